Context: an optimization exercise on an open-source flow, tuned for small area. The choices shown serve that exercise and are no tape-out recipe. RTL that was checked went through simulation tests only; none was proved equivalent to the original. The runs stand in the order in which they began. Some may have run side by side, so a run need not build on the results above it, and the first need not be the original design. Some runs may be left out. An edit can pass the tests and still lose a function that they never use. No functional check of the RTL was part of run 1. Power is estimated from default activity; no workload was simulated.

### flow/run.sh
#!/bin/bash
# synth_recipe.tcl (not shown) runs the flow's synth.tcl, then flattens the netlist and writes it again
# the make line also repeats each setting of config.mk as NAME=value (left out here)
make -C /OpenROAD-flow-scripts/flow DESIGN_CONFIG=/design/flow/config.mk WORK_HOME=/design/flow/orfs CLKGATE_MAP_FILE= SYNTH_SCRIPT=/design/flow/synth_recipe.tcl finish
### flow/config.mk
export PLATFORM = sky130hd
export DESIGN_NAME = avg_median
export DESIGN_NICKNAME = avg_median
export VERILOG_FILES = /design/flow/design.v
export SDC_FILE = /design/flow/constraint.sdc
export NUM_CORES = 4
export LEC_CHECK = 0
export CAP_MARGIN = 20
export CORE_MARGIN = 2
export CORE_UTILIZATION = 45
export SLEW_MARGIN = 20
### flow/constraint.sdc
create_clock -name core_clock -period 8.0 [get_ports {Clk}]
set_input_delay 1.6000 -clock core_clock [delete_from_list [all_inputs] [get_ports {Clk}]]
set_output_delay 1.6000 -clock core_clock [all_outputs]
set_load 0.01 [all_outputs]
### flow/design.v
module MovingAverage #(
  parameter G_AVERAGE_LENGTH_LOG = 10   
)(
  input wire Clk,                       
  input wire Reset,                     
  input wire signed [15:0] InputA,      
  input wire signed [15:0] InputB,      
  input wire [15:0] Control0,           
  input wire [15:0] Control1,           
  output wire signed [15:0] OutputA,    
  output wire signed [15:0] OutputB     
);
  reg signed [15:0] p_moving_average [0:2**G_AVERAGE_LENGTH_LOG-1];   
  reg signed [16+G_AVERAGE_LENGTH_LOG-1:0] r_acc;                     
  reg r_data_valid;                                                   
  reg signed [15:0] temp_reg;                                         
  integer j;
  always @ (posedge Clk) begin
    if (Reset == 1'b1) begin                                          
      for (j=0; j<2**G_AVERAGE_LENGTH_LOG; j=j+1) begin
        p_moving_average[j] <= 16'd0;                                 
      end   
      for (j=0; j<16+G_AVERAGE_LENGTH_LOG; j=j+1) begin
        r_acc[j]<= 1'b0;                                              
      end
      temp_reg <= 16'd0;                                              
    end else begin
      p_moving_average[0] <= InputA;                                  
      for (j=1; j<2**G_AVERAGE_LENGTH_LOG; j=j+1) begin
        p_moving_average[j] <= p_moving_average[j-1];
      end
      r_acc <= r_acc + InputA - p_moving_average[2**G_AVERAGE_LENGTH_LOG-1];         
      temp_reg <= r_acc[16+G_AVERAGE_LENGTH_LOG-1:G_AVERAGE_LENGTH_LOG];             
    end
  end
  assign OutputA = temp_reg;
  assign OutputB = 16'sd0;   
endmodule
module MovingMedian (
  input wire Clk,                            
  input wire Reset,                          
  input wire signed [15:0] Input,            
  output wire signed [15:0] Output           
);
  reg signed [15:0] moving_window [0:4];
  reg signed [15:0] staged_sort [0:29];
  reg signed [15:0] median;
  always @(posedge Clk) begin
    integer i;
    if (Reset==1'b1)
      for (i=0; i<5; i=i+1) begin
        moving_window[i] <= 0;                         
      end
    else
    begin
      moving_window[0] <= Input;                       
      for (i=1; i<5; i=i+1) begin
        moving_window[i] <= moving_window[i-1];
      end
    end
  end
  always @(posedge Clk) begin
    integer i,j;
    if (Reset==1'b1) begin
      for (i=0; i<30; i=i+1) begin
          staged_sort[i] <= 0;                         
      end
      median <= 16'd0;
    end else begin
      for (j=0;j<5; j=j+1) begin
        staged_sort[j] <= moving_window[j];
      end
      if (staged_sort[0]>staged_sort[1]) begin
        staged_sort[5] <= staged_sort[1];
        staged_sort[6] <= staged_sort[0];
      end else begin
        staged_sort[5] <= staged_sort[0];
        staged_sort[6] <= staged_sort[1];
      end
      if (staged_sort[2]>staged_sort[3]) begin
        staged_sort[7] <= staged_sort[3];
        staged_sort[8] <= staged_sort[2];
      end else begin
        staged_sort[7] <= staged_sort[2];
        staged_sort[8] <= staged_sort[3];
      end
      staged_sort[9]<=staged_sort[4];  
      staged_sort[10]<= staged_sort[5];
      if (staged_sort[6]>staged_sort[7]) begin
        staged_sort[11] <= staged_sort[7];
        staged_sort[12] <= staged_sort[6];
      end else begin
        staged_sort[11] <= staged_sort[6];
        staged_sort[12] <= staged_sort[7];
      end
      if (staged_sort[8]>staged_sort[9]) begin
        staged_sort[13] <= staged_sort[9];
        staged_sort[14] <= staged_sort[8];
      end else begin
        staged_sort[13] <= staged_sort[8];
        staged_sort[14] <= staged_sort[9];
      end
      if (staged_sort[10]>staged_sort[11]) begin
        staged_sort[15] <= staged_sort[11];
        staged_sort[16] <= staged_sort[10];
      end else begin
        staged_sort[15] <= staged_sort[10];
        staged_sort[16] <= staged_sort[11];
      end
      if (staged_sort[12]>staged_sort[13]) begin
        staged_sort[17] <= staged_sort[13];
        staged_sort[18] <= staged_sort[12];
      end else begin
        staged_sort[17] <= staged_sort[12];
        staged_sort[18] <= staged_sort[13];
      end
      staged_sort[19] <= staged_sort[14];
      staged_sort[20] <= staged_sort[20];
      if (staged_sort[16]>staged_sort[17]) begin
        staged_sort[21] <= staged_sort[17];
        staged_sort[22] <= staged_sort[16];
      end else begin
        staged_sort[21] <= staged_sort[16];
        staged_sort[22] <= staged_sort[17];
      end
      if (staged_sort[18]>staged_sort[19]) begin
        staged_sort[23] <= staged_sort[19];
        staged_sort[24] <= staged_sort[18];
      end else begin
        staged_sort[23] <= staged_sort[18];
        staged_sort[24] <= staged_sort[19];
      end
      if (staged_sort[20]>staged_sort[21]) begin
        staged_sort[25] <= staged_sort[21];
        staged_sort[26] <= staged_sort[20];
      end else begin
        staged_sort[25] <= staged_sort[20];
        staged_sort[26] <= staged_sort[21];
      end
      if (staged_sort[22]>staged_sort[23]) begin
        staged_sort[27] <= staged_sort[23];
        staged_sort[28] <= staged_sort[22];
      end else begin
        staged_sort[27] <= staged_sort[22];
        staged_sort[28] <= staged_sort[23];
      end
      staged_sort[29] <= staged_sort[24];
      median <=staged_sort[27];
    end
  end
  assign Output = median;
endmodule
module avg_median (
    input wire Clk,
    input wire Reset,
    input wire signed [15:0] InputA,
    output wire signed [15:0] OutputA,
    output wire signed [15:0] OutputB
);
  MovingAverage #(.G_AVERAGE_LENGTH_LOG(8)) M1(Clk, Reset, InputA, 16'sd0, 16'd0, 16'd0, OutputA, );
  MovingMedian M2(Clk, Reset, InputA, OutputB);
endmodule
==> key figures, run 1 <==
Die
  • Die Y: around 530 µm
  • Initial Util: a little under half
  • DIE AREA: about 280000 µm²
  • FP Rows: 193
  • Die Width: between 500 and 600 µm
  • Ports: 50
  • Area of the core: ~280000 µm²

Clocking
  • CTS tree: done
  • Clock sinks: 4408
  • Register clock-pin slew on the reported worst setup and hold paths: 0.06 ns
  • H-tree lvl count: 5
  • Post-CTS Repair Setup Buffers: 0
  • CTS max path bufs: 4
  • Cts hold-fix bufs: 0
  • Clock Latency Late Sink: between 0.9 and 1 ns
  • CTS root buf: clkbuf_16
  • CTS Buf Count: 430
  • Post-CTS sizing: 0

Finish
  • Max reg flops: around 4000
  • Layout area overhead: 15.2%
  • Largest register by flop count: M1.p_moving_average
  • Final instance area: 144000 µm²
  • NumNets Final: around 11000
  • Layout cell share with drive strength beyond 1: between 7 and 8%
  • # fillers: roughly 24000

Synth
  • Post-synth top area share: roughly 70%
  • Top post-synthesis cells by area: dfxtp_1, nor2b_1, mux2i_1, ha_1, clkbuf_1
  • Synth Net Count: 10500
  • Synth area leader: dfxtp_1
  • Yosys warnings: 5
  • Asr flop ratio synth: 0%
  • Post-synth EDFFs: 0
  • Post-synthesis sequential area ratio: about 71%
  • Post-synth cell types: 51
  • Synth Cell Area: roughly 130000 µm²
  • Post-synth top flop: dfxtp_1
  • #FFs+latches synth: between 4000 and 5000
  • Post-Synthesis Cells: 10300
  • Mean Syn Cell Area: between 10 and 15 µm²

Timing
  • Crit share post-route: 57.7%
  • Final setup fails: 0
  • RSZ-0062 raised after global routing: no
  • Min Clock Period, post-route: 4.62 ns
  • Setup_tns: 0 ns
  • Clock Skew: just over 0.08 ns
  • Slew Limit Fails: 0
  • Worst slew pin tran: ~1.1 ns
  • Final Hold Vio Count: 0
  • Final worst setup slack: between 3 and 4 ns
  • Fmax: 216 MHz
  • Worst slew margin: 27.9%

Hold path
  • Hold Startpoint: M1.p_moving_average[86][12]$_SDFF_PP0_
  • Hold EP: M1.p_moving_average[87][12]$_SDFF_PP0_
  • Hold Path Stages: 1
  • Hold crit path type: reg2reg

Routing
  • Final ANT Viol Nets: 0
  • Wire per inst: ~12 µm
  • DR vias: slightly above 60000
  • DRT iter0 DRCs: 2677
  • Wire length on met2: around 75000 µm
  • DR WL met3: 7100 µm
  • Met1 WL: around 90000 µm
  • First-pass DRT Iterations: 6
  • Top Layer Used: met4
  • DRC viols: 0
  • DR vias/cell: approximately 4.2
  • Final WL: ~180000 µm

Pwr
  • Worst vdd ir: 0.207 mV
  • Leak Pwr: approximately 58 nW
  • Comb pwr share: between 4 and 5%
  • Clock power share: a little under half
  • P_int: roughly 35 mW
  • Switch Pwr: approximately 9.5 mW
  • Power Density: 312 nW/µm²
  • Seq pwr share: between 40% and 50%
  • Switch share: around a fifth

GRT
  • Remaining Overflow, GRT: 0
  • Global-route wire length before repair: a little over 300000 µm
  • Antenna violations before repair: 1
  • GR Util All Layers: 12.7%
  • Pin count of the biggest net entering global routing: between 200 and 250
  • Number of global-route vias before repair: 61800

Setup path
  • Flop2flop setup slack: approximately 4.3 ns
  • Critical Setup Path Class: in2reg
  • Worst EP arrival: roughly 5.4 ns
  • Worst flop-to-flop path endpoint: M1.r_acc[23]$_SDFF_PP0_
  • FF-to-FF Start: M1.p_moving_average[255][1]$_SDFF_PP0_
  • CP Capture Type: flip-flop
  • Required time worst endpoint: just under 9 ns
  • CP max FO: 5
  • Worst Reg-to-Reg Cells: 10
  • Worst Setup Start Kind: input port

Place
  • Post-DP Area: 129000 µm²
  • Final RePlAce weighted congestion: ~0.8
  • Pre-CTS setup slack: between 2 and 2.5 ns
  • HPWL after DPL: roughly 96000 µm
  • IO Port Bufs: roughly 50

Run
  • Max Cap Violations: 0

Run status
  • Outcome: finished clean
==> metrics by stage <==
step           util, %  instances  hold WS (ns)  power [mW]
2_1_floorplan        -      10300         0.414        24.0
3_3_place_gp      46.6      13600         0.416        24.5
3_5_place_dp      46.6      13600         0.420        24.5
4_1_cts           52.1      14400         0.367        45.7
5_1_grt           52.1      14400         0.389        46.8
6_report          52.1      14400         0.380        44.9
==> layer usage <==
layer  vias up  track usage, %
li1      31500               -
met1     28700            18.2
met2       594            19.1
met3       355            2.78
met4         0            3.95
met5         -               0
==> cells by family after synthesis <==
kind of cell | share of synthesized area (%)
flip-flops | 70.5
AND/OR/NAND/NOR | 22.0
buffers and inverters | 2.52
AO/OA/AOI/OAI | 0.939
adder cells (fa/ha/maj) | 2.06
XOR/XNOR | 0.161
multiplexers | 1.81
==> layout make-up <==
class	count	area, µm²	share of cell area [%]
clock buffer	613	12500	8.70
multi-input combinational	5104	33700	23.4
inverter	321	1200	0.836
tap	3705	4640	3.22
timing repair buffer	97	1080	0.753
clock inverter	183	2680	1.86
antenna	2	5.00	0.00347
sequential	4408	88200	61.2
==> cell usage in the layout, fill, tap and decap left out, types with 17 or more instances in the layout <==
master and instances:
bufinv_16 53, fa_1 23, inv_1 321, clkbuf_16 435, clkbuf_8 99, dfxtp_1 4408
buf_4 30, clkinv_2 90, o21ai_0 29, a21oi_1 64, nand2b_1 98, clkdlybuf4s50_1 48
ha_1 169, buf_12 17, nand2_1 24, nand4_1 20, nor2b_1 4066, clkbuf_1 79
mux2i_1 225, nor2_1 203
==> how the worst max path moves through the flow <==
stage	start	to	slack (ns)	cells past startpoint
after floorplan	InputA[1]	M1.r_acc[20]$_SDFF_PP0_	3.63	11
after global placement	InputA[1]	M1.r_acc[23]$_SDFF_PP0_	2.40	12
after detailed placement	InputA[1]	M1.r_acc[23]$_SDFF_PP0_	2.49	12
after CTS	InputA[1]	M1.r_acc[23]$_SDFF_PP0_	3.48	12
after global routing	InputA[1]	M1.r_acc[20]$_SDFF_PP0_	3.24	12
final	InputA[1]	M1.r_acc[23]$_SDFF_PP0_	3.38	12
==> power by group through the flow <==
stage                     clock network, mW  logic [mW]  registers [mW]
after global placement                    0        1.92            22.6
after detailed placement                  0        1.91            22.6
after floorplan                           0        1.46            22.6
final                                  20.9        1.88            22.1
after global routing                   22.6        2.10            22.1
after CTS                              21.6        1.91            22.1
==> cells in the mapped netlist, drive strengths merged (4+ instances only) <==
cell type  count
a211oi        11
a21boi         6
a21o          16
a21oi         64
and3           7
and4          13
buf           19
clkbuf       485
dfxtp       4408
fa            23
ha           169
inv          321
mux2i        225
nand2         24
nand2b        98
nand3         16
nand3b         4
nand4         20
nor2         203
nor2b       4066
nor3          16
nor4           6
o211ai        16
o21a           7
o21ai         30
o21bai        10
o31a           5
xnor2         16
xor2           7
==> worst max-delay path: stages <==
cell and delay [ns]:
clkdlybuf4s50_1 0.45, inv_1 0.07, fa_1 0.54, inv_1 0.07, ha_1 0.32, a211oi_1 0.27, nor2_1 0.14, o41ai_2 0.53
a41oi_1 0.44, a2111oi_0 0.56, nor2_1 0.12, mux2_2 0.29
==> run 2: changes to the inputs <==
==> flow/design.v (replaced) <==
module MovingAverage (
  input wire Clk,
  input wire Reset,
  input wire signed [15:0] InputA,       
  input wire signed [15:0] Oldest,       
  input wire OldestValid,                
  output wire signed [15:0] OutputA
);
  reg signed [23:0] r_acc;
  reg signed [15:0] temp_reg;
  wire signed [15:0] old = OldestValid ? Oldest : 16'sd0;
  always @(posedge Clk) begin
    if (Reset) begin
      r_acc <= 24'sd0;
      temp_reg <= 16'sd0;
    end else begin
      r_acc <= r_acc + InputA - old;
      temp_reg <= r_acc[23:8];
    end
  end
  assign OutputA = temp_reg;
endmodule
module MovingMedian (
  input wire Clk,
  input wire Reset,
  input wire [16*6-1:0] Taps,       
  input wire [5:0] TapsValid,       
  output wire signed [15:0] Output
);
  wire signed [15:0] t6 = Taps[0 +: 16];
  reg [3:0] c1;
  reg [2:0] c2;
  reg [1:0] c3;
  reg       c4;
  wire t6_pos = !t6[15] && (t6[14:0] != 15'd0);
  wire [4:1] gt_new;
  genvar d;
  generate
    for (d = 1; d <= 4; d = d + 1) begin : cmp
      wire signed [15:0] other = Taps[16*d +: 16];
      assign gt_new[d] = TapsValid[0] & (TapsValid[d] ? (t6 > other) : t6_pos);
    end
  endgenerate
  always @(posedge Clk) begin
    if (Reset) begin
      c1 <= 4'd0;
      c2 <= 3'd0;
      c3 <= 2'd0;
      c4 <= 1'b0;
    end else begin
      c1 <= {c1[2:0], gt_new[1]};
      c2 <= {c2[1:0], gt_new[2]};
      c3 <= {c3[0],   gt_new[3]};
      c4 <= gt_new[4];
    end
  end
  wire g01 = c1[0], g12 = c1[1], g23 = c1[2], g34 = c1[3];
  wire g02 = c2[0], g13 = c2[1], g24 = c2[2];
  wire g03 = c3[0], g14 = c3[1];
  wire g04 = c4;
  wire [3:0] b0 = { g04,  g03,  g02,  g01};
  wire [3:0] b1 = { g14,  g13,  g12, !g01};
  wire [3:0] b2 = { g24,  g23, !g12, !g02};
  wire [3:0] b3 = { g34, !g23, !g13, !g03};
  wire [3:0] b4 = {!g34, !g24, !g14, !g04};
  function two_of_four(input [3:0] b);
    two_of_four = (b == 4'b0011) | (b == 4'b0101) | (b == 4'b0110) |
                  (b == 4'b1001) | (b == 4'b1010) | (b == 4'b1100);
  endfunction
  wire [4:0] sel = {two_of_four(b4) & TapsValid[5], two_of_four(b3) & TapsValid[4],
                    two_of_four(b2) & TapsValid[3], two_of_four(b1) & TapsValid[2],
                    two_of_four(b0) & TapsValid[1]};
  assign Output = ({16{sel[0]}} & Taps[16*1 +: 16]) |
                  ({16{sel[1]}} & Taps[16*2 +: 16]) |
                  ({16{sel[2]}} & Taps[16*3 +: 16]) |
                  ({16{sel[3]}} & Taps[16*4 +: 16]) |
                  ({16{sel[4]}} & Taps[16*5 +: 16]);
endmodule
module avg_median (
    input wire Clk,
    input wire Reset,
    input wire signed [15:0] InputA,
    output wire signed [15:0] OutputA,
    output wire signed [15:0] OutputB
);
  reg [16*256-1:0] sr;
  always @(posedge Clk)
    sr <= {sr[16*255-1:0], InputA};
  reg [8:0] cnt;
  always @(posedge Clk)
    if (Reset)
      cnt <= 9'd0;
    else if (!cnt[8])
      cnt <= cnt + 9'd1;
  wire valid255 = cnt[8];
  wire [5:0] valid_med;    
  genvar g;
  generate
    for (g = 0; g < 6; g = g + 1) begin : vm
      assign valid_med[g] = cnt[8] | (cnt[7:0] >= (g + 7));
    end
  endgenerate
  MovingAverage M1 (
    .Clk(Clk), .Reset(Reset), .InputA(InputA),
    .Oldest(sr[16*255 +: 16]), .OldestValid(valid255),
    .OutputA(OutputA)
  );
  MovingMedian M2 (
    .Clk(Clk), .Reset(Reset),
    .Taps(sr[16*6 +: 16*6]), .TapsValid(valid_med),
    .Output(OutputB)
  );
endmodule
==> key figures, run 2 <==
Hold path
  • Hold crit path type: reg2reg

Clocking
  • Post-CTS Repair Setup Buffers: 0 (unchanged)
  • H-tree lvl count: 5 (unchanged)
  • CTS Buf Count: 383 (-11%)
  • CTS tree: done
  • CTS max path bufs: 4 (unchanged)
  • Post-CTS sizing: 0 (unchanged)
  • Clock sinks: 4155 (-5.7%)
  • Register clock-pin slew on the reported worst setup and hold paths: 0.06 ns (about the same)
  • Cts hold-fix bufs: 0 (unchanged)
  • Clock Latency Late Sink: 0.95 ns (about the same)
  • CTS root buf: clkbuf_16

Synth
  • Post-synth top flop: dfxtp_1
  • Synth area leader: dfxtp_1
  • Asr flop ratio synth: 0% (unchanged)
  • Most frequent cell after synthesis: dfxtp_1
  • Post-synth cell types: 59 (+16%)
  • Post-synth EDFFs: 0 (unchanged)
  • Post-synthesis sequential area ratio: 94.3% (+24 points)
  • Top cells by count, synth: dfxtp_1, inv_1, ha_1
  • Top post-synthesis cells by area: dfxtp_1, ha_1, inv_1, fa_1, a21oi_1
  • Post-synth top area share: 94.3% (+24 points)
  • Yosys warnings: 3 (-2)
  • Synth Cell Area: 88200 µm² (-29%)
  • Mean Syn Cell Area: 18.1 µm² (+49%)
  • Post-Synthesis Cells: 4882 (-53%)
  • Synth Net Count: 5015 (-52%)
  • #FFs+latches synth: 4155 (-5.7%)

Place
  • Final RePlAce weighted congestion: 0.775 (-2.9%)
  • Pre-CTS setup slack: 2.51 ns (+0.0147 ns)
  • IO Port Bufs: 49 (unchanged)
  • Post-DP Area: 91900 µm² (-29%)
  • HPWL after DPL: 55500 µm (-42%)

Setup path
  • Worst Reg-to-Reg Cells: 11 (+1)
  • CP max FO: 16 (+11)
  • Worst EP arrival: 3.84 ns (-1.56 ns)
  • Required time worst endpoint: 6.40 ns (-2.38 ns)
  • Worst setup endpoint: OutputB[9]
  • Crit path launch: cnt[7]$_SDFFE_PP0N_
  • Flop2flop setup slack: 4.02 ns (-0.31 ns)
  • FF-to-FF Start: cnt[8]$_SDFF_PP0_
  • Worst Setup Start Kind: flip-flop
  • Worst flop-to-flop path endpoint: M1.r_acc[20]$_SDFF_PP0_
  • Critical Setup Path Class: reg2out
  • CP Capture Type: primary output

Die
  • Die Y: 447 µm (-16%)
  • Area of the core: 195000 µm² (-30%)
  • Die Width: 447 µm (-16%)
  • FP Rows: 162 (-16%)
  • DIE AREA: 200000 µm² (-29%)
  • Ports: 50 (unchanged)
  • Initial Util: 45.3% (about the same)

Finish
  • Register Area: 83200 µm² (-5.7%)
  • Most frequent cells in the layout: dfxtp_1, clkbuf_16, inv_1
  • # fillers: 15300 (-36%)
  • Layout Utilization: 53.8% (+1.6 points)
  • Layout area overhead: 18.7%
  • NumNets Final: 5429 (-49%)
  • Most common cell after layout, fill and taps aside: dfxtp_1
  • Multi-input logic area: 4370 µm² (-87%)
  • Final instance area: 105000 µm² (-27%)
  • Layout cell share with drive strength beyond 1: 11.4% (+4.2 points)
  • Max reg flops: 4096 (+2.8%)

Timing
  • Crit share post-route: 68.0% (+10 points)
  • Slew Limit Fails: 0 (unchanged)
  • Min Clock Period, post-route: 5.44 ns (+0.819 ns)
  • Final setup fails: 0 (unchanged)
  • Final worst setup slack: 2.56 ns (-0.819 ns)
  • Setup_tns: 0 ns (unchanged)
  • Fmax: 184 MHz (-15%)
  • Final Hold Vio Count: 0 (unchanged)
  • Worst slew pin tran: 1.12 ns (+0.0411 ns)
  • Worst slew margin: 25.1% (-2.7 points)
  • Clock Skew: 0.0695 ns (-0.0136 ns)
  • RSZ-0062 raised after global routing: no

Pwr
  • Clock power share: 44.7% (-1.9 points)
  • Switch Pwr: 7.86 mW (-17%)
  • P_int: 32.2 mW (-9.2%)
  • Power Density: 382 nW/µm² (+23%)
  • Seq pwr share: 52.7% (+3.5 points)
  • Leak Pwr: 42.9 nW (-26%)
  • Worst vdd ir: 0.246 mV (+19%)
  • Comb pwr share: 2.6% (-1.6 points)
  • Switch share: 19.6% (-1.5 points)

Routing
  • DR vias/cell: 3.90 (-8.0%)
  • Final WL: 105000 µm (-41%)
  • DRC viols: 0 (unchanged)
  • DR vias: 32000 (-48%)
  • Wire per inst: 12.8 µm (+3.5%)
  • Final ANT Viol Nets: 0 (unchanged)
  • DRT iter0 DRCs: 1562 (-42%)
  • First-pass DRT Iterations: 6 (unchanged)

GRT
  • Global-route wire length before repair: 173000 µm (-44%)
  • Remaining Overflow, GRT: 0 (unchanged)
  • Pin count of the biggest net entering global routing: 67 (-71%)
  • Number of global-route vias before repair: 32800 (-47%)
  • Antenna violations before repair: 3 (+2)
  • GR Util All Layers: 10.8% (-1.9 points)

Run status
  • Outcome: finished clean

Run
  • Max Cap Violations: 0 (unchanged)
-- run 2: metrics by stage --
stage                     std cells  power, mW  hold slack, ns
after floorplan                4882       22.2           0.310
after global placement         7535       22.6           0.310
after detailed placement       7535       22.6           0.312
after CTS                      8205       40.6           0.265
after global routing           8206       41.6           0.267
final                          8211       40.0           0.267
-- run 2: cell families (layout without fill, tap and decap cells) --
group | Yosys count | after routing | share of synthesized area, %
AOI/OAI and AO/OA | 180 | 180 | 1.45
and+or+nand+nor | 222 | 222 | 1.29
other | 0 | 6 | 0
buffers and inverters | 174 | 873 | 0.752
DFF | 4155 | 4155 | 94.3
xor gates and xnor gates | 26 | 26 | 0.258
muxes | 10 | 10 | 0.123
adders and majority gates | 115 | 115 | 1.83
-- run 2: area by class of cell --
class,count,area share (%)
antenna,6,0.0143
clock buffer,525,10.5
clock inverter,145,1.77
inverter,150,0.538
multi-input combinational,553,4.17
sequential,4155,79.4
tap,2624,3.13
timing repair buffer,53,0.492
-- run 2: power by group through the flow --
stage / Sequential [mW] / Clock [mW] / Combinational [mW]
after floorplan: 21.5 / 0 / 0.735
after global placement: 21.6 / 0 / 1.06
after detailed placement: 21.5 / 0 / 1.06
after CTS: 21.1 / 18.5 / 1.07
after global routing: 21.1 / 19.3 / 1.19
final: 21.1 / 17.9 / 1.04
-- run 2: critical path, cell delays in order (launching register included) --
cell,delay [ns]
dfxtp_1,0.33
or4_4,0.56
nor3_1,0.63
a21oi_2,0.36
a222oi_1,0.31
nand2_1,0.15
clkdlybuf4s50_1,0.60
-- run 2: per-layer routing --
layer  up-vias  track usage, %  share of wire (%)  wire length [µm]
met4         0            5.37                3.9              4090
met1     15000            15.3                 51             53600
met3       348            2.91                4.5              4760
met5         -               0                  0                 0
li1      16200               -                  -                 -
met2       474            15.3                 41             42600
-- run 2: worst min path at each step --
stage	start	end	slack, ns	cells past startpoint
after floorplan	sr[984]$_DFF_P_	sr[1000]$_DFF_P_	0.31	0
after CTS	sr[894]$_DFF_P_	sr[910]$_DFF_P_	0.26	0
after global placement	sr[868]$_DFF_P_	sr[884]$_DFF_P_	0.31	0
after detailed placement	sr[84]$_DFF_P_	sr[100]$_DFF_P_	0.31	0
after global routing	sr[394]$_DFF_P_	sr[410]$_DFF_P_	0.27	0
final	sr[894]$_DFF_P_	sr[910]$_DFF_P_	0.27	0
==> run 3: changes to the inputs <==
--- a/flow/config.mk
+++ b/flow/config.mk
@@ -9,3 +9,5 @@
 export CORE_MARGIN = 2
-export CORE_UTILIZATION = 45
+export CORE_UTILIZATION = 85
+export CTS_CLUSTER_DIAMETER = 100
+export CTS_CLUSTER_SIZE = 32
 export SLEW_MARGIN = 20
==> key figures, run 3 <==
Run status
  • Outcome: did not finish
  • Last flow stage reached: 3_5_place_dp
  • Err: Error: detail_place.tcl, 38 bad optional access

Place
  • IO Port Bufs: 49 (unchanged)
  • Final RePlAce weighted congestion: 0.819 (+5.6%)

Die
  • FP Rows: 118 (-27%)
  • Die Y: 326 µm (-27%)
  • Die Width: 326 µm (-27%)
  • Initial Util: 85.5% (+40 points)
  • Ports: 50 (unchanged)

Synth
  • Post-synth cell types: 59 (unchanged)
  • Post-synthesis sequential area ratio: 94.3% (unchanged)
  • Top cells by count, synth: dfxtp_1, inv_1, ha_1
  • Mean Syn Cell Area: 18.1 µm² (unchanged)
  • Synth Net Count: 5015 (unchanged)
  • Top post-synthesis cells by area: dfxtp_1, ha_1, inv_1, fa_1, a21oi_1
  • Yosys warnings: 3 (unchanged)
  • Most frequent cell after synthesis: dfxtp_1
  • Post-synth top flop: dfxtp_1
  • Post-Synthesis Cells: 4882 (unchanged)
  • Synth Cell Area: 88200 µm² (unchanged)
  • #FFs+latches synth: 4155 (unchanged)
  • Asr flop ratio synth: 0% (unchanged)
  • Post-synth top area share: 94.3% (unchanged)
  • Synth area leader: dfxtp_1
  • Post-synth EDFFs: 0 (unchanged)
==> run 3: cell counts after synthesis <==
No cell type changed its count.
==> run 3: metrics by stage <==
stage / hold slack [ns] / cells
2_1_floorplan: 0.310 / 4882
3_3_place_gp: 0.310 / 6290
==> run 3: power by group through the flow <==
stage	sequential, mW	clock (mW)	combinational [mW]
2_1_floorplan	21.5	0	0.735
3_3_place_gp	21.5	0	0.990
==> run 3: cell families after synthesis <==
| family | share of synthesized area, % |
|---|---|
| compound gates | 1.45 |
| xor+xnor | 0.258 |
| fa+ha+maj | 1.83 |
| buf+inv | 0.752 |
| flops | 94.3 |
| mux | 0.123 |
| simple gates | 1.29 |
==> run 3: how the worst max path moves through the flow <==
stage | to | startpoint | slack (ns) | cells past startpoint
2_1_floorplan | M1.r_acc[20]$_SDFF_PP0_ | InputA[1] | 3.73 | 10
3_3_place_gp | M1.r_acc[20]$_SDFF_PP0_ | InputA[1] | 2.63 | 11
==> run 4: changes to the inputs <==
--- a/flow/design.v
+++ b/flow/design.v
@@ -16,3 +16,3 @@
     end else begin
-      r_acc <= r_acc + InputA - old;
+      r_acc <= r_acc - ({{8{old[15]}}, old} - {{8{InputA[15]}}, InputA});
       temp_reg <= r_acc[23:8];
@@ -40,3 +40,4 @@
       wire signed [15:0] other = Taps[16*d +: 16];
-      assign gt_new[d] = TapsValid[0] & (TapsValid[d] ? (t6 > other) : t6_pos);
+      wire [16:0] s = {1'b0, ~other[15], other[14:0]} + {1'b0, t6[15], ~t6[14:0]} + 17'd1;
+      assign gt_new[d] = TapsValid[0] & (TapsValid[d] ? !s[16] : t6_pos);
     end
==> flow/flow/run.sh (new file) <==
#!/bin/bash
# Standard layout, with the clock tree built from the arguments in flow/cts_args.txt.
set -euo pipefail
ARGS=$(cat flow/cts_args.txt)
bash standard.sh "CTS_ARGS=$ARGS" finish > make_finish.log 2>&1
==> flow/flow/cts_args.txt (new file) <==
-sink_clustering_enable -repair_clock_nets -sink_clustering_size 30 -sink_clustering_max_diameter 40 -distance_between_buffers 60
==> flow/standard.sh (new file) <==
#!/bin/bash
# synth_recipe.tcl (not shown) runs the flow's synth.tcl, then flattens the netlist and writes it again
# the make line also repeats each setting of config.mk as NAME=value (left out here)
make -C /OpenROAD-flow-scripts/flow DESIGN_CONFIG=/design/flow/config.mk WORK_HOME=/design/flow/orfs CLKGATE_MAP_FILE= SYNTH_SCRIPT=/design/flow/synth_recipe.tcl "${@:-finish}"
--- a/flow/config.mk
+++ b/flow/config.mk
@@ -9,5 +9,3 @@
 export CORE_MARGIN = 2
-export CORE_UTILIZATION = 85
-export CTS_CLUSTER_DIAMETER = 100
-export CTS_CLUSTER_SIZE = 32
+export CORE_UTILIZATION = 75
 export SLEW_MARGIN = 20
removed: flow/run.sh
==> key figures, run 4 <==
Die
  • Initial Util: 75.5% (-9.9 points)
  • Ports: 50 (unchanged)
  • Die Width: 346 µm (+6.0%)
  • Die Y: 346 µm (+6.0%)
  • FP Rows: 125 (+5.9%)

Place
  • Post-DP Area: approximately 90000 µm²
  • Pre-CTS setup slack: roughly 1.9 ns
  • IO Port Bufs: 49 (unchanged)
  • HPWL after DPL: ~53000 µm
  • Final RePlAce weighted congestion: 0.793 (-3.1%)

Run status
  • Outcome: did not finish
  • Err: [ERROR DPL-0033] detailed placement checks failed during check placement.
  • Last flow stage reached: 4_1_cts

Synth
  • Post-synthesis sequential area ratio: 94.9% (+0.59 points)
  • Synth Cell Area: 87700 µm² (-0.63%)
  • Post-synth top area share: 94.9% (+0.59 points)
  • Post-synth cell types: 63 (+6.8%)
  • Post-Synthesis Cells: 4785 (-2.0%)
  • Top cells by count, synth: dfxtp_1, ha_1, nand2_1
  • Most frequent cell after synthesis: dfxtp_1
  • Yosys warnings: 3 (unchanged)
  • Mean Syn Cell Area: 18.3 µm² (+1.4%)
  • Synth area leader: dfxtp_1
  • Asr flop ratio synth: 0% (unchanged)
  • #FFs+latches synth: 4155 (unchanged)
  • Synth Net Count: 4901 (-2.3%)
  • Post-synth top flop: dfxtp_1
  • Post-synth EDFFs: 0 (unchanged)
  • Top post-synthesis cells by area: dfxtp_1, ha_1, a21o_1, xor2_1, nor2b_1

Clocking
  • CTS root buf: clkbuf_16
  • Post-CTS Repair Setup Buffers: 0
  • Cts hold-fix bufs: 0
  • CTS max path bufs: 6
  • CTS Buf Count: roughly 240
  • H-tree lvl count: 4
  • Clock sinks: roughly 4200
  • Post-CTS sizing: 0
-- run 4: changes by cell type after synthesis, sizes merged, moves of 7 or more --
cell | before | now
xor2 | 16 | 23
a21oi | 48 | 37
nand2b | 3 | 11
nor2 | 60 | 46
nand4 | 17 | 8
xnor2 | 10 | 18
fa | 23 | 2
inv | 150 | 46
-- run 4: power by group through the flow --
stage                     logic [mW]  clock network, mW  registers (mW)
after detailed placement       0.544                  0            21.6
after global placement         0.532                  0            21.6
after floorplan                0.405                  0            21.5
-- run 4: how the worst min path moves through the flow --
stage	slack (ns)	endpoint	cells past startpoint
2_1_floorplan	0.31	sr[1000]$_DFF_P_	0
3_3_place_gp	0.31	sr[3527]$_DFF_P_	0
3_5_place_dp	0.31	sr[1116]$_DFF_P_	0
-- run 4: logic make-up after synthesis --
group / share of synthesized area, %
fa+ha+maj: 1.42
mux: 0.106
xor+xnor: 0.410
buf+inv: 0.295
simple gates: 1.38
flops: 94.9
compound gates: 1.50
-- run 4: stage by stage --
stage / cells / total power, mW / hold WS [ns] / util, %
after detailed placement: 6340 / 22.1 / 0.312 / 77.5
after global placement: 6340 / 22.1 / 0.310 / 77.5
after floorplan: 4785 / 21.9 / 0.310 / -
==> run 5: changes to the inputs <==
==> flow/flow/cts_args.txt (replaced) <==
-sink_clustering_enable -repair_clock_nets -sink_clustering_size 28 -sink_clustering_max_diameter 60 -distance_between_buffers 60 -balance_levels
==> key figures, run 5 <==
Timing
  • WHS: 0.312 ns
  • Worst slew pin tran: roughly 1.1 ns
  • Final Hold Vio Count: 0
  • Crit share post-route: between 70% and 80%
  • Min Clock Period, post-route: ~5.7 ns
  • Fmax: between 150 and 200 MHz
  • RSZ-0062 raised after global routing: no
  • Slew Limit Fails: 0
  • Clock Skew: slightly above 0.04 ns
  • Final setup fails: 0
  • Worst slew margin: between 20% and 30%
  • Setup_tns: 0 ns

Synth
  • Top cells by count, synth: dfxtp_1, ha_1, nand2_1
  • Synth Cell Area: 87700 µm² (unchanged)
  • Synth area leader: dfxtp_1
  • Post-synth EDFFs: 0 (unchanged)
  • Post-Synthesis Cells: 4785 (unchanged)
  • #FFs+latches synth: 4155 (unchanged)
  • Post-synth top area share: 94.9% (unchanged)
  • Mean Syn Cell Area: 18.3 µm² (unchanged)
  • Post-synth top flop: dfxtp_1
  • Yosys warnings: 3 (unchanged)
  • Most frequent cell after synthesis: dfxtp_1
  • Post-synth cell types: 63 (unchanged)
  • Asr flop ratio synth: 0% (unchanged)
  • Top post-synthesis cells by area: dfxtp_1, ha_1, a21o_1, xor2_1, nor2b_1
  • Synth Net Count: 4901 (unchanged)
  • Post-synthesis sequential area ratio: 94.9% (unchanged)

Die
  • Ports: 50 (unchanged)
  • Die Width: 346 µm (unchanged)
  • DIE AREA: about 120000 µm²
  • FP Rows: 125 (unchanged)
  • Area of the core: roughly 120000 µm²
  • Die Y: 346 µm (unchanged)
  • Initial Util: 75.5% (unchanged)

Pwr
  • Clock power share: 32.2%
  • Comb pwr share: approximately 1.8%
  • Switch Pwr: ~6.4 mW
  • Final Total Pwr: around 32 mW
  • P_int: between 20 and 30 mW
  • Switch share: between 20% and 30%
  • Leak Pwr: 38.7 nW
  • Seq pwr share: approximately two thirds
  • Worst vdd ir: ~0.24 mV
  • Power Density: about 340 nW/µm²

Finish
  • Layout cell share with drive strength beyond 1: approximately 4.5%
  • Layout Utilization: between 80% and 90%
  • Most frequent cells in the layout: dfxtp_1, clkbuf_16, ha_1
  • Most common cell after layout, fill and taps aside: dfxtp_1
  • Max reg flops: roughly 4100
  • Layout area overhead: 8.37%
  • NumNets Final: 5120
  • Final cell count without fillers: 6550

Setup path
  • Worst EP arrival: between 4 and 5 ns
  • CP max stage cell: a21boi_2
  • Crit path buf inv count: 1
  • Worst Setup Start Kind: flip-flop
  • Family with the most delay on the worst path: compound AO/OA/AOI/OAI gates
  • CP max FO: 23
  • Worst path most repeated cell: nand2_1
  • Cell-by-cell trace of the critical path: nor3_1 -> nand2_1 -> a21o_1 -> a21boi_2 -> a222oi_1 -> nand2_1 -> clkdlybuf4s50_1
  • CP Capture Type: primary output
  • Worst path max stage delay: 0.89 ns
  • Critical Setup Path Class: reg2out
  • Required time worst endpoint: roughly 6.4 ns

Clocking
  • CTS Buf Count: 186 (-23%)
  • Post-CTS sizing: 0 (unchanged)
  • Clock Latency Late Sink: 0.95 ns
  • H-tree lvl count: 4 (unchanged)
  • CTS root buf: clkbuf_16
  • Clock sinks: 4155 (unchanged)
  • CTS tree: done
  • Post-CTS Repair Setup Buffers: 0 (unchanged)
  • Cts hold-fix bufs: 0 (unchanged)
  • Register clock-pin slew on the reported worst setup and hold paths: 0.10 ns
  • CTS max path bufs: 6 (unchanged)

Run status
  • Outcome: finished clean

Routing
  • Wire per inst: approximately 19 µm
  • DRC viols: 0
  • Final WL: approximately 130000 µm
  • DRT iter0 DRCs: between 1500 and 2000
  • DR vias: 31400
  • DR vias/cell: 4.79
  • First-pass DRT Iterations: 5
  • Final ANT Viol Nets: 0

GRT
  • Global-route wire length before repair: around 200000 µm
  • Antenna violations before repair: 19
  • Number of global-route vias before repair: 34600
  • Remaining Overflow, GRT: 0
  • GR Util All Layers: between 20% and 30%
  • Pin count of the biggest net entering global routing: 58

Place
  • IO Port Bufs: 49 (unchanged)
  • Inst Count DP: 6340 (unchanged)
  • HPWL after DPL: 53300 µm (unchanged)
  • Final RePlAce weighted congestion: 0.793 (unchanged)

Hold path
  • Hold crit path type: reg2reg

Run
  • Max Cap Violations: 0
-- run 5: cell counts after synthesis --
No cell type changed its count.
-- run 5: power by group through the flow --
stage / combinational, mW / clock, mW / sequential [mW]
final: 0.572 / 10.3 / 21.1
after global routing: 0.629 / 11.2 / 21.2
after CTS: 0.570 / 10.5 / 21.1
after detailed placement: 0.544 / 0 / 21.6
after global placement: 0.532 / 0 / 21.6
after floorplan: 0.405 / 0 / 21.5
-- run 5: routing by layer --
layer | share of wire, % | global-route usage, %
met5 | 0 | 0
met4 | 2.8 | 6.23
met3 | 4.0 | 3.02
met2 | 50 | 36.5
met1 | 44 | 29.4
-- run 5: final timing paths --
path | from | to | slack [ns] | depth (start not counted)
setup / recovery | cnt[8]$_SDFF_PP0_ | OutputB[4] | 2.27 | 7
hold reg to reg | sr[3783]$_DFF_P_ | sr[3799]$_DFF_P_ | 0.31 | 0
setup reg to reg | cnt[8]$_SDFF_PP0_ | M1.r_acc[21]$_SDFF_PP0_ | 3.17 | 17
hold / removal | sr[3783]$_DFF_P_ | sr[3799]$_DFF_P_ | 0.31 | 0
-- run 5: layout make-up --
| cell class | instances | area (µm²) |
|---|---|---|
| sequential | 4155 | 83200 |
| timing repair buffer | 53 | 515 |
| multi-input combinational | 562 | 4220 |
| clock buffer | 191 | 4720 |
| tap | 1524 | 1910 |
| inverter | 46 | 173 |
| fill | 5143 | 21100 |
| clock inverter | 17 | 264 |
| antenna | 2 | 5.00 |
-- run 5: metrics by stage --
stage	cell area [µm²]	worst slack (ns)
after floorplan	87700	3.08
after global placement	90000	1.93
after detailed placement	90000	1.89
after CTS	95000	1.90
after global routing	95000	2.11
final	95000	2.27
-- run 5: cell families after synthesis --
group	share of synthesized area [%]
buffers and inverters	0.295
xor gates and xnor gates	0.410
AOI/OAI and AO/OA	1.50
adders and majority gates	1.42
DFF	94.9
muxes	0.106
and+or+nand+nor	1.38
-- run 5: worst reg2reg max path, cell delays in order, from the launching register on --
cell       delay, ns
dfxtp_2         0.73
nand2_1         0.14
ha_1            0.24
fa_1            0.41
and2b_1         0.25
o2111ai_1       0.18
and3_4          0.23
o21bai_1        0.17
a21o_1          0.17
nand3_1         0.10
a311oi_1        0.33
xnor2_1         0.18
ha_1            0.31
or2_2           0.31
a21oi_1         0.20
a21oi_1         0.11
mux2i_1         0.27
mux2_1          0.38
==> run 6: changes to the inputs <==
==> flow/flow/run.sh (replaced) <==
#!/bin/bash
# Standard layout, with extra ORFS make variables, one VAR=value per line in
# flow/make_vars.txt (for example the clock tree's CTS_ARGS).
set -euo pipefail
mapfile -t VARS < <(grep -v '^\s*$' flow/make_vars.txt)
bash standard.sh "${VARS[@]}" finish > make_finish.log 2>&1
==> flow/flow/make_vars.txt (new file) <==
CTS_ARGS=-sink_clustering_enable -repair_clock_nets -sink_clustering_size 28 -sink_clustering_max_diameter 60 -distance_between_buffers 60 -balance_levels -dont_use_dummy_load
BUFFER_PORTS_ARGS=-buffer_cell sky130_fd_sc_hd__buf_1
removed: flow/flow/cts_args.txt
==> key figures, run 6 <==
Run status
  • Outcome: finished clean

Setup path
  • CP max FO: 23 (unchanged)
  • Worst Setup Start Kind: flip-flop
  • Flop2flop setup slack: 2.81 ns (-0.36 ns)
  • FF-to-FF Start: cnt[8]$_SDFF_PP0_
  • CP Capture Type: primary output
  • Required time worst endpoint: 6.40 ns (about the same)
  • Worst flop-to-flop path endpoint: M1.r_acc[18]$_SDFF_PP0_
  • Worst setup endpoint: OutputB[12]
  • Critical Setup Path Class: reg2out
  • Crit path launch: cnt[8]$_SDFF_PP0_
  • Worst Reg-to-Reg Cells: 18 (+1)
  • Worst EP arrival: 4.50 ns (+0.37 ns)

Finish
  • Max reg flops: 4096 (unchanged)
  • Layout area overhead: 7.66%
  • Layout cell share with drive strength beyond 1: 4.10% (-0.42 points)
  • Most frequent cells in the layout: dfxtp_1, clkbuf_16, ha_1
  • Most common cell after layout, fill and taps aside: dfxtp_1
  • Layout Utilization: 81.3% (-0.54 points)
  • NumNets Final: 5121 (+0.020%)
  • Final instance area: 94400 µm² (-0.66%)
  • # fillers: 5191 (+0.93%)

Clocking
  • Register clock-pin slew on the reported worst setup and hold paths: 0.11 ns (about the same)
  • Cts hold-fix bufs: 0 (unchanged)
  • CTS Buf Count: 186 (unchanged)
  • CTS tree: done
  • Post-CTS sizing: 0 (unchanged)
  • H-tree lvl count: 4 (unchanged)
  • Clock sinks: 4155 (unchanged)
  • Clock Latency Late Sink: 0.95 ns (about the same)
  • CTS root buf: clkbuf_16
  • CTS max path bufs: 6 (unchanged)
  • Post-CTS Repair Setup Buffers: 0 (unchanged)

Pwr
  • Final Total Pwr: 31.6 mW (-1.3%)
  • Leak Pwr: 38.4 nW (-0.70%)
  • Worst vdd ir: 0.302 mV (+26%)
  • Power Density: 335 nW/µm² (-0.60%)

Place
  • Final RePlAce weighted congestion: 0.777 (-2.0%)
  • HPWL after DPL: 53900 µm (+1.0%)
  • Pre-CTS setup slack: 2.38 ns (+0.484 ns)
  • IO Port Bufs: 49 (unchanged)
  • Post-DP Area: 89700 µm² (-0.33%)

Synth
  • Post-synth top flop: dfxtp_1
  • Synth Net Count: 4901 (unchanged)
  • #FFs+latches synth: 4155 (unchanged)
  • Post-synth cell types: 63 (unchanged)
  • Synth area leader: dfxtp_1
  • Asr flop ratio synth: 0% (unchanged)
  • Most frequent cell after synthesis: dfxtp_1
  • Yosys warnings: 3 (unchanged)
  • Top post-synthesis cells by area: dfxtp_1, ha_1, a21o_1, xor2_1, nor2b_1
  • Mean Syn Cell Area: 18.3 µm² (unchanged)
  • Post-synth EDFFs: 0 (unchanged)
  • Post-synth top area share: 94.9% (unchanged)
  • Top cells by count, synth: dfxtp_1, ha_1, nand2_1
  • Synth Cell Area: 87700 µm² (unchanged)
  • Post-Synthesis Cells: 4785 (unchanged)
  • Post-synthesis sequential area ratio: 94.9% (unchanged)

Die
  • Die Y: 346 µm (unchanged)
  • Area of the core: 116000 µm² (unchanged)
  • Initial Util: 75.5% (unchanged)
  • DIE AREA: 120000 µm² (unchanged)
  • FP Rows: 125 (unchanged)
  • Ports: 50 (unchanged)
  • Die Width: 346 µm (unchanged)

GRT
  • GR Util All Layers: 21.3% (-0.25 points)
  • Global-route wire length before repair: 199000 µm (-0.38%)
  • Number of global-route vias before repair: 34300 (-0.68%)
  • Pin count of the biggest net entering global routing: 58 (unchanged)
  • Antenna violations before repair: 8 (-11)
  • Remaining Overflow, GRT: 0 (unchanged)

Timing
  • Setup_tns: 0 ns (unchanged)
  • Slew Limit Fails: 0 (unchanged)
  • Worst slew pin tran: 1.14 ns (+0.000213 ns)
  • Min Clock Period, post-route: 6.10 ns (+0.368 ns)
  • Final setup fails: 0 (unchanged)
  • RSZ-0062 raised after global routing: no
  • Crit share post-route: 76.2% (+4.6 points)
  • Worst slew margin: 23.4% (+0.19 points)
  • Clock Skew: 0.0780 ns (+0.0373 ns)
  • Final worst setup slack: 1.90 ns (-0.368 ns)
  • Fmax: 164 MHz (-6.0%)
  • Final Hold Vio Count: 0 (unchanged)

Routing
  • First-pass DRT Iterations: 5 (unchanged)
  • DRC viols: 0 (unchanged)
  • Wire per inst: 19.0 µm (-1.3%)
  • DR vias/cell: 4.80 (+0.26%)
  • DRT iter0 DRCs: 1859 (-4.8%)
  • Final WL: 124000 µm (-1.6%)
  • DR vias: 31300 (-0.045%)
  • Final ANT Viol Nets: 0 (unchanged)

Hold path
  • Hold crit path type: reg2reg

Run
  • Max Cap Violations: 0 (unchanged)
## run 6: cell counts after synthesis
No cell type changed its count.
## run 6: power breakdown
group	switching, mW	leakage [nW]	internal, mW	total (mW)
Combinational	0.297	2.37	0.246	0.542
Sequential	0.161	33.8	21.0	21.1
Clock	5.77	2.29	4.19	9.96
## run 6: layout make-up
class                           instances  area [µm²]  area share, %
Sequential cell                      4155       83200           88.1
Clock buffer                          186        4650           4.93
Multi-Input combinational cell        562        4220           4.47
Tap cell                             1524        1910           2.02
Timing Repair Buffer                   54         223          0.236
Inverter                               46         173          0.183
Antenna cell                            3        7.51        0.00796
## run 6: metrics by stage
| stage | instances | hold WS, ns |
|---|---|---|
| 2_1_floorplan | 4785 | 0.310 |
| 3_3_place_gp | 6341 | 0.310 |
| 3_5_place_dp | 6341 | 0.312 |
| 4_1_cts | 6527 | 0.266 |
| 5_1_grt | 6527 | 0.267 |
| 6_report | 6530 | 0.270 |
## run 6: per-layer routing
metal / GRT usage, % / vias to the layer above / part of all wire [%]
li1: - / 15300 / -
met1: 29.4 / 15100 / 45
met2: 36.1 / 623 / 49
met3: 2.90 / 238 / 3.8
met4: 5.37 / 0 / 2.4
met5: 0 / - / 0
## run 6: worst min-delay path by stage
| stage | startpoint | end | slack (ns) | cells past startpoint |
|---|---|---|---|---|
| 2_1_floorplan | sr[984]$_DFF_P_ | sr[1000]$_DFF_P_ | 0.31 | 0 |
| 3_3_place_gp | sr[3365]$_DFF_P_ | sr[3381]$_DFF_P_ | 0.31 | 0 |
| 3_5_place_dp | sr[1160]$_DFF_P_ | sr[1176]$_DFF_P_ | 0.31 | 0 |
| 4_1_cts | sr[3590]$_DFF_P_ | sr[3606]$_DFF_P_ | 0.27 | 0 |
| 5_1_grt | sr[46]$_DFF_P_ | sr[62]$_DFF_P_ | 0.27 | 0 |
| 6_report | sr[3590]$_DFF_P_ | sr[3606]$_DFF_P_ | 0.27 | 0 |
## run 6: critical path: stages, from the launching register on
cell and delay (ns):
dfxtp_1 1.04, nor3_1 0.16, nand2_1 0.22, a21o_1 0.18, a21oi_1 0.12, a31oi_2 0.94, a222oi_1 0.34, nand2_1 0.27
buf_1 0.26
## run 6: cells by family (layout without fill, tap and decap cells)
logic type	Yosys count	in the layout	synth area share (%)
DFF	4155	4155	94.9
and+or+nand+nor	230	230	1.38
AOI/OAI and AO/OA	184	184	1.50
adders and majority gates	98	98	1.42
buffers and inverters	68	286	0.295
xor gates and xnor gates	41	41	0.410
muxes	9	9	0.106
other	0	3	0
==> run 7: changes to the inputs <==
==> flow/flow/make_vars.txt (replaced) <==
CTS_ARGS=-sink_clustering_enable -repair_clock_nets -sink_clustering_size 28 -sink_clustering_max_diameter 60 -distance_between_buffers 60 -balance_levels -dont_use_dummy_load -buf_list {sky130_fd_sc_hd__clkbuf_16 sky130_fd_sc_hd__buf_12} -sink_clustering_buffer sky130_fd_sc_hd__buf_12 -tree_buf sky130_fd_sc_hd__clkbuf_16 -root_buf sky130_fd_sc_hd__clkbuf_16
==> key figures, run 7 <==
Clocking
  • Clock Latency Late Sink: 0.93 ns (-0.02 ns)
  • Clock sinks: 4155 (unchanged)
  • H-tree lvl count: 4 (unchanged)
  • Post-CTS Repair Setup Buffers: 0 (unchanged)
  • CTS tree: done
  • CTS Buf Count: 186 (unchanged)
  • Post-CTS sizing: 0 (unchanged)
  • CTS max path bufs: 6 (unchanged)
  • CTS root buf: clkbuf_16
  • Cts hold-fix bufs: 0 (unchanged)
  • Register clock-pin slew on the reported worst setup and hold paths: 0.09 ns (-0.02 ns)

Synth
  • Mean Syn Cell Area: 18.3 µm² (unchanged)
  • Most frequent cell after synthesis: dfxtp_1
  • Synth Net Count: 4901 (unchanged)
  • Post-Synthesis Cells: 4785 (unchanged)
  • Asr flop ratio synth: 0% (unchanged)
  • Top cells by count, synth: dfxtp_1, ha_1, nand2_1
  • Yosys warnings: 3 (unchanged)
  • Post-synth top area share: 94.9% (unchanged)
  • #FFs+latches synth: 4155 (unchanged)
  • Synth Cell Area: 87700 µm² (unchanged)
  • Top post-synthesis cells by area: dfxtp_1, ha_1, a21o_1, xor2_1, nor2b_1
  • Post-synthesis sequential area ratio: 94.9% (unchanged)
  • Post-synth EDFFs: 0 (unchanged)
  • Post-synth top flop: dfxtp_1
  • Post-synth cell types: 63 (unchanged)
  • Synth area leader: dfxtp_1

Timing
  • Worst slew margin: 25.5% (+2.0 points)
  • Worst slew pin tran: 1.12 ns (-0.0270 ns)
  • Fmax: 175 MHz (+6.6%)
  • Final Hold Vio Count: 0 (unchanged)
  • Crit share post-route: 71.5% (-4.7 points)
  • Setup_tns: 0 ns (unchanged)
  • Clock Skew: 0.0903 ns (+0.0123 ns)
  • Min Clock Period, post-route: 5.72 ns (-0.377 ns)
  • RSZ-0062 raised after global routing: no
  • Slew Limit Fails: 0 (unchanged)
  • Final setup fails: 0 (unchanged)

Routing
  • DR vias: 31100 (-0.85%)
  • DRC viols: 0 (unchanged)
  • Final ANT Viol Nets: 0 (unchanged)
  • DRT iter0 DRCs: 1872 (+0.70%)
  • Wire per inst: 18.9 µm (-0.64%)
  • First-pass DRT Iterations: 8 (+3)
  • Final WL: 123000 µm (-0.66%)
  • DR vias/cell: 4.76 (-0.83%)

Die
  • Area of the core: 116000 µm² (unchanged)
  • FP Rows: 125 (unchanged)
  • Ports: 50 (unchanged)
  • Die Width: 346 µm (unchanged)
  • Die Y: 346 µm (unchanged)
  • DIE AREA: 120000 µm² (unchanged)
  • Initial Util: 75.5% (unchanged)

Setup path
  • FF-to-FF Start: cnt[8]$_SDFF_PP0_
  • Worst Reg-to-Reg Cells: 18 (unchanged)
  • Worst EP arrival: 4.12 ns (-0.38 ns)
  • CP max FO: 23 (unchanged)
  • CP Capture Type: primary output
  • Flop2flop setup slack: 3.09 ns (+0.28 ns)
  • Critical Setup Path Class: reg2out
  • Worst flop-to-flop path endpoint: M1.r_acc[22]$_SDFF_PP0_
  • Worst Setup Start Kind: flip-flop
  • Required time worst endpoint: 6.40 ns (about the same)

Pwr
  • Power Density: 333 nW/µm² (-0.49%)
  • Leak Pwr: 38.1 nW (-0.89%)
  • Worst vdd ir: 0.265 mV (-12%)

GRT
  • Pin count of the biggest net entering global routing: 58 (unchanged)
  • Antenna violations before repair: 6 (-2)
  • Number of global-route vias before repair: 34000 (-0.93%)
  • GR Util All Layers: 21.1% (-0.16 points)
  • Remaining Overflow, GRT: 0 (unchanged)
  • Global-route wire length before repair: 197000 µm (-0.88%)

Place
  • Post-DP Area: 90000 µm² (+0.33%)
  • IO Port Bufs: 49 (unchanged)
  • Final RePlAce weighted congestion: 0.793 (+2.1%)
  • HPWL after DPL: 53300 µm (-1.0%)

Finish
  • Most common cell after layout, fill and taps aside: dfxtp_1
  • Max reg flops: 4096 (unchanged)
  • Layout cell share with drive strength beyond 1: 4.12% (+0.021 points)
  • Final instance area: 93900 µm² (-0.51%)
  • Layout Utilization: 80.9% (-0.41 points)
  • Most frequent cells in the layout: dfxtp_1, buf_12, ha_1
  • Layout area overhead: 7.11%
  • NumNets Final: 5120 (-0.020%)

Hold path
  • Hold crit path type: reg2reg
  • Hold Startpoint: sr[13]$_DFF_P_
  • Hold Path Stages: 0 (unchanged)
  • Hold EP: sr[29]$_DFF_P_

Run status
  • Outcome: finished clean

Run
  • Max Cap Violations: 0 (unchanged)
run 7: cell counts after synthesis:
Identical to the previous run, type by type.
run 7: per-layer routing:
layer	global-route usage (%)	routed length (µm)	vias to the layer above
li1	-	-	15300
met1	29.1	55000	14900
met2	35.7	60500	584
met3	3.10	4970	253
met4	5.31	2950	2
met5	0	13	-
run 7: worst max-delay path by stage:
stage                       from                       to  slack, ns  depth (start not counted)
2_1_floorplan          InputA[0]  M1.r_acc[17]$_SDFF_PP0_       3.08                         16
3_3_place_gp           InputA[0]  M1.r_acc[18]$_SDFF_PP0_       1.93                         18
3_5_place_dp           InputA[0]  M1.r_acc[20]$_SDFF_PP0_       1.89                         18
4_1_cts        cnt[8]$_SDFF_PP0_               OutputB[4]       1.87                          7
5_1_grt        cnt[8]$_SDFF_PP0_               OutputB[0]       2.09                          9
6_report       cnt[8]$_SDFF_PP0_               OutputB[0]       2.28                          9
run 7: kinds of logic after synthesis:
| family | share of synthesized area (%) |
|---|---|
| adders and majority gates | 1.42 |
| and+or+nand+nor | 1.38 |
| buffers and inverters | 0.295 |
| xor gates and xnor gates | 0.410 |
| AOI/OAI and AO/OA | 1.50 |
| muxes | 0.106 |
| DFF | 94.9 |
run 7: report_power, final:
part	leakage, nW	switching [mW]	internal, mW
clock network	1.84	5.89	3.72
logic	2.48	0.298	0.272
registers	33.8	0.165	21.0
total	38.1	6.35	25.0
run 7: critical path, cell delays in order (launching register included):
cell             delay (ns)
dfxtp_2                0.52
nor3_1                 0.41
nand2_1                0.17
a21o_1                 0.23
a21oi_1                0.37
a31oi_1                0.08
buf_4                  0.24
a222oi_1               0.40
nand2_1                0.21
clkdlybuf4s50_1        0.54
run 7: layout make-up:
type,count,area [µm²]
sequential,4155,83200
fill,5250,22200
multi-input combinational,562,4220
clock buffer,186,3880
tap,1524,1910
timing repair buffer,53,515
inverter,46,173
antenna,3,7.51
run 7: stage by stage:
stage | power [mW] | hold WS [ns] | instances | worst slack, ns
global placement | 22.1 | 0.310 | 6340 | 1.93
finish | 31.3 | 0.256 | 6529 | 2.28
CTS | 31.5 | 0.254 | 6526 | 1.87
floorplan | 21.9 | 0.310 | 4785 | 3.08
detailed placement | 22.1 | 0.312 | 6340 | 1.89
global route | 32.2 | 0.260 | 6526 | 2.09
==> run 8: changes to the inputs <==
--- a/flow/design.v
+++ b/flow/design.v
@@ -3,3 +3,4 @@
   input wire Reset,
-  input wire signed [15:0] InputA,       
+  input wire signed [15:0] Newest,       
+  input wire NewestValid,                
   input wire signed [15:0] Oldest,       
@@ -8,15 +9,32 @@
 );
-  reg signed [23:0] r_acc;
-  reg signed [15:0] temp_reg;
-  wire signed [15:0] old = OldestValid ? Oldest : 16'sd0;
-  always @(posedge Clk) begin
-    if (Reset) begin
-      r_acc <= 24'sd0;
-      temp_reg <= 16'sd0;
-    end else begin
-      r_acc <= r_acc - ({{8{old[15]}}, old} - {{8{InputA[15]}}, InputA});
-      temp_reg <= r_acc[23:8];
+  reg [23:0] r_acc;
+  wire [15:0] a  = Newest & {16{NewestValid}};
+  wire [15:0] nb = ~(Oldest & {16{OldestValid}});
+  wire [16:0] dc;
+  wire [16:0] d;
+  assign dc[0] = 1'b1;
+  genvar i;
+  generate
+    for (i = 0; i < 16; i = i + 1) begin : sub
+      assign d[i]    = a[i] ^ nb[i] ^ dc[i];
+      assign dc[i+1] = (a[i] & nb[i]) | (dc[i] & (a[i] ^ nb[i]));
     end
-  end
-  assign OutputA = temp_reg;
+  endgenerate
+  assign d[16] = a[15] ^ nb[15] ^ dc[16];
+  wire [24:0] sc;
+  wire [23:0] s;
+  assign sc[0] = 1'b0;
+  generate
+    for (i = 0; i < 24; i = i + 1) begin : add
+      wire di = d[i < 16 ? i : 16];
+      assign s[i]    = r_acc[i] ^ di ^ sc[i];
+      assign sc[i+1] = (r_acc[i] & di) | (sc[i] & (r_acc[i] ^ di));
+    end
+  endgenerate
+  always @(posedge Clk)
+    if (Reset)
+      r_acc <= 24'd0;
+    else
+      r_acc <= s;
+  assign OutputA = r_acc[23:8];
 endmodule
@@ -29,3 +47,3 @@
 );
-  wire signed [15:0] t6 = Taps[0 +: 16];
+  wire [15:0] t6 = Taps[0 +: 16];
   reg [3:0] c1;
@@ -34,10 +52,15 @@
   reg       c4;
+  wire [15:0] nt6 = {t6[15], ~t6[14:0]};
   wire t6_pos = !t6[15] && (t6[14:0] != 15'd0);
   wire [4:1] gt_new;
-  genvar d;
+  genvar d, i;
   generate
     for (d = 1; d <= 4; d = d + 1) begin : cmp
-      wire signed [15:0] other = Taps[16*d +: 16];
-      wire [16:0] s = {1'b0, ~other[15], other[14:0]} + {1'b0, t6[15], ~t6[14:0]} + 17'd1;
-      assign gt_new[d] = TapsValid[0] & (TapsValid[d] ? !s[16] : t6_pos);
+      wire [15:0] o = {~Taps[16*d + 15], Taps[16*d +: 15]};
+      wire [16:0] c;
+      assign c[0] = 1'b1;
+      for (i = 0; i < 16; i = i + 1) begin : bt
+        assign c[i+1] = (o[i] & nt6[i]) | (c[i] & (o[i] | nt6[i]));
+      end
+      assign gt_new[d] = TapsValid[0] & (TapsValid[d] ? !c[16] : t6_pos);
     end
@@ -86,5 +109,5 @@
 );
-  reg [16*256-1:0] sr;
+  reg [16*257-1:0] sr;
   always @(posedge Clk)
-    sr <= {sr[16*255-1:0], InputA};
+    sr <= {sr[16*256-1:0], InputA};
   reg [8:0] cnt;
@@ -93,5 +116,6 @@
       cnt <= 9'd0;
-    else if (!cnt[8])
+    else if (!(cnt[8] & cnt[0]))
       cnt <= cnt + 9'd1;
-  wire valid255 = cnt[8];
+  wire valid0   = |cnt;
+  wire valid256 = cnt[8] & cnt[0];
   wire [5:0] valid_med;    
@@ -104,4 +128,5 @@
   MovingAverage M1 (
-    .Clk(Clk), .Reset(Reset), .InputA(InputA),
-    .Oldest(sr[16*255 +: 16]), .OldestValid(valid255),
+    .Clk(Clk), .Reset(Reset),
+    .Newest(sr[0 +: 16]), .NewestValid(valid0),
+    .Oldest(sr[16*256 +: 16]), .OldestValid(valid256),
     .OutputA(OutputA)
==> flow/flow/make_vars.txt (replaced) <==
CTS_ARGS=-sink_clustering_enable -repair_clock_nets -sink_clustering_max_diameter 60 -distance_between_buffers 60 -balance_levels -dont_use_dummy_load -sink_clustering_size 28
BUFFER_PORTS_ARGS=-buffer_cell sky130_fd_sc_hd__buf_1
==> key figures, run 8 <==
Place
  • HPWL after DPL: 48200 µm (-9.6%)
  • Post-DP Area: 88600 µm² (-1.5%)
  • IO Port Bufs: 49 (unchanged)
  • Pre-CTS setup slack: -2.13 ns (-4.02 ns)
  • Inst Count DP: 6174 (-2.6%)
  • Final RePlAce weighted congestion: 0.809 (+2.0%)

Clocking
  • H-tree lvl count: 4 (unchanged)
  • CTS root buf: clkbuf_16
  • Post-CTS sizing: 4 (+4)
  • CTS Buf Count: 183 (-1.6%)
  • CTS max path bufs: 6 (unchanged)
  • Cts hold-fix bufs: 0 (unchanged)
  • Post-CTS Repair Setup Buffers: 2 (+2)
  • Clock sinks: 4155 (unchanged)

Run status
  • Err: [ERROR DPL-0033] detailed placement checks failed during check placement.
  • Outcome: did not finish
  • Last flow stage reached: 4_1_cts

Die
  • Initial Util: 75.7% (+0.15 points)
  • Die Y: 344 µm (-0.63%)
  • Ports: 50 (unchanged)
  • FP Rows: 124 (-0.80%)
  • Die Width: 344 µm (-0.63%)

Synth
  • Synth Net Count: 4690 (-4.3%)
  • Top post-synthesis cells by area: dfxtp_1, fa_1, nand2_1, inv_1, nor2_1
  • Post-synthesis sequential area ratio: 96.1% (+1.2 points)
  • Most frequent cell after synthesis: dfxtp_1
  • Post-synth top flop: dfxtp_1
  • Mean Syn Cell Area: 18.7 µm² (+2.1%)
  • Synth Cell Area: 86500 µm² (-1.3%)
  • Post-synth EDFFs: 0 (unchanged)
  • Synth area leader: dfxtp_1
  • Post-synth top area share: 96.1% (+1.2 points)
  • Asr flop ratio synth: 0% (unchanged)
  • Post-Synthesis Cells: 4629 (-3.3%)
  • #FFs+latches synth: 4155 (unchanged)
  • Yosys warnings: 3 (unchanged)
  • Top cells by count, synth: dfxtp_1, nand2_1, inv_1
  • Post-synth cell types: 64 (+1.6%)
run 8: cell types whose count changed after synthesis, moves of 11 or more:
| cell | before | now |
|---|---|---|
| fa_1 | 2 | 37 |
| xnor2_1 | 18 | 6 |
| xor2_1 | 23 | 11 |
| a21oi_1 | 37 | 17 |
| a21o_1 | 28 | 1 |
| nor2b_1 | 31 | 20 |
| and2_1 | 16 | 1 |
| buf_4 | 0 | 16 |
| maj3_1 | 0 | 11 |
| ha_1 | 96 | 6 |
run 8: power groups by stage:
stage                     Clock [mW]  Sequential, mW  Combinational (mW)
after detailed placement           0            21.5               0.310
after global placement             0            21.5               0.303
after floorplan                    0            21.5               0.228
run 8: worst min path at each step:
stage	from	to	cells past startpoint
3_3_place_gp	sr[362]$_DFF_P_	sr[378]$_DFF_P_	0
3_5_place_dp	sr[1135]$_DFF_P_	sr[1151]$_DFF_P_	0
2_1_floorplan	sr[984]$_DFF_P_	sr[1000]$_DFF_P_	0
run 8: metrics by stage:
stage	utilization, %	hold WS, ns	total power [mW]
after floorplan	-	0.310	21.7
after global placement	77.5	0.310	21.8
after detailed placement	77.5	0.312	21.8
run 8: cell families after synthesis:
kind of cell    Yosys count  share of synthesized area (%)
compound gates          119                           1.03
xor+xnor                 17                          0.172
fa+ha+maj                54                           1.07
buf+inv                  96                          0.503
flops                  4155                           96.1
mux                       1                         0.0116
simple gates            187                           1.09
==> run 9: changes to the inputs <==
==> flow/flow/make_vars.txt (replaced) <==
CTS_ARGS=-sink_clustering_enable -repair_clock_nets -sink_clustering_max_diameter 50 -distance_between_buffers 60 -balance_levels -dont_use_dummy_load -sink_clustering_size 24 -buf_list {sky130_fd_sc_hd__clkbuf_16 sky130_fd_sc_hd__buf_12} -sink_clustering_buffer sky130_fd_sc_hd__buf_12 -tree_buf sky130_fd_sc_hd__clkbuf_16 -root_buf sky130_fd_sc_hd__clkbuf_16
BUFFER_PORTS_ARGS=-buffer_cell sky130_fd_sc_hd__buf_1
==> key figures, run 9 <==
Place
  • HPWL after DPL: 48200 µm (unchanged)
  • Final RePlAce weighted congestion: 0.809 (unchanged)
  • Post-DP Area: 88600 µm² (unchanged)
  • IO Port Bufs: 49 (unchanged)
  • Inst Count DP: 6174 (unchanged)

Die
  • Die Y: 344 µm (unchanged)
  • Die Width: 344 µm (unchanged)
  • FP Rows: 124 (unchanged)
  • Ports: 50 (unchanged)
  • Initial Util: 75.7% (unchanged)

Synth
  • Synth Cell Area: 86500 µm² (unchanged)
  • Post-synth top area share: 96.1% (unchanged)
  • Top cells by count, synth: dfxtp_1, nand2_1, inv_1
  • Most frequent cell after synthesis: dfxtp_1
  • Yosys warnings: 3 (unchanged)
  • Mean Syn Cell Area: 18.7 µm² (unchanged)
  • Synth area leader: dfxtp_1
  • Top post-synthesis cells by area: dfxtp_1, fa_1, nand2_1, inv_1, nor2_1
  • #FFs+latches synth: 4155 (unchanged)
  • Asr flop ratio synth: 0% (unchanged)
  • Post-synthesis sequential area ratio: 96.1% (unchanged)
  • Post-synth top flop: dfxtp_1
  • Post-synth EDFFs: 0 (unchanged)
  • Post-synth cell types: 64 (unchanged)
  • Post-Synthesis Cells: 4629 (unchanged)
  • Synth Net Count: 4690 (unchanged)

Clocking
  • CTS root buf: clkbuf_16
  • Cts hold-fix bufs: 0 (unchanged)
  • Post-CTS Repair Setup Buffers: 1 (-1)
  • Clock sinks: 4155 (unchanged)
  • CTS max path bufs: 6 (unchanged)
  • Post-CTS sizing: 3 (-1)
  • H-tree lvl count: 4 (unchanged)
  • CTS Buf Count: 214 (+17%)

Run status
  • Last flow stage reached: 4_1_cts
  • Err: [ERROR DPL-0033] detailed placement checks failed during check placement.
  • Outcome: did not finish
-- run 9: kinds of logic after synthesis --
logic type	Yosys count	share of synthesized area (%)
buffers and inverters	96	0.503
muxes	1	0.0116
xor gates and xnor gates	17	0.172
and+or+nand+nor	187	1.09
adders and majority gates	54	1.07
DFF	4155	96.1
AOI/OAI and AO/OA	119	1.03
-- run 9: worst max path at each step --
stage                                    endpoint  slack (ns)
after global placement    M1.r_acc[23]$_SDFF_PP0_       -2.00
after detailed placement  M1.r_acc[23]$_SDFF_PP0_       -2.13
after floorplan           M1.r_acc[23]$_SDFF_PP0_       -2.16
-- run 9: power groups by stage --
stage / clock [mW] / sequential, mW / combinational (mW)
detailed placement: 0 / 21.5 / 0.310
global placement: 0 / 21.5 / 0.303
floorplan: 0 / 21.5 / 0.228
-- run 9: per-stage QoR --
step                setup slack (ns)  setup TNS [ns]
global placement               -2.00           -7.92
detailed placement             -2.13           -8.46
floorplan                      -2.16           -9.23
==> run 10: changes to the inputs <==
==> flow/flow/make_vars.txt (replaced) <==
CTS_ARGS=-sink_clustering_enable -repair_clock_nets -sink_clustering_max_diameter 60 -distance_between_buffers 60 -balance_levels -dont_use_dummy_load -sink_clustering_size 28
BUFFER_PORTS_ARGS=-buffer_cell sky130_fd_sc_hd__buf_1
--- a/flow/config.mk
+++ b/flow/config.mk
@@ -9,3 +9,3 @@
 export CORE_MARGIN = 2
-export CORE_UTILIZATION = 75
+export CORE_UTILIZATION = 70
 export SLEW_MARGIN = 20
==> key figures, run 10 <==
Setup path
  • Worst Reg-to-Reg Cells: 32
  • CP max FO: 2
  • Worst path most repeated cell: fa_2
  • Critical Setup Path Class: reg2reg
  • CP max stage cell: or4_4
  • Worst path max stage delay: about 0.55 ns
  • Required time worst endpoint: between 8 and 9 ns
  • FF-to-FF Start: cnt[7]$_SDFFE_PP0P_
  • Worst Setup Start Kind: flip-flop
  • Worst EP arrival: between 10 and 15 ns
  • Crit path buf inv count: 1
  • Flop2flop setup slack: -2.12 ns
  • Family with the most delay on the worst path: adder cells
  • Worst flop-to-flop path endpoint: M1.r_acc[23]$_SDFF_PP0_
  • CP Capture Type: flip-flop

Finish
  • NumNets Final: just under 5000
  • Most frequent cells in the layout: dfxtp_1, clkbuf_16, inv_1, nand2_1, buf_1
  • Layout area overhead: 8.17%
  • Max reg flops: approximately 4100
  • Largest register by flop count: sr
  • Layout cell share with drive strength beyond 1: 5.65%
  • Most common cell after layout, fill and taps aside: dfxtp_1
  • Final instance area: approximately 94000 µm²

Synth
  • Synth area leader: dfxtp_1
  • Post-synthesis sequential area ratio: 96.1% (unchanged)
  • Post-synth top area share: 96.1% (unchanged)
  • Mean Syn Cell Area: 18.7 µm² (unchanged)
  • Post-synth top flop: dfxtp_1
  • Top post-synthesis cells by area: dfxtp_1, fa_1, nand2_1, inv_1, nor2_1
  • Post-synth cell types: 64 (unchanged)
  • Asr flop ratio synth: 0% (unchanged)
  • #FFs+latches synth: 4155 (unchanged)
  • Yosys warnings: 3 (unchanged)
  • Post-Synthesis Cells: 4629 (unchanged)
  • Synth Net Count: 4690 (unchanged)
  • Post-synth EDFFs: 0 (unchanged)
  • Top cells by count, synth: dfxtp_1, nand2_1, inv_1
  • Synth Cell Area: 86500 µm² (unchanged)
  • Most frequent cell after synthesis: dfxtp_1

Pwr
  • Switch Pwr: around 5.9 mW
  • Comb pwr share: about 1.1%
  • Seq pwr share: about two thirds
  • Power Density: 332 nW/µm²
  • P_int: approximately 25 mW
  • Switch share: between 10% and 20%
  • Worst vdd ir: ~0.27 mV
  • Clock power share: about 31%
  • Leak Pwr: roughly 38 nW
  • Final Total Pwr: roughly 31 mW

Die
  • FP Rows: 128 (+3.2%)
  • Die Width: 356 µm (+3.5%)
  • Die Y: 356 µm (+3.5%)
  • Area of the core: roughly 120000 µm²
  • DIE AREA: between 100000 and 150000 µm²
  • Ports: 50 (unchanged)
  • Initial Util: 70.8% (-4.9 points)

Timing
  • Fmax: ~99 MHz
  • Worst slew pin tran: between 1 and 1.5 ns
  • Final Hold Vio Count: 0
  • Slew Limit Fails: 0
  • Setup_tns: -8.70 ns
  • Final setup fails: 7
  • Final worst setup slack: -2.12 ns
  • Worst slew margin: about a quarter
  • Clock Skew: roughly 0.04 ns
  • Crit share post-route: 127%
  • RSZ-0062 raised after global routing: yes
  • Min Clock Period, post-route: about 10 ns

GRT
  • Remaining Overflow, GRT: 0
  • Global-route wire length before repair: around 150000 µm
  • Met3 GRT Util: approximately 3.3%
  • Antenna violations before repair: 5
  • Number of global-route vias before repair: 29100
  • GR Util All Layers: ~15%
  • Met1 Usage GRT: 24.7%
  • Pin count of the biggest net entering global routing: a little over 40
  • M2 GR Usage: between 20% and 30%
  • GRT Max-Usage Layer: met1

Clocking
  • Register clock-pin slew on the reported worst setup and hold paths: 0.10 ns
  • Clock sinks: 4155 (unchanged)
  • CTS max path bufs: 6 (unchanged)
  • CTS tree: done
  • H-tree lvl count: 4 (unchanged)
  • CTS root buf: clkbuf_16
  • Clock Latency Late Sink: about 0.94 ns
  • CTS Buf Count: 185 (-14%)

Routing
  • DRT iter0 DRCs: about 1700
  • DR vias: ~29000
  • Final WL: between 90000 and 100000 µm
  • DR vias/cell: 4.44
  • First-pass DRT Iterations: 6
  • Final ANT Viol Nets: 0
  • DRC viols: 0
  • Wire per inst: 14.6 µm

Hold path
  • Hold EP: sr[208]$_DFF_P_
  • Hold Path Stages: 0
  • Hold Startpoint: sr[192]$_DFF_P_
  • Hold crit path type: reg2reg

Run status
  • Layout check failures: negative setup slack
  • Outcome: finished with violations

Place
  • Final RePlAce weighted congestion: 0.817 (+0.99%)
  • IO Port Bufs: 49 (unchanged)
  • Post-DP Area: 88800 µm² (+0.13%)
  • HPWL after DPL: 47600 µm (-1.2%)
  • Pre-CTS setup slack: -2.13 ns (-0.00282 ns)

Run
  • Max Cap Violations: 0
## run 10: cell counts after synthesis
Identical to the previous run, type by type.
## run 10: worst max path at each step
| stage | from | end | depth (start not counted) |
|---|---|---|---|
| floorplan | cnt[7]$_SDFFE_PP0P_ | M1.r_acc[23]$_SDFF_PP0_ | 32 |
| global placement | cnt[7]$_SDFFE_PP0P_ | M1.r_acc[23]$_SDFF_PP0_ | 31 |
| detailed placement | cnt[7]$_SDFFE_PP0P_ | M1.r_acc[23]$_SDFF_PP0_ | 31 |
| CTS | cnt[7]$_SDFFE_PP0P_ | M1.r_acc[23]$_SDFF_PP0_ | 31 |
| global route | cnt[7]$_SDFFE_PP0P_ | M1.r_acc[23]$_SDFF_PP0_ | 32 |
| finish | cnt[7]$_SDFFE_PP0P_ | M1.r_acc[23]$_SDFF_PP0_ | 32 |
## run 10: kinds of logic after synthesis
kind of cell / after synthesis / share of synthesized area [%]
flops: 4155 / 96.1
simple gates: 187 / 1.09
compound gates: 119 / 1.03
buf+inv: 96 / 0.503
fa+ha+maj: 54 / 1.07
xor+xnor: 17 / 0.172
mux: 1 / 0.0116
## run 10: stage by stage
stage,hold slack (ns),instances,utilization (%)
CTS,0.300,6493,76.6
floorplan,0.310,4629,-
finish,0.299,6498,76.6
global placement,0.310,6283,72.6
global route,0.307,6494,76.6
detailed placement,0.312,6283,72.6
## run 10: power by group through the flow
stage	sequential, mW	clock, mW	combinational [mW]
global route	21.1	10.7	0.381
global placement	21.5	0	0.303
floorplan	21.5	0	0.228
detailed placement	21.5	0	0.307
CTS	21.0	10.0	0.339
finish	21.0	9.72	0.336
## run 10: layout make-up
type	count	area (µm²)
Antenna cell	4	10.0
Inverter	57	214
Sequential cell	4155	83200
Multi-Input combinational cell	378	3010
Tap cell	1625	2030
Timing Repair Buffer	94	523
Fill cell	6747	28600
Clock buffer	185	4630
## run 10: what timing repair did
action / in CTS / in global routing
endpoints found under the setup margin: 7 / 8
pin swaps: 4 / 5
setup buffers: 25 / 1
hold buffers: 0 / 0
gates resized for setup: 0 / 2
## run 10: routing by layer
layer | wire, µm | share of wire, %
met5 | 0 | 0
met2 | 36300 | 38
met4 | 2470 | 2.6
met3 | 4640 | 4.9
met1 | 51700 | 54
==> run 11: changes to the inputs <==
==> flow/flow/make_vars.txt (replaced) <==
CTS_ARGS=-sink_clustering_enable -repair_clock_nets -sink_clustering_max_diameter 35 -distance_between_buffers 60 -balance_levels -dont_use_dummy_load -sink_clustering_size 28
BUFFER_PORTS_ARGS=-buffer_cell sky130_fd_sc_hd__buf_1
==> key figures, run 11 <==
Clocking
  • Clock Latency Late Sink: 1.06 ns (+0.12 ns)
  • CTS max path bufs: 7 (+1)
  • Clock sinks: 4155 (unchanged)
  • CTS tree: done
  • CTS Buf Count: 377 (+100%)
  • H-tree lvl count: 5 (+1)
  • CTS root buf: clkbuf_16
  • Cts hold-fix bufs: 0 (unchanged)
  • Register clock-pin slew on the reported worst setup and hold paths: 0.12 ns (+0.02 ns)

Setup path
  • FF-to-FF Start: cnt[7]$_SDFFE_PP0P_
  • CP max stage cell: or4_4
  • CP max FO: 7 (+5)
  • Worst Setup Start Kind: flip-flop
  • CP Capture Type: flip-flop
  • Worst EP arrival: 10.98 ns (+0.09 ns)
  • Worst path max stage delay: 0.55 ns (about the same)
  • Family with the most delay on the worst path: adder cells
  • Critical Setup Path Class: reg2reg
  • Crit path launch: cnt[7]$_SDFFE_PP0P_
  • Required time worst endpoint: 8.86 ns (+0.09 ns)
  • Crit path buf inv count: 25 (+24)
  • Worst path most repeated cell: buf_4

Synth
  • Post-Synthesis Cells: 4629 (unchanged)
  • Synth Net Count: 4690 (unchanged)
  • Most frequent cell after synthesis: dfxtp_1
  • Post-synth top flop: dfxtp_1
  • Asr flop ratio synth: 0% (unchanged)
  • Mean Syn Cell Area: 18.7 µm² (unchanged)
  • Synth Cell Area: 86500 µm² (unchanged)
  • Synth area leader: dfxtp_1
  • Top cells by count, synth: dfxtp_1, nand2_1, inv_1
  • Post-synth cell types: 64 (unchanged)
  • #FFs+latches synth: 4155 (unchanged)
  • Yosys warnings: 3 (unchanged)
  • Post-synth EDFFs: 0 (unchanged)
  • Post-synthesis sequential area ratio: 96.1% (unchanged)
  • Post-synth top area share: 96.1% (unchanged)
  • Top post-synthesis cells by area: dfxtp_1, fa_1, nand2_1, inv_1, nor2_1

Timing
  • RSZ-0062 raised after global routing: yes
  • Slew Limit Fails: 0 (unchanged)
  • WHS: 0.262 ns (-0.0369 ns)
  • Final setup fails: 7 (unchanged)
  • Min Clock Period, post-route: 10.12 ns (-0.0000600 ns)
  • Clock Skew: 0.0727 ns (+0.0316 ns)
  • Worst slew margin: 26.3% (+0.93 points)
  • Final Hold Vio Count: 0 (unchanged)
  • Worst slew pin tran: 1.11 ns (-0.0140 ns)
  • Crit share post-route: 127% (about the same)
  • Final worst setup slack: -2.12 ns (+0.0000600 ns)
  • Fmax: 98.8 MHz (about the same)

Die
  • Area of the core: 122000 µm² (unchanged)
  • DIE AREA: 126000 µm² (unchanged)
  • FP Rows: 128 (unchanged)
  • Ports: 50 (unchanged)
  • Die Y: 356 µm (unchanged)
  • Initial Util: 70.8% (unchanged)
  • Die Width: 356 µm (unchanged)

GRT
  • Antenna violations before repair: 10 (+5)
  • Remaining Overflow, GRT: 0 (unchanged)
  • GR Util All Layers: 20.6% (+5.4 points)
  • Global-route wire length before repair: 202000 µm (+31%)
  • Pin count of the biggest net entering global routing: 41 (unchanged)
  • Number of global-route vias before repair: 35500 (+22%)

Pwr
  • Final Total Pwr: 36.5 mW (+17%)
  • Worst vdd ir: 0.314 mV (+16%)
  • Power Density: 371 nW/µm² (+12%)
  • Leak Pwr: 40.0 nW (+6.3%)

Hold path
  • Hold Startpoint: sr[2930]$_DFF_P_
  • Hold crit path type: reg2reg

Finish
  • # fillers: 5608 (-17%)
  • Most frequent cells in the layout: dfxtp_1, clkbuf_16, inv_1, nand2_1, buf_1
  • Most common cell after layout, fill and taps aside: dfxtp_1
  • Final cell count without fillers: 6689 (+2.9%)
  • Max reg flops: 4112 (unchanged)
  • Largest register by flop count: sr
  • Multi-input logic area: 3000 µm² (-0.17%)
  • Layout area overhead: 13.7%
  • Layout cell share with drive strength beyond 1: 9.25% (+3.6 points)
  • Layout Utilization: 80.5% (+3.9 points)
  • NumNets Final: 5125 (+3.9%)
  • Register Area: 83200 µm² (unchanged)

Routing
  • DRT iter0 DRCs: 1541 (-9.9%)
  • First-pass DRT Iterations: 5 (-1)
  • DR vias/cell: 4.63 (+4.3%)
  • DR vias: 31000 (+7.4%)
  • Final WL: 125000 µm (+31%)
  • DRC viols: 0 (unchanged)
  • Final ANT Viol Nets: 0 (unchanged)
  • Wire per inst: 18.7 µm (+28%)

Run status
  • Layout check failures: negative setup slack
  • Outcome: finished with violations

Run
  • Max Cap Violations: 0 (unchanged)

Place
  • Final RePlAce weighted congestion: 0.817 (unchanged)
  • Pre-CTS setup slack: -2.13 ns (unchanged)
  • Inst Count DP: 6283 (unchanged)
  • HPWL after DPL: 47600 µm (unchanged)
  • IO Port Bufs: 49 (unchanged)
-- run 11: cell type report --
class                      count  share of cell area (%)
antenna                        2                 0.00509
clock buffer                 377                    9.59
inverter                      57                   0.217
multi-input combinational    378                    3.05
sequential                  4155                    84.5
tap                         1625                    2.07
timing repair buffer          95                   0.539
-- run 11: metrics by stage --
| stage | setup TNS, ns | area, µm² |
|---|---|---|
| floorplan | -9.23 | 86600 |
| global placement | -8.36 | 88800 |
| detailed placement | -8.79 | 88800 |
| CTS | -8.33 | 98400 |
| global route | -10.15 | 98400 |
| finish | -8.70 | 98400 |
-- run 11: worst paths after layout --
path	to	slack [ns]	cells after the start
worst max register to register	M1.r_acc[23]$_SDFF_PP0_	-2.12	47
worst min register to register	sr[2946]$_DFF_P_	0.26	0
worst min-delay path	sr[2946]$_DFF_P_	0.26	0
worst max-delay path	M1.r_acc[23]$_SDFF_PP0_	-2.12	47
-- run 11: cell families (layout without fill, tap and decap cells) --
kind of cell | Yosys count | count (layout) | synth area share [%]
buffers and inverters | 96 | 529 | 0.503
AND/OR/NAND/NOR | 187 | 187 | 1.09
flip-flops | 4155 | 4155 | 96.1
multiplexers | 1 | 1 | 0.0116
adder cells (fa/ha/maj) | 54 | 54 | 1.07
XOR/XNOR | 17 | 17 | 0.172
AO/OA/AOI/OAI | 119 | 119 | 1.03
other | 0 | 2 | 0
-- run 11: where the power goes --
part	switching (mW)	leakage [nW]	internal [mW]
clock network	6.78	4.65	8.28
logic	0.212	1.56	0.130
registers	0.118	33.8	20.9
-- run 11: per-layer routing --
| metal | track usage (%) | wire length, µm | vias to the layer above |
|---|---|---|---|
| met5 | 0 | 22 | - |
| met2 | 33.1 | 59800 | 597 |
| met3 | 3.80 | 4620 | 254 |
| met1 | 28.8 | 57700 | 15000 |
| met4 | 6.79 | 2830 | 4 |
| li1 | - | - | 15100 |
-- run 11: timing repair --
item | CTS | global route
setup buffers | 25 | 2
resized for setup | 0 | 1
endpoints found under the setup margin | 7 | 8
pin swaps | 5 | 2
-- run 11: worst register-to-register path, delay by kind of cell (launching register included) --
family | cells | cell delay (ns)
adders and majority gates | 15 | 5.27
xor gates and xnor gates | 2 | 0.32
and+or+nand+nor | 5 | 0.95
DFF | 1 | 0.32
buffers and inverters | 25 | 3.11

static timing again, ports no longer ideal:
In the flow no input, the clock included, has a driving cell. The finished layouts below were timed again as built, in two steps. Step 1 sets driving cells, clkbuf_16 on the clock port and buf_2 on the other inputs (assumed; they add their load-dependent delay and slew). Step 2 adds t to the input delays and takes it off the output delays; t is the mean of the earliest and latest rising clock arrival at the registers after step 1. Input paths then give back, and output paths get back, about the clock's delay inside the block. Three values: no drivers, after step 1, after step 2; two values: the first two.
run	shift t [ns]	setup WS [ns]	latest minus earliest clock arrival (ns)	worst data-port slew with drivers (ns)
run 1	0.994	3.380 / 3.427 / 2.433	0.087 / 0.086	0.09
run 2	0.995	2.561 / 2.474 / 2.521	0.086 / 0.086	0.07
run 5	1.007	2.271 / 2.197 / 1.782	0.052 / 0.052	0.09
run 6	0.985	1.903 / 1.832 / 2.287	0.082 / 0.082	0.09
run 7	0.972	2.280 / 2.201 / 1.703	0.107 / 0.107	0.09
run 10	0.995	-2.122 / -2.122 / -2.122	0.043 / 0.043	0.14
run 11	1.113	-2.122 / -2.122 / -2.122	0.093 / 0.092	0.13
For run 1, which loses most, drivers alone change the setup slack by +0.047 ns; drivers and shift together by -0.947 ns.
